This design comes from an exercise in tuning for small area on the open sky130 flow, not from production work.
Where RTL was checked, it was by simulation tests only, not by an equivalence proof against the original.
Runs are listed by start time; runs that overlapped did not see each other's results, and the first one shown may already differ from the original design.
Some runs may be left out. An edit can pass the tests and still lose a function that they never use.
For run 3, only the layout was checked, not whether the RTL still works.

===== flow/config.mk =====
export PLATFORM = sky130hd
export DESIGN_NAME = top
export DESIGN_NICKNAME = top
export VERILOG_FILES = /design/flow/design.v
export SDC_FILE = /design/flow/constraint.sdc
export NUM_CORES = 4
export LEC_CHECK = 0
export CAP_MARGIN = 20
export CORE_MARGIN = 2
export CORE_UTILIZATION = 40
export SLEW_MARGIN = 20

===== flow/constraint.sdc =====
create_clock -name core_clock -period 10.0 [get_ports {clk}]
set_input_delay 2.0000 -clock core_clock [delete_from_list [all_inputs] [get_ports {clk}]]
set_output_delay 2.0000 -clock core_clock [all_outputs]
set_load 0.01 [all_outputs]

===== flow/design.v =====
`timescale 1ns / 1ps
module counter #(
    parameter END = 15,
    parameter WIDTH = 4
)(
    input clk, 
    input reset, 
    input cnt_inc, 
    output cnt_end
);
reg [WIDTH - 1:0] cnt;
assign cnt_end = (cnt == END);
always @(posedge clk, posedge reset) begin
	if (reset) cnt <= 0;
	else if (cnt_end) cnt <= 0;
	else if (cnt_inc) cnt <= cnt + 1;
end
endmodule
`timescale 1ns / 1ps
module keyboard #(
    parameter CNT_THRESHOLD=1000-1
)(
    input  wire       clk,
    input  wire       reset,
    input  wire [3:0] row,            
    output reg  [3:0] col,            
    output reg  [3:0] keyboard_num   
);
wire cnt_end;
counter #(CNT_THRESHOLD, 24)u_counter(
    .clk(clk), 
    .reset(reset), 
    .cnt_inc(1),
    .cnt_end(cnt_end)
);
reg[15:0] key;
reg[15:0] key_r;
wire[15:0] key_posedge = (~key_r) & key;  
always @(posedge clk, posedge reset) begin
    if (reset == 1) begin
        keyboard_num <= 0;   
    end else if (key_posedge) begin
		if (key_posedge[0]) keyboard_num <= 'hd;
		else if (key_posedge[1]) keyboard_num <= 'hc;
		else if (key_posedge[2]) keyboard_num <= 'hb;
		else if (key_posedge[3]) keyboard_num <= 'ha;
		else if (key_posedge[4]) keyboard_num <= 'hf;
		else if (key_posedge[5]) keyboard_num <= 'h9;
		else if (key_posedge[6]) keyboard_num <= 'h6;
		else if (key_posedge[7]) keyboard_num <= 'h3;
		else if (key_posedge[8]) keyboard_num <= 'h0;
		else if (key_posedge[9]) keyboard_num <= 'h8;
		else if (key_posedge[10]) keyboard_num <= 'h5;
		else if (key_posedge[11]) keyboard_num <= 'h2;
		else if (key_posedge[12]) keyboard_num <= 'he;
		else if (key_posedge[13]) keyboard_num <= 'h7;
		else if (key_posedge[14]) keyboard_num <= 'h4;
		else if (key_posedge[15]) keyboard_num <= 'h1;
	end else begin
		keyboard_num <= 0;
	end
end
always @(posedge clk, posedge reset) begin
    if (reset == 1)           col <= 4'b1111;
    else if (col ==  4'b1111) col <= 4'b1110;
    else if (cnt_end)         col <= {col[2:0], col[3]};
end
always @(posedge clk, posedge reset) begin
    if (reset == 1) key_r <= 0;
    else key_r <= key;
end
always @(posedge clk, posedge reset) begin
    if (reset == 1) key <= 0;
    else if (cnt_end) begin
        if (col[0] == 0) key[3:0]   <= ~row;
        if (col[1] == 0) key[7:4]   <= ~row;
        if (col[2] == 0) key[11:8]  <= ~row;
        if (col[3] == 0) key[15:12] <= ~row;
    end
end
endmodule
`timescale 1ns / 1ps
module set_num(
    input wire clk,
    input wire rst,
    input wire set_password,
    input wire test,
    input wire [3:0] num,
    input wire [4:0] current_state,
    output reg [1:0] num7,
    output reg [1:0] num6,
    output reg [1:0] num5
);
always @ (posedge clk or posedge rst) begin
    if(rst) begin
        num7 <= 2'd0;
        num6 <= 2'd0;
        num5 <= 2'd0;
    end
    else if(set_password || test) begin
        num7 <= 1'b0;
        num6 <= 1'b0;
        num5 <= 1'b0;
    end
    else if(current_state == 5'd1 || current_state == 5'd3) begin
        if(num7 == 1'b0 && (num == 2'd1 || num == 2'd2 || num == 2'd3))
            num7 <= num;
        else if(num7 != 1'b0 && num6 == 1'b0 &&(num == 2'd1 || num == 2'd2 || num == 2'd3))
            num6 <= num;
        else if(num6 != 1'b0 && num5 == 1'b0 &&(num == 2'd1 || num == 2'd2 || num == 2'd3))
            num5 <= num;
    end
end
endmodule
`timescale 1ns / 1ps
module big_sequence(
    input wire clk,
    input wire rst, 
    input wire set_password, 
    input wire enter, 
    input wire test, 
    input wire gled1,
    input wire rled2,
    output reg flag0,
    output reg flagf,
    output reg gled0,
    output reg [4:0] current_state
);
parameter IDLE = 5'd7;
parameter S0 = 5'd0; 
parameter S1 = 5'd1; 
parameter S2 = 5'd2; 
parameter S3 = 5'd3; 
parameter S4 = 5'd4; 
parameter S5 = 5'd5; 
parameter S6 = 5'd6; 
reg [4:0]next_state;
always @ (posedge clk or posedge rst) begin
    if(rst)
        current_state <= IDLE;
    else
        current_state <= next_state;
end
always @ (posedge clk or posedge rst) begin
    if(rst)
        next_state <= S0;
    else
        case(current_state)
            S0: if(set_password == 1'b1)
                    next_state <= S1;
                else ;
            S1: if(enter == 1'b1)
                    next_state <= S2;
                else ;
            S2: if(test == 1'b1)
                    next_state <= S3;
                else ;
            S3: if(enter == 1'b1)
                    next_state <= S4;
                else ;
            S4: if(gled1 == 1'b1)
                    next_state <= S5;
                else if(rled2 == 1'b1)
                    next_state <= S6;
                else if(test == 1'b1)
                    next_state <= S3;
            S5: if(set_password == 1'b1)
                    next_state <= S1;
                else ;
            S6: ;
            default: ;
        endcase
end
always @ (posedge clk) begin
        case(current_state)
            S0: begin
                flag0 <= 1'b1;
                flagf <= 1'b0;
                gled0 <= 1'b0;
                end
            S1: begin
                flag0 <= 1'b0;
                gled0 <= 1'b0;
                end
            S2: begin
                flag0 <= 1'b1;
                gled0 <= 1'b1;
                end
            S3: begin
                flag0 <= 1'b0;
                end
            S4: begin
                flag0 <= 1'b1;
                end
            S5: begin
                flag0 <= 1'b1;
                end
            S6: begin
                flag0 <= 1'b0;
                flagf <= 1'b1;
                end
            default ;
        endcase
end
endmodule
`timescale 1ns / 1ps
module small_sequence(
    input wire clk,
    input wire rst,
    input wire [4:0]big_current_state,
    input wire [1:0]num7,
    input wire [1:0]num6,
    input wire [1:0]num5,
    input wire test,
    output reg gled1,
    output reg rled0,
    output reg rled1,
    output reg rled2
);
reg[1:0] num_7;
reg[1:0] num_6;
reg[1:0] num_5; 
reg[3:0] cnt;
reg [4:0]current_state;
reg [4:0]next_state;
reg flag;
parameter S1 = 5'd1; 
parameter S2 = 5'd2; 
parameter S3 = 5'd3; 
parameter S4 = 5'd4; 
parameter IDLE = 5'd4;
parameter s0 = 5'd0;
parameter s1 = 5'd1;
parameter s2 = 5'd2;
parameter s3 = 5'd3;
always @ (posedge clk or posedge rst) begin
    if(rst) begin
        gled1 <= 1'b0;
        rled0 <= 1'b0;
        rled1 <= 1'b0;
        rled2 <= 1'b0;
        flag <= 1'b0;
        end
    else if(big_current_state == S1) begin
        gled1 <= 1'b0;
        rled0 <= 1'b0;
        rled1 <= 1'b0;
        rled2 <= 1'b0;
        end
    else if(big_current_state == S3) begin
        flag <= 1'b0;
    end
    else if(current_state == s3) begin
        gled1 <= 1'b1;
        rled0 <= 1'b0;
        rled1 <= 1'b0;
        rled2 <= 1'b0;
    end
    else if(cnt == 4'd10 && current_state != s3 && rled0 == 1'b0 && flag == 1'b0) begin
        rled0 <= 1'b1;
        flag <= 1'b1;
    end
    else if(cnt == 4'd10 && current_state != s3 && rled0 == 1'b1 && rled1 == 1'b0 && flag == 1'b0) begin
        rled1 <= 1'b1;
        flag <= 1'b1;
    end
    else if(cnt == 4'd10 && current_state != s3 && rled0 == 1'b1 && rled1 == 1'b1 && rled2 == 1'b0 && flag == 1'b0) begin
        rled2 <= 1'b1;
        flag <= 1'b1;
    end
end
always @ (posedge clk or posedge rst) begin
    if(rst) begin
        num_7 <= 1'b0;
        num_6 <= 1'b0;
        num_5 <= 1'b0;
        end
    else if(big_current_state == S2 && test == 1'b0) begin
        num_7 <= num7;
        num_6 <= num6;
        num_5 <= num5;
        end
end
always @ (posedge clk or posedge rst) begin
    if(rst)
        current_state <= IDLE;
    else
        current_state <= next_state;
end
always @ (posedge clk or posedge rst) begin
    if(rst)
        next_state <= s0;
    else if(big_current_state == S1 || big_current_state == S3)
        next_state <= s0;
    else if(big_current_state == S4)
        case(current_state)
            s0: if(num7 == num_7)
                    next_state <= s1;
                else ;
            s1: if(num6 == num_6)
                    next_state <= s2;
                else ;
            s2: if(num5 == num_5)
                    next_state <= s3;
                else ;
            default: ;
        endcase
end
always @ (posedge clk or posedge rst) begin
    if(rst)
        cnt <= 1'b0;
    else if(big_current_state == S3)
        cnt <= 1'b0;
    else if(big_current_state == S4 && cnt < 4'd10)
        cnt <= cnt + 1'b1;
end
endmodule
`timescale 1ns / 1ps
module timer(
	input wire clk,
    input wire rst,
    output reg [7:0]led_en
);
reg [25:0]cnt_2ms;
wire flag_2ms;
parameter cnt2ms_Max = 26'd200;
assign flag_2ms = (cnt_2ms == cnt2ms_Max - 26'd1);
always @ (posedge clk or posedge rst) begin
    if(rst) begin
        cnt_2ms <= 26'd0;
    end
    else begin
        if(flag_2ms)
            cnt_2ms <= 26'd0;
        else
            cnt_2ms <= cnt_2ms + 26'd1;
    end
end
always @ (posedge clk or posedge rst) begin
    if(rst) led_en <= 8'b11111110;
    else begin
        if(flag_2ms)
            led_en <= {led_en[6:0], led_en[7]};
        else
            led_en <= led_en;
    end
end
endmodule
`timescale 1ns / 1ps
module tub_show(
    input wire clk,
    input wire rst,
    input wire [1:0] num7,
    input wire [1:0] num6,
    input wire [1:0] num5,
    input wire flag0,
    input wire flagf,
    output wire [7:0] led_en,
    output reg led_ca,
    output reg led_cb,
    output reg led_cc,
    output reg led_cd,
    output reg led_ce,
    output reg led_cf,
    output reg led_cg,
    output reg led_dp
);
always @ (posedge clk) begin
    if(flag0 == 1'b1) begin
        led_ca <= 0;led_cb <= 0;led_cc <= 0;led_cd <= 0;led_ce <= 0;led_cf <= 0;led_cg <= 1;led_dp <= 1;
    end
    else if(flagf == 1'b1) begin
        led_ca <= 0;led_cb <= 1;led_cc <= 1;led_cd <= 1;led_ce <= 0;led_cf <= 0;led_cg <= 0;led_dp <= 1;
    end
    else begin
        if(~led_en[7]) begin
            if(num7 == 2'd0) begin
                led_ca <= 1;led_cb <= 1;led_cc <= 1;led_cd <= 1;led_ce <= 1;led_cf <= 1;led_cg <= 1;led_dp <= 1;
            end
            else if(num7 == 2'd1) begin
                led_ca <= 1;led_cb <= 0;led_cc <= 0;led_cd <= 1;led_ce <= 1;led_cf <= 1;led_cg <= 1;led_dp <= 1;
            end
            else if(num7 == 2'd2) begin
                led_ca <= 0;led_cb <= 0;led_cc <= 1;led_cd <= 0;led_ce <= 0;led_cf <= 1;led_cg <= 0;led_dp <= 1;
            end
            else if(num7 == 2'd3) begin
                led_ca <= 0;led_cb <= 0;led_cc <= 0;led_cd <= 0;led_ce <= 1;led_cf <= 1;led_cg <= 0;led_dp <= 1;
            end
        end
        else if(~led_en[6]) begin
            if(num6 == 2'd0) begin
                led_ca <= 1;led_cb <= 1;led_cc <= 1;led_cd <= 1;led_ce <= 1;led_cf <= 1;led_cg <= 1;led_dp <= 1;
            end
            else if(num6 == 2'd1) begin
                led_ca <= 1;led_cb <= 0;led_cc <= 0;led_cd <= 1;led_ce <= 1;led_cf <= 1;led_cg <= 1;led_dp <= 1;
            end
            else if(num6 == 2'd2) begin
                led_ca <= 0;led_cb <= 0;led_cc <= 1;led_cd <= 0;led_ce <= 0;led_cf <= 1;led_cg <= 0;led_dp <= 1;
            end
            else if(num6 == 2'd3) begin
                led_ca <= 0;led_cb <= 0;led_cc <= 0;led_cd <= 0;led_ce <= 1;led_cf <= 1;led_cg <= 0;led_dp <= 1;
            end
        end
        else if(~led_en[5]) begin
            if(num5 == 2'd0) begin
                led_ca <= 1;led_cb <= 1;led_cc <= 1;led_cd <= 1;led_ce <= 1;led_cf <= 1;led_cg <= 1;led_dp <= 1;
            end
            else if(num5 == 2'd1) begin
                led_ca <= 1;led_cb <= 0;led_cc <= 0;led_cd <= 1;led_ce <= 1;led_cf <= 1;led_cg <= 1;led_dp <= 1;
            end
            else if(num5 == 2'd2) begin
                led_ca <= 0;led_cb <= 0;led_cc <= 1;led_cd <= 0;led_ce <= 0;led_cf <= 1;led_cg <= 0;led_dp <= 1;
            end
            else if(num5 == 2'd3) begin
                led_ca <= 0;led_cb <= 0;led_cc <= 0;led_cd <= 0;led_ce <= 1;led_cf <= 1;led_cg <= 0;led_dp <= 1;
            end
        end
        else begin
            led_ca <= 1;led_cb <= 1;led_cc <= 1;led_cd <= 1;led_ce <= 1;led_cf <= 1;led_cg <= 1;led_dp <= 1;
        end
    end
end
timer u_timer(
    .clk(clk),
    .rst(rst),
    .led_en(led_en)
);
endmodule
`timescale 1ns / 1ps
module top(
    input wire clk,
    input wire rst, 
    input wire set_password, 
    input wire enter, 
    input wire test, 
    input wire [3:0] row,
    output wire [3:0] col,
    output wire [7:0] led_en,
    output wire led_ca,
    output wire led_cb,
    output wire led_cc,
    output wire led_cd,
    output wire led_ce,
    output wire led_cf,
    output wire led_cg,
    output wire led_dp,
    output wire gled0, 
    output wire gled1, 
    output wire rled0, 
    output wire rled1, 
    output wire rled2 
);
wire flag0;
wire flagf;
wire [3:0] num;
wire [1:0] num7;
wire [1:0] num6;
wire [1:0] num5;
wire [4:0] current_state;
keyboard u_keyboard(
    .clk(clk), 
    .reset(rst), 
    .row(row), 
    .col(col), 
    .keyboard_num(num)
);
set_num u_set_num(
    .clk(clk),
    .rst(rst),
    .set_password(set_password),
    .test(test),
    .num(num),
    .current_state(current_state),
    .num7(num7),
    .num6(num6),
    .num5(num5)
);
big_sequence u_big_sequence(
    .clk(clk), 
    .rst(rst),  
    .set_password(set_password),
    .enter(enter),
    .test(test),
    .gled1(gled1),
    .rled2(rled2),
    .flag0(flag0), 
    .flagf(flagf), 
    .gled0(gled0),
    .current_state(current_state)
);
small_sequence u_small_sequence( 
    .clk(clk),
    .rst(rst),
    .big_current_state(current_state),
    .num7(num7),
    .num6(num6),
    .num5(num5),
    .test(test),
    .gled1(gled1),
    .rled0(rled0),
    .rled1(rled1),
    .rled2(rled2)
);
tub_show u_tub_show(
    .clk(clk),
    .rst(rst),
    .num7(num7),
    .num6(num6),
    .num5(num5),
    .flag0(flag0),
    .flagf(flagf),
    .led_en(led_en),
    .led_ca(led_ca),
    .led_cb(led_cb),
    .led_cc(led_cc),
    .led_cd(led_cd),
    .led_ce(led_ce),
    .led_cf(led_cf),
    .led_cg(led_cg),
    .led_dp(led_dp)
);
endmodule

===== flow/run.sh =====
#!/bin/bash
# synth_recipe.tcl (not shown) runs the flow's synth.tcl, then flattens the netlist and writes it again
# the make line also repeats each setting of config.mk as NAME=value (left out here)
make -C /OpenROAD-flow-scripts/flow DESIGN_CONFIG=/design/flow/config.mk WORK_HOME=/design/flow/orfs CLKGATE_MAP_FILE= SYNTH_SCRIPT=/design/flow/synth_recipe.tcl finish

==> metrics.cfg, run 1 <==
[outcome]
status=no timing/DRC/antenna violations

[layout]
syn2layout_area_growth_pct=17.3
nets=685
fillers=1506
utilization_pct=47.4
layout-drive-gt1-share_pct=11.7
n_antenna_cell=0

[logic_synthesis]
synth.net_count=645
synth_area_per_cell_um2=10.8
yosys_register_bits=144
syn_inst=615
synth_cell_types=59
ys_seq_area_share_pct=54.4
async_flop_share_pct=93.1
yosysWarningCount=8
synth_flop_cell=dfrtp_1
syn_area_um2=6630
synth_edf_count=3

[timing]
fin_crit_sh_pct=36.6
final-setup-viol-count=0
rsz0062_at_grt=no
slew_headroom_pct=39.1
hold_violations=0
skew_ps=14.1
fmax_mhz=273
period_needed_ps=3660
slew_viol_final=0
tns_ps=0
tightest_slew_ps=914

[grt]
grtUsageTotal_pct=15.7
grt_pass1_vias=4586
grt_pass1_wl_um=22300
grt-ovfl-total=0
antenna_found_initial=0
grt_max_degree=75

[floorplan]
die_x_um=133
initial_core_util_pct=40.4
fp.dieH_um=133
dieArea_um2=17600
coreArea_um2=16400
placementRows=47
io_pins=34

[min_path]
holdPathStages=0
min_path_type=reg -> reg

[cts]
clock-sinks=144
cts_made_buffers=17
post_cts_resized=0
clkTransAtPathRegs_ps=60
insertion_delay_ps=430
cts_hold_buffers=0
cts_buffer_depth=2
post_cts_buffers=0
cts_tree=done
root_buffer=clkbuf_16
h-tree-depth=4

[setup_path]
cp_num_buf_inv=1
crit_cells=1
worstPathArrival_ps=1660
worstSetupPathType=reg -> out
slowest_stage=dfstp_2
path_cells=clkdlybuf4s50_1
cp_top_family=flip-flops
slowest_delay_ps=660
worstRegToRegCells=5
start_kind=register
cp_max_fo=13
cp-end-kind=output port
cp_data_required_time_ps=8000

[place]
gp_congestion=0.808
portBuffers=32
dp.final_hpwl_um=9160

[route]
drc_errors=0
drtIter0Drc=237
viasPerCell=5.18
wl_per_cell_um=14.6
wirelength_um=12900
first_pass_iters=5
num_vias=4603
drtAntennaViolNets=0

[flow_run]
cap_viol_max_count=0

-- per-stage QoR --
stage / instance area (µm²) / hold slack (ps) / worst slack (ps) / cells
after floorplan: 6630 / 346 / 4440 / 615
after global placement: 7180 / 356 / 6040 / 855
after detailed placement: 7190 / 365 / 6010 / 856
after CTS: 7770 / 379 / 6330 / 888
after global routing: 7770 / 385 / 6230 / 888
final: 7770 / 377 / 6340 / 888
-- registers in the layout, indices dropped and copies added (netlist names), 3 cells and up --
signal	count
u_big_sequence.current_state	5
u_big_sequence.next_state	5
u_keyboard.col	4
u_keyboard.key	16
u_keyboard.key_r	16
u_keyboard.keyboard_num	4
u_keyboard.u_counter.cnt	24
u_small_sequence.cnt	4
u_small_sequence.current_state	3
u_tub_show.u_timer.cnt_2ms	26
u_tub_show.u_timer.led_en	8
-- Yosys cell counts (3+ instances only) --
library cell / count / area (µm²)
xnor2_1: 30 / 263
dfstp_2: 15 / 394
nor4_4: 3 / 63.8
buf_2: 3 / 15.0
nand4_1: 11 / 68.8
dfrtp_1: 119 / 2980
o21ai_0: 12 / 60.1
nor2b_1: 12 / 75.1
dfxtp_1: 7 / 140
inv_1: 21 / 78.8
a221oi_1: 4 / 35.0
or2_2: 3 / 18.8
ha_1: 21 / 263
and3_1: 16 / 100
and4_1: 5 / 43.8
a31oi_1: 6 / 37.5
nor4_1: 7 / 43.8
or3_1: 3 / 18.8
nor4b_1: 3 / 26.3
nor3_1: 22 / 110
nor2_1: 72 / 270
a21oi_1: 32 / 160
nand3_1: 29 / 145
clkbuf_1: 8 / 30.0
nand2_1: 36 / 135
o31ai_1: 4 / 30.0
xor2_1: 21 / 184
mux2i_1: 10 / 100
mux2_2: 18 / 203
edfxtp_1: 3 / 90.1
a311oi_1: 3 / 26.3
nand2b_1: 16 / 100
-- layer usage --
metal	up-vias	GRT usage (%)	wire length, µm
li1	2248	-	-
met1	2236	20.2	6010
met2	104	25.4	6240
met3	15	4.56	510
met4	0	5.68	174
met5	-	0	0
-- layout make-up --
type	count	area [µm²]	area share [%]
sequential	144	3600	46.3
multi-input combinational	436	2890	37.1
clock buffer	17	425	5.47
timing repair buffer	35	343	4.41
tap	220	275	3.54
clock inverter	15	161	2.08
inverter	21	81.3	1.05
-- cells in the final DEF, fill, tap and decap left out, types with 16 or more instances in the layout --
cell type / instances
xnor2_1: 30
dfrtp_1: 119
inv_1: 20
and3_1: 16
nand2b_1: 16
clkbuf_16: 17
nand2_1: 36
nor3_1: 22
mux2_2: 18
ha_1: 21
nand3_1: 29
clkdlybuf4s50_1: 32
nor2_1: 72
xor2_1: 21
a21oi_1: 32
-- kinds of logic (layout without fill, tap and decap cells) --
kind of cell / Yosys count / after routing / share of synthesized area, %
buf+inv: 35 / 88 / 2.10
compound gates: 78 / 78 / 7.32
simple gates: 256 / 256 / 20.8
xor+xnor: 51 / 51 / 6.74
mux: 28 / 28 / 4.57
fa+ha+maj: 21 / 21 / 3.96
flops: 144 / 144 / 54.4
other cells: 2 / 2 / 0.113
-- worst paths after layout --
check / slack [ps] / startpoint / to
min in group asynchronous: 2050 / rst / u_keyboard.key_r[5]
max reg2reg: 7580 / u_keyboard.u_counter.cnt[20] / u_keyboard.col[2]
max in group asynchronous: 6570 / rst / u_big_sequence.current_state[3]
min: 380 / u_small_sequence.next_state[1] / u_small_sequence.current_state[1]
max: 6340 / u_tub_show.u_timer.led_en[7] / led_en[7]
min reg2reg: 380 / u_small_sequence.next_state[1] / u_small_sequence.current_state[1]
Power of run 1 is not shown: the default activity estimate is doubtful for this run.
==> inputs of run 2 (changes only) <==
==> flow/design.v (replaced) <==
`timescale 1ns / 1ps
module top(
    input wire clk,
    input wire rst,
    input wire set_password,
    input wire enter,
    input wire test,
    input wire [3:0] row,
    output wire [3:0] col,
    output wire [7:0] led_en,
    output wire led_ca,
    output wire led_cb,
    output wire led_cc,
    output wire led_cd,
    output wire led_ce,
    output wire led_cf,
    output wire led_cg,
    output wire led_dp,
    output reg  gled0,
    output reg  gled1,
    output reg  rled0,
    output reg  rled1,
    output reg  rled2
);
reg [7:0] c200;
reg [2:0] r5;
reg [2:0] dig;
reg [1:0] q;
wire f200 = c200[7] & c200[6] & c200[2] & c200[1] & c200[0];    
wire cnt_end = f200 & r5[2];                                     
always @(posedge clk or posedge rst) begin
    if (rst) begin
        c200 <= 8'd0;
        r5   <= 3'd0;
        dig  <= 3'd0;
        q    <= 2'd0;
    end else begin
        c200 <= f200 ? 8'd0 : c200 + 8'd1;
        if (f200) begin
            dig <= dig + 3'd1;
            r5  <= r5[2] ? 3'd0 : r5 + 3'd1;
        end
        if (cnt_end) q <= q + 2'd1;
    end
end
assign led_en = ~(8'd1 << dig);
localparam S0 = 3'd0, S1 = 3'd1, S2 = 3'd2, S3 = 3'd3, S4 = 3'd4, S5 = 3'd5, S6 = 3'd6, IDLE = 3'd7;
reg [2:0] cur;
reg [2:0] nxt;
assign col = (cur == IDLE) ? 4'b1111 : ~(4'd1 << q);
reg [3:0] kh, km, kt;
reg f1, f2;
wire [3:0] pe = ~row & ~kh;                     
wire shift = cnt_end & (q != 2'd0);
wire fire = shift & pe[3] & ~pe[2] & ~pe[1] & ~pe[0];
always @(posedge clk or posedge rst) begin
    if (rst) begin
        kh <= 4'd0;
        km <= 4'd0;
        kt <= 4'd0;
        f1 <= 1'b0;
        f2 <= 1'b0;
    end else begin
        if (shift) begin
            kh <= km;
            km <= kt;
            kt <= ~row;
        end
        f1 <= fire;
        f2 <= f1;
    end
end
wire [1:0] d = {q[1], ~q[0]};
reg [1:0] num7, num6, num5;
always @(posedge clk or posedge rst) begin
    if (rst) begin
        num7 <= 2'd0;
        num6 <= 2'd0;
        num5 <= 2'd0;
    end else if (set_password || test) begin
        num7 <= 2'd0;
        num6 <= 2'd0;
        num5 <= 2'd0;
    end else if ((cur == S1 || cur == S3) && f2) begin
        if (num7 == 2'd0)      num7 <= d;
        else if (num6 == 2'd0) num6 <= d;
        else if (num5 == 2'd0) num5 <= d;
    end
end
always @(posedge clk or posedge rst) begin
    if (rst) begin
        cur <= IDLE;
        nxt <= S0;
    end else begin
        cur <= nxt;
        case (cur)
            S0: if (set_password) nxt <= S1;
            S1: if (enter) nxt <= S2;
            S2: if (test) nxt <= S3;
            S3: if (enter) nxt <= S4;
            S4: if (gled1) nxt <= S5;
                else if (rled2) nxt <= S6;
                else if (test) nxt <= S3;
            S5: if (set_password) nxt <= S1;
            default: ;
        endcase
    end
end
reg flag0, flagf;
always @(posedge clk) begin
    case (cur)
        S0: begin flag0 <= 1'b1; flagf <= 1'b0; gled0 <= 1'b0; end
        S1: begin flag0 <= 1'b0; gled0 <= 1'b0; end
        S2: begin flag0 <= 1'b1; gled0 <= 1'b1; end
        S3: flag0 <= 1'b0;
        S4: flag0 <= 1'b1;
        S5: flag0 <= 1'b1;
        S6: begin flag0 <= 1'b0; flagf <= 1'b1; end
        default: ;
    endcase
end
reg [1:0] pw7, pw6, pw5;
reg [1:0] scur, snxt;
reg [3:0] cnt;
reg flag;
always @(posedge clk or posedge rst) begin
    if (rst) begin
        gled1 <= 1'b0;
        rled0 <= 1'b0;
        rled1 <= 1'b0;
        rled2 <= 1'b0;
        flag  <= 1'b0;
    end else if (cur == S1) begin
        gled1 <= 1'b0;
        rled0 <= 1'b0;
        rled1 <= 1'b0;
        rled2 <= 1'b0;
    end else if (cur == S3) begin
        flag <= 1'b0;
    end else if (scur == 2'd3) begin
        gled1 <= 1'b1;
        rled0 <= 1'b0;
        rled1 <= 1'b0;
        rled2 <= 1'b0;
    end else if (cnt == 4'd10 && !flag) begin
        if (!rled0) begin
            rled0 <= 1'b1;
            flag  <= 1'b1;
        end else if (!rled1) begin
            rled1 <= 1'b1;
            flag  <= 1'b1;
        end else if (!rled2) begin
            rled2 <= 1'b1;
            flag  <= 1'b1;
        end
    end
end
always @(posedge clk or posedge rst) begin
    if (rst) begin
        pw7 <= 2'd0;
        pw6 <= 2'd0;
        pw5 <= 2'd0;
    end else if (cur == S2 && !test) begin
        pw7 <= num7;
        pw6 <= num6;
        pw5 <= num5;
    end
end
always @(posedge clk or posedge rst) begin
    if (rst) begin
        scur <= 2'd0;
        snxt <= 2'd0;
    end else begin
        scur <= snxt;
        if (cur == S1 || cur == S3)
            snxt <= 2'd0;
        else if (cur == S4)
            case (scur)
                2'd0: if (num7 == pw7) snxt <= 2'd1;
                2'd1: if (num6 == pw6) snxt <= 2'd2;
                2'd2: if (num5 == pw5) snxt <= 2'd3;
                default: ;
            endcase
    end
end
always @(posedge clk or posedge rst) begin
    if (rst)
        cnt <= 4'd0;
    else if (cur == S3)
        cnt <= 4'd0;
    else if (cur == S4 && cnt != 4'd10)
        cnt <= cnt + 4'd1;
end
reg [6:0] seg;    
reg [1:0] shown;
always @(*) begin
    if (dig == 3'd7)      shown = num7;
    else if (dig == 3'd6) shown = num6;
    else if (dig == 3'd5) shown = num5;
    else                  shown = 2'd0;
end
always @(posedge clk) begin
    if (flag0)
        seg <= 7'b1000000;
    else if (flagf)
        seg <= 7'b0001110;
    else
        case (shown)
            2'd0: seg <= 7'b1111111;
            2'd1: seg <= 7'b1111001;
            2'd2: seg <= 7'b0100100;
            default: seg <= 7'b0110000;
        endcase
end
assign led_ca = seg[0];
assign led_cb = seg[1];
assign led_cc = seg[2];
assign led_cd = seg[3];
assign led_ce = seg[4];
assign led_cf = seg[5];
assign led_cg = seg[6];
assign led_dp = 1'b1;
endmodule
==> metrics.cfg, run 2 <==
[min_path]
hp-start=f1
min_path_type=reg -> reg
min_to=f2
holdPathStages=0

[place]
place_inst=447
dp.final_hpwl_um=4120
pre_cts_ws_ps=6320
gp_congestion=0.748
portBuffers=32

[setup_path]
worstRegToRegCells=5
worstPathArrival_ps=2000
cp_max_fo=17
cp-end-kind=output port
cp_data_required_time_ps=8000
worstSetupPathType=reg -> out
reg2reg_slack_ps=7940
start_kind=register
crit-reg2reg-launch=cur[0]
timing.rr.end=num5[1]

[logic_synthesis]
yosysWarningCount=1
synthXorXnorAreaFrac_pct=3.95
synth_top_family_by_area=simple AND/OR/NAND/NOR gates
synthMuxAreaShare_pct=6.10
yosys_register_bits=71
synth_area_per_cell_um2=10.4
syn_area_um2=3320
syn_inst=320
synthSimpleGateAreaFrac_pct=16.7
synth_compound_area_share_pct=9.41
synthTopCellsByArea=dfrtp_1 (44%), ha_1 (7.2%), mux2_2 (4.7%)
synth_edf_count=3
async_flop_share_pct=85.9
yosys.area.top_type=dfrtp_1
synth_common_cells=dfrtp_1 (58), nand2_1 (40), nor2_1 (33), o21ai_0 (21), ha_1 (19)
synth_cell_types=45
synth_fa_ha_area_share_pct=7.15
synth_flop_cell=dfrtp_1
synth_top_area_share_pct=43.7
ys_seq_area_share_pct=53.0
synth.net_count=348
yosysMostFrequentCell=dfrtp_1

[timing]
setup_slack_ps=6000
slew_headroom_pct=49.4
skew_ps=7.75
period_needed_ps=4000
slew_viol_final=0
hold_violations=0
final-setup-viol-count=0
rsz0062_at_grt=no
fmax_mhz=250
tightest_slew_ps=759
tns_ps=0
fin_crit_sh_pct=40.0

[floorplan]
io_pins=34
coreArea_um2=8130
fp.dieH_um=95.2
initial_core_util_pct=40.9
placementRows=33
dieArea_um2=9050
die_x_um=95.2

[layout]
syn2layout_area_growth_pct=18.5
largest_register=c200
nets=381
largestRegisters=c200 (8), seg (7)
final_common_cell=dfrtp_1
final-seq-area_um2=1760
layout-drive-gt1-share_pct=10.6
final_cells=463
mostFrequentLayoutCells=dfrtp_1 (58), nand2_1 (40), nor2_1 (33)
fillers=750
n_antenna_cell=0
multi_input_area_um2=1440
largest_reg_flops=8

[route]
drtAntennaViolNets=0
num_vias=2257
met3_length_um=167
wirelength_um=5800
first_pass_iters=4
top_layer=met4
wl_per_cell_um=12.5
drt-met1-wl_um=2940
drtIter0Drc=72
drc_errors=0
wl_met2_um=2640
viasPerCell=4.87

[cts]
post_cts_buffers=0
cts_tree=done
post_cts_resized=0
cts_hold_buffers=0
cts_buffer_depth=2
cts_made_buffers=9
h-tree-depth=3
insertion_delay_ps=330
clkTransAtPathRegs_ps=70
clock-sinks=71
root_buffer=clkbuf_8

[grt]
grtUsageTotal_pct=14.2
grt-ovfl-total=0
antenna_found_initial=0
grt_max_degree=62
grt_pass1_vias=2160
grt_pass1_wl_um=9940

[outcome]
status=no timing/DRC/antenna violations

[flow_run]
cap_viol_max_count=0

[run 2: cell count changes in the layout (fill, tap and decap cells not counted), sizes merged, moves of 12 or more]
cell / before / now
nor2: 72 / 33
a21oi: 32 / 14
nand2b: 16 / 4
nand3: 29 / 9
dfrtp: 119 / 58
xnor2: 30 / 5
inv: 31 / 15
dfstp: 15 / 3
and3: 16 / 4
[run 2: how the worst max path moves through the flow]
stage	startpoint	to	cells past startpoint
floorplan	rst	c200[0]	1
global placement	cur[0]	col[3]	3
detailed placement	cur[1]	col[3]	3
CTS	cur[1]	col[3]	3
global route	cur[0]	col[3]	3
finish	cur[1]	col[3]	3
[run 2: routing by layer]
metal	vias up	track usage, %
met4	0	5.07
met2	41	22.1
met3	5	3.79
met5	-	0
li1	1148	-
met1	1063	19.0
[run 2: area by class of cell]
class,count,area share (%)
tap,105,3.34
clock inverter,2,0.889
timing repair buffer,33,8.32
sequential,71,44.7
inverter,15,1.43
clock buffer,14,4.67
multi-input combinational,223,36.7
[run 2: kinds of logic after synthesis]
kind of cell,Yosys count
flops,71
mux,18
fa+ha+maj,19
buf+inv,26
other cells,1
compound gates,53
simple gates,117
xor+xnor,15
[run 2: critical path, cell delays in order, from the launching register on]
cell	delay (ps)
dfstp_2	700
nand3_1	270
nand2_1	160
clkdlybuf4s50_1	540
[run 2: through the flow]
step | instance area [µm²] | hold slack, ps | utilization, %
2_1_floorplan | 3320 | 331 | -
4_1_cts | 3940 | 357 | 48.4
6_report | 3940 | 353 | 48.4
5_1_grt | 3940 | 362 | 48.4
3_5_place_dp | 3720 | 340 | 45.7
3_3_place_gp | 3720 | 336 | 45.7
Power of run 2 is not shown: the default activity estimate is doubtful for this run.
==> inputs of run 3 (changes only) <==
--- a/flow/design.v
+++ b/flow/design.v
@@ -1,76 +1,25 @@
 `timescale 1ns / 1ps
-module top(
+module lock_ctrl(
     input wire clk,
     input wire rst,
     input wire set_password,
     input wire enter,
     input wire test,
-    input wire [3:0] row,
-    output wire [3:0] col,
-    output wire [7:0] led_en,
-    output wire led_ca,
-    output wire led_cb,
-    output wire led_cc,
-    output wire led_cd,
-    output wire led_ce,
-    output wire led_cf,
-    output wire led_cg,
-    output wire led_dp,
+    input wire f2,             
+    input wire [1:0] d,        
+    input wire [2:0] dig,      
+    output wire idle,          
+    output wire [6:0] segs,    
     output reg  gled0,
     output reg  gled1,
     output reg  rled0,
     output reg  rled1,
     output reg  rled2
 );
-reg [7:0] c200;
-reg [2:0] r5;
-reg [2:0] dig;
-reg [1:0] q;
-wire f200 = c200[7] & c200[6] & c200[2] & c200[1] & c200[0];    
-wire cnt_end = f200 & r5[2];                                     
-always @(posedge clk or posedge rst) begin
-    if (rst) begin
-        c200 <= 8'd0;
-        r5   <= 3'd0;
-        dig  <= 3'd0;
-        q    <= 2'd0;
-    end else begin
-        c200 <= f200 ? 8'd0 : c200 + 8'd1;
-        if (f200) begin
-            dig <= dig + 3'd1;
-            r5  <= r5[2] ? 3'd0 : r5 + 3'd1;
-        end
-        if (cnt_end) q <= q + 2'd1;
-    end
-end
-assign led_en = ~(8'd1 << dig);
 localparam S0 = 3'd0, S1 = 3'd1, S2 = 3'd2, S3 = 3'd3, S4 = 3'd4, S5 = 3'd5, S6 = 3'd6, IDLE = 3'd7;
 reg [2:0] cur;
 reg [2:0] nxt;
-assign col = (cur == IDLE) ? 4'b1111 : ~(4'd1 << q);
-reg [3:0] kh, km, kt;
-reg f1, f2;
-wire [3:0] pe = ~row & ~kh;                     
-wire shift = cnt_end & (q != 2'd0);
-wire fire = shift & pe[3] & ~pe[2] & ~pe[1] & ~pe[0];
-always @(posedge clk or posedge rst) begin
-    if (rst) begin
-        kh <= 4'd0;
-        km <= 4'd0;
-        kt <= 4'd0;
-        f1 <= 1'b0;
-        f2 <= 1'b0;
-    end else begin
-        if (shift) begin
-            kh <= km;
-            km <= kt;
-            kt <= ~row;
-        end
-        f1 <= fire;
-        f2 <= f1;
-    end
-end
-wire [1:0] d = {q[1], ~q[0]};
+assign idle = (cur == IDLE);
 reg [1:0] num7, num6, num5;
 always @(posedge clk or posedge rst) begin
     if (rst) begin
@@ -212,12 +161,87 @@
             default: seg <= 7'b0110000;
         endcase
 end
-assign led_ca = seg[0];
-assign led_cb = seg[1];
-assign led_cc = seg[2];
-assign led_cd = seg[3];
-assign led_ce = seg[4];
-assign led_cf = seg[5];
-assign led_cg = seg[6];
+assign segs = seg;
+endmodule
+`timescale 1ns / 1ps
+module top(
+    input wire clk,
+    input wire rst,
+    input wire set_password,
+    input wire enter,
+    input wire test,
+    input wire [3:0] row,
+    output wire [3:0] col,
+    output wire [7:0] led_en,
+    output wire led_ca,
+    output wire led_cb,
+    output wire led_cc,
+    output wire led_cd,
+    output wire led_ce,
+    output wire led_cf,
+    output wire led_cg,
+    output wire led_dp,
+    output wire gled0,
+    output wire gled1,
+    output wire rled0,
+    output wire rled1,
+    output wire rled2
+);
+reg [7:0] c200;
+reg [2:0] r5;
+reg [2:0] dig;
+reg [1:0] q;
+wire f200 = c200[7] & c200[6] & c200[2] & c200[1] & c200[0];    
+wire cnt_end = f200 & r5[2];                                     
+always @(posedge clk or posedge rst) begin
+    if (rst) begin
+        c200 <= 8'd0;
+        r5   <= 3'd0;
+        dig  <= 3'd0;
+        q    <= 2'd0;
+    end else begin
+        c200 <= f200 ? 8'd0 : c200 + 8'd1;
+        if (f200) begin
+            dig <= dig + 3'd1;
+            r5  <= r5[2] ? 3'd0 : r5 + 3'd1;
+        end
+        if (cnt_end) q <= q + 2'd1;
+    end
+end
+assign led_en = ~(8'd1 << dig);
+wire idle;
+assign col = idle ? 4'b1111 : ~(4'd1 << q);
+reg [3:0] kh, km, kt;
+reg f1, f2;
+wire [3:0] pe = ~row & ~kh;                     
+wire shift = cnt_end & (q != 2'd0);
+wire fire = shift & pe[3] & ~pe[2] & ~pe[1] & ~pe[0];
+always @(posedge clk or posedge rst) begin
+    if (rst) begin
+        kh <= 4'd0;
+        km <= 4'd0;
+        kt <= 4'd0;
+        f1 <= 1'b0;
+        f2 <= 1'b0;
+    end else begin
+        if (shift) begin
+            kh <= km;
+            km <= kt;
+            kt <= ~row;
+        end
+        f1 <= fire;
+        f2 <= f1;
+    end
+end
+wire [1:0] d = {q[1], ~q[0]};
+wire [6:0] segs;
+lock_ctrl u_ctrl(
+    .clk(clk), .rst(rst),
+    .set_password(set_password), .enter(enter), .test(test),
+    .f2(f2), .d(d), .dig(dig),
+    .idle(idle), .segs(segs),
+    .gled0(gled0), .gled1(gled1), .rled0(rled0), .rled1(rled1), .rled2(rled2)
+);
+assign {led_cg, led_cf, led_ce, led_cd, led_cc, led_cb, led_ca} = segs;
 assign led_dp = 1'b1;
 endmodule
--- a/flow/config.mk
+++ b/flow/config.mk
@@ -8,4 +8,6 @@
 export CAP_MARGIN = 20
 export CORE_MARGIN = 2
 export CORE_UTILIZATION = 40
+export CTS_BUF_LIST = sky130_fd_sc_hd__clkbuf_4
+export CTS_CLUSTER_SIZE = 20
 export SLEW_MARGIN = 20
==> metrics.cfg, run 3 <==
[grt]
grt-ovfl-total=0
grt_pass1_wl_um=10100
grt_max_degree=62
grtUsageTotal_pct=14.5
antenna_found_initial=0
grt_pass1_vias=2135

[logic_synthesis]
synth_top_area_share_pct=43.7
synth_cell_types=50
yosys.area.top_type=dfrtp_1
ys_seq_area_share_pct=53.0
yosysMostFrequentCell=dfrtp_1
synth_area_per_cell_um2=10.2
synth_edf_count=3
async_flop_share_pct=85.9
synth.net_count=354
yosys_register_bits=71
synth_common_cells=dfrtp_1 (58), nand2_1 (57), nor2_1 (23), a21oi_1 (20), ha_1 (19)
yosysWarningCount=2
synth_flop_cell=dfrtp_1
synthTopCellsByArea=dfrtp_1 (44%), ha_1 (7.2%), nand2_1 (6.4%)
syn_inst=326
syn_area_um2=3320

[route]
met3_length_um=237
drc_errors=0
wl_met2_um=2540
drtIter0Drc=87
viasPerCell=4.91
drt-met1-wl_um=2920
top_layer=met4
drtAntennaViolNets=0
wl_per_cell_um=12.4
num_vias=2313
wirelength_um=5850
first_pass_iters=4

[timing]
tightest_slew_ps=767
period_needed_ps=4050
fin_crit_sh_pct=40.5
tns_ps=0
setup_slack_ps=5950
skew_ps=12.5
hold_violations=0
slew_headroom_pct=48.9
final-setup-viol-count=0
whs_ps=360
rsz0062_at_grt=no
fmax_mhz=247
slew_viol_final=0

[place]
gp_congestion=0.779
pre_cts_ws_ps=6370
dp.final_hpwl_um=4180
portBuffers=32
dpl_cell_area_um2=3730

[setup_path]
worstRegToRegCells=5
cp-end-kind=output port
reg2reg_slack_ps=8110
cp_data_required_time_ps=8000
crit-reg2reg-launch=c200[2]
worstPathArrival_ps=2050
timing.rr.end=kt[1]
worstSetupPathType=reg -> out
start_kind=register
cp_max_fo=20

[min_path]
holdPathStages=0
hp-start=f1
min_to=f2
min_path_type=reg -> reg

[layout]
nets=389
largest_reg_flops=8
largest_register=c200
layout-drive-gt1-share_pct=9.56
mostFrequentLayoutCells=dfrtp_1 (58), nand2_1 (57), clkdlybuf4s50_1 (32)
largestRegisters=c200 (8), u_ctrl.seg (7)
final_common_cell=dfrtp_1
fillers=768
syn2layout_area_growth_pct=16.4
final_area_um2=3870
n_antenna_cell=0

[cts]
h-tree-depth=3
cts_hold_buffers=0
cts_made_buffers=9
post_cts_buffers=0
clock-sinks=71
cts_tree=done
insertion_delay_ps=410
clkTransAtPathRegs_ps=110
root_buffer=clkbuf_4
cts_buffer_depth=2
post_cts_resized=0

[floorplan]
placementRows=33
die_x_um=95.1
dieArea_um2=9050
initial_core_util_pct=40.8
io_pins=34
coreArea_um2=8130
fp.dieH_um=95.1

[flow_run]
cap_viol_max_count=0

[outcome]
status=no timing/DRC/antenna violations

-- run 3: changes by cell type in the layout (fill, tap and decap cells not counted), sizes merged, moves of 3 or more --
cell	change
a21oi	+6
a21o	+3
mux2	-7
clkbuf	-3
nand2	+17
or3	+3
inv	+3
xor2	-4
nor2	-9
o21ai	-6
-- run 3: worst max-delay path by stage --
stage	slack, ps	to	start
6_report	5950	col[2]	u_ctrl.cur[2]
3_5_place_dp	6370	col[2]	u_ctrl.cur[2]
2_1_floorplan	6490	c200[0]	rst
3_3_place_gp	6400	col[1]	u_ctrl.cur[2]
4_1_cts	5910	col[2]	u_ctrl.cur[2]
5_1_grt	5770	col[2]	u_ctrl.cur[2]
-- run 3: critical path: stages (launching register included) --
cell             delay (ps)
dfstp_2                 720
nand3_1                 260
nand2_1                 130
clkdlybuf4s50_1         540
-- run 3: cells by family after synthesis --
| kind of cell | share of synthesized area, % |
|---|---|
| AND/OR/NAND/NOR | 17.6 |
| other | 0.113 |
| multiplexers | 3.92 |
| XOR/XNOR | 3.17 |
| flip-flops | 53.0 |
| AO/OA/AOI/OAI | 11.6 |
| buffers and inverters | 3.43 |
| adder cells (fa/ha/maj) | 7.16 |
-- run 3: per-stage QoR --
step | instances | utilization (%)
final | 471 | 47.5
after global routing | 471 | 47.5
after CTS | 471 | 47.5
after detailed placement | 455 | 45.9
after global placement | 455 | 45.9
after floorplan | 326 | -
-- run 3: per-layer routing --
metal	up-vias	track usage (%)
met5	-	0
met4	0	6.76
met3	14	3.72
met2	49	20.8
met1	1072	20.4
li1	1178	-
-- run 3: final cells by class --
| cell class | instances | area (µm²) | area share (%) |
|---|---|---|---|
| Tap cell | 105 | 131 | 3.40 |
| Timing Repair Buffer | 33 | 328 | 8.48 |
| Clock inverter | 5 | 50.0 | 1.29 |
| Multi-Input combinational cell | 228 | 1450 | 37.4 |
| Clock buffer | 11 | 82.6 | 2.14 |
| Sequential cell | 71 | 1760 | 45.5 |
| Inverter | 18 | 67.6 | 1.75 |
Power of run 3 is not shown: the default activity estimate is doubtful for this run.
==> inputs of run 4 (changes only) <==
--- a/flow/design.v
+++ b/flow/design.v
@@ -57,14 +57,12 @@
 end
 reg flag0, flagf;
 always @(posedge clk) begin
+    flag0 <= (cur == S0) || (cur == S2) || (cur == S4) || (cur == S5);
     case (cur)
-        S0: begin flag0 <= 1'b1; flagf <= 1'b0; gled0 <= 1'b0; end
-        S1: begin flag0 <= 1'b0; gled0 <= 1'b0; end
-        S2: begin flag0 <= 1'b1; gled0 <= 1'b1; end
-        S3: flag0 <= 1'b0;
-        S4: flag0 <= 1'b1;
-        S5: flag0 <= 1'b1;
-        S6: begin flag0 <= 1'b0; flagf <= 1'b1; end
+        S0: begin flagf <= 1'b0; gled0 <= 1'b0; end
+        S1: gled0 <= 1'b0;
+        S2: gled0 <= 1'b1;
+        S6: flagf <= 1'b1;
         default: ;
     endcase
 end
@@ -140,7 +138,6 @@
     else if (cur == S4 && cnt != 4'd10)
         cnt <= cnt + 4'd1;
 end
-reg [6:0] seg;    
 reg [1:0] shown;
 always @(*) begin
     if (dig == 3'd7)      shown = num7;
@@ -148,20 +145,25 @@
     else if (dig == 3'd5) shown = num5;
     else                  shown = 2'd0;
 end
+reg cc, cd, ce;
 always @(posedge clk) begin
     if (flag0)
-        seg <= 7'b1000000;
+        {cc, cd, ce} <= 3'b000;
     else if (flagf)
-        seg <= 7'b0001110;
+        {cc, cd, ce} <= 3'b110;
     else
         case (shown)
-            2'd0: seg <= 7'b1111111;
-            2'd1: seg <= 7'b1111001;
-            2'd2: seg <= 7'b0100100;
-            default: seg <= 7'b0110000;
+            2'd0: {cc, cd, ce} <= 3'b111;
+            2'd1: {cc, cd, ce} <= 3'b011;
+            2'd2: {cc, cd, ce} <= 3'b100;
+            default: {cc, cd, ce} <= 3'b001;
         endcase
 end
-assign segs = seg;
+wire ca = cd & ce;
+wire cb = cc & cd;
+wire cf = (cc ^ cd) | ce;
+wire cg = ~(cd ^ ce) & ~(cc & ~cd);
+assign segs = {cg, cf, ce, cd, cc, cb, ca};
 endmodule
 `timescale 1ns / 1ps
 module top(
@@ -190,7 +192,6 @@
 reg [7:0] c200;
 reg [2:0] r5;
 reg [2:0] dig;
-reg [1:0] q;
 wire f200 = c200[7] & c200[6] & c200[2] & c200[1] & c200[0];    
 wire cnt_end = f200 & r5[2];                                     
 always @(posedge clk or posedge rst) begin
@@ -198,16 +199,15 @@
         c200 <= 8'd0;
         r5   <= 3'd0;
         dig  <= 3'd0;
-        q    <= 2'd0;
     end else begin
         c200 <= f200 ? 8'd0 : c200 + 8'd1;
         if (f200) begin
             dig <= dig + 3'd1;
             r5  <= r5[2] ? 3'd0 : r5 + 3'd1;
         end
-        if (cnt_end) q <= q + 2'd1;
-    end
-end
+    end
+end
+wire [1:0] q = dig[1:0] - r5[1:0];
 assign led_en = ~(8'd1 << dig);
 wire idle;
 assign col = idle ? 4'b1111 : ~(4'd1 << q);
==> flow/flow/run.sh (new file) <==
#!/bin/bash
# Standard layout, with small port buffers and a clock tree without dummy loads.
set -euo pipefail
bash standard.sh \
  BUFFER_PORTS_ARGS="-buffer_cell sky130_fd_sc_hd__buf_1" \
  CTS_ARGS="-sink_clustering_enable -repair_clock_nets -dont_use_dummy_load -sink_clustering_size 30 -sink_clustering_max_diameter 100 -buf_list sky130_fd_sc_hd__clkbuf_4" \
  finish > make_finish.log 2>&1
==> flow/standard.sh (new file) <==
#!/bin/bash
# synth_recipe.tcl (not shown) runs the flow's synth.tcl, then flattens the netlist and writes it again
# the make line also repeats each setting of config.mk as NAME=value (left out here)
make -C /OpenROAD-flow-scripts/flow DESIGN_CONFIG=/design/flow/config.mk WORK_HOME=/design/flow/orfs CLKGATE_MAP_FILE= SYNTH_SCRIPT=/design/flow/synth_recipe.tcl "${@:-finish}"
==> flow/config.mk (replaced) <==
export PLATFORM = sky130hd
export DESIGN_NAME = top
export DESIGN_NICKNAME = top
export VERILOG_FILES = /design/flow/design.v
export SDC_FILE = /design/flow/constraint.sdc
export NUM_CORES = 4
export LEC_CHECK = 0
export ABC_AREA = 1
export CAP_MARGIN = 20
export CORE_MARGIN = 2
export CORE_UTILIZATION = 40
export SLEW_MARGIN = 20
removed: flow/run.sh
==> metrics.cfg, run 4 <==
[grt]
antenna_found_initial=0
grt-ovfl-total=0
grt_pass1_vias=2353
grtUsageTotal_pct=15.8
grt_pass1_wl_um=10700
grt_max_degree=60

[place]
dp.final_hpwl_um=4470
gp_congestion=0.783
portBuffers=32

[logic_synthesis]
synth_cell_types=35
synth_compound_area_share_pct=11.2
synth_area_per_cell_um2=8.74
synthTopCellsByArea=dfrtp_1 (44%), nand2_1 (9.2%), ha_1 (7.4%)
synth.net_count=394
synth_common_cells=nand2_1 (78), dfrtp_1 (56), inv_1 (56), o21ai_0 (39), nand3_1 (28)
yosys.area.top_type=dfrtp_1
syn_area_um2=3200
synth_top_family_by_area=simple AND/OR/NAND/NOR gates
async_flop_share_pct=90.8
synth_fa_ha_area_share_pct=7.43
synth_top_area_share_pct=43.8
yosys_register_bits=65
synth_edf_count=2
synthSimpleGateAreaFrac_pct=21.6
synthXorXnorAreaFrac_pct=1.33
synth_flop_cell=dfrtp_1
yosysWarningCount=2
yosysMostFrequentCell=nand2_1
synthMuxAreaShare_pct=0
ys_seq_area_share_pct=50.7
syn_inst=366

[timing]
rsz0062_at_grt=no
final-setup-viol-count=0
hold_violations=0
fmax_mhz=250
tightest_slew_ps=749
slew_headroom_pct=50.1
skew_ps=28.9
slew_viol_final=0
fin_crit_sh_pct=40.1
tns_ps=0
period_needed_ps=4010

[layout]
layout-drive-gt1-share_pct=5.94
fillers=750
syn2layout_area_growth_pct=9.12
mostFrequentLayoutCells=nand2_1 (78), dfrtp_1 (56), inv_1 (55)
largest_register=c200
n_antenna_cell=0
nets=434
final_common_cell=nand2_1
largest_reg_flops=8

[route]
viasPerCell=4.74
drtIter0Drc=119
drc_errors=0
wl_per_cell_um=12.0
first_pass_iters=4
num_vias=2397
wirelength_um=6080
drtAntennaViolNets=0

[setup_path]
cp_max_fo=4
cp-end-kind=output port
cp_top_family=XOR/XNOR gates
slowest_delay_ps=400
slowest_stage=dfrtp_1
path_cells=inv_1, ha_1, xor2_1, xor2_2, inv_1, nand3_1, buf_1
crit_top_cell=inv_1
worstPathArrival_ps=2010
worstSetupPathType=reg -> out
cp_num_buf_inv=3
start_kind=register
cp_data_required_time_ps=8000

[floorplan]
initial_core_util_pct=41.4
die_x_um=93.4
fp.dieH_um=93.4
io_pins=34
dieArea_um2=8730
placementRows=32
coreArea_um2=7730

[cts]
cts_buffer_depth=2
h-tree-depth=3
clock-sinks=65
root_buffer=clkbuf_4
cts_hold_buffers=0
cts_tree=done
clkTransAtPathRegs_ps=80
post_cts_resized=0
insertion_delay_ps=420
cts_made_buffers=9
post_cts_buffers=0

[flow_run]
cap_viol_max_count=0

[min_path]
min_path_type=reg -> reg

[outcome]
status=no timing/DRC/antenna violations

## run 4: cell count changes after synthesis, sizes merged, moves of 4 or more
cell	change
a21o	-6
inv	+39
mux2	-8
mux2i	-4
nand2	+23
nand2b	-4
nand3	+23
nand3b	-5
nor3	-5
o21ai	+25
o22ai	+4
xnor2	-5
## run 4: kinds of logic after synthesis
family	Yosys count
compound gates	68
xor+xnor	4
fa+ha+maj	19
buf+inv	61
flops	65
other cells	1
simple gates	148
## run 4: worst paths after layout
| check | startpoint | to | slack, ps | cells past startpoint |
|---|---|---|---|---|
| worst max-delay path | dig[0] | col[3] | 5990 | 7 |
| worst min-delay path | f1 | f2 | 370 | 0 |
| worst max register to register | dig[0] | f1 | 8250 | 7 |
| worst min register to register | f1 | f2 | 370 | 0 |
| max in group asynchronous | rst | u_ctrl.pw7[1] | 7710 | 3 |
| min in group asynchronous | rst | kh[0] | 1740 | 3 |
## run 4: per-stage QoR
stage / utilization [%] / setup slack [ps] / cells / instance area (µm²) / hold slack, ps
floorplan: - / 6550 / 366 / 3200 / 331
global placement: 44.3 / 6470 / 497 / 3420 / 352
detailed placement: 44.3 / 6410 / 497 / 3420 / 352
CTS: 45.2 / 5960 / 506 / 3490 / 380
global route: 45.2 / 5750 / 506 / 3490 / 388
finish: 45.2 / 5990 / 506 / 3490 / 373
## run 4: per-layer routing
| layer | GRT usage [%] | up-vias | share of wire [%] |
|---|---|---|---|
| met1 | 20.1 | 1073 | 48 |
| met3 | 5.64 | 11 | 5.4 |
| met2 | 25.1 | 44 | 45 |
| li1 | - | 1269 | - |
| met4 | 4.78 | 0 | 1.4 |
| met5 | 0 | - | 0 |
## run 4: cell type report
cell class	count	area (µm²)	share of cell area [%]
clock buffers	9	67.6	1.94
inverters	57	214	6.13
multi-input cells	240	1330	38.2
flip-flops and latches	65	1620	46.4
well taps	102	128	3.66
repair buffers	33	128	3.66
Power of run 4 is not shown: the default activity estimate is doubtful for this run.
==> inputs of run 5 (changes only) <==
==> flow/flow/run.sh (replaced) <==
#!/bin/bash
# Standard layout, with small port buffers and a clock tree without dummy loads.
set -euo pipefail
bash standard.sh \
  BUFFER_PORTS_ARGS="-buffer_cell sky130_fd_sc_hd__buf_1" \
  CTS_ARGS="-sink_clustering_enable -repair_clock_nets -dont_use_dummy_load -buf_list sky130_fd_sc_hd__clkbuf_4" \
  finish > make_finish.log 2>&1
==> metrics.cfg, run 5 <==
[route]
wirelength_um=6080
viasPerCell=4.74
first_pass_iters=4
drc_errors=0
wl_per_cell_um=12.0
drtIter0Drc=119
drtAntennaViolNets=0
num_vias=2397

[logic_synthesis]
synth_top_area_share_pct=43.8
yosys.area.top_type=dfrtp_1
synth.net_count=394
synth_area_per_cell_um2=8.74
syn_inst=366
synthTopCellsByArea=dfrtp_1 (44%), nand2_1 (9.2%), ha_1 (7.4%)
yosysWarningCount=2
synth_edf_count=2
yosysMostFrequentCell=nand2_1
ys_seq_area_share_pct=50.7
synth_common_cells=nand2_1 (78), dfrtp_1 (56), inv_1 (56), o21ai_0 (39), nand3_1 (28)
synth_cell_types=35
async_flop_share_pct=90.8
yosys_register_bits=65
synth_flop_cell=dfrtp_1
syn_area_um2=3200

[grt]
antenna_found_initial=0
grtUsageTotal_pct=15.8
grt_pass1_wl_um=10700
grt_pass1_vias=2353
grt-ovfl-total=0
grt_max_degree=60

[place]
dpl_cell_area_um2=3420
dp.final_hpwl_um=4470
portBuffers=32
gp_congestion=0.783

[layout]
multi_input_area_um2=1330
utilization_pct=45.2
largest_register=c200
largest_reg_flops=8
final-seq-area_um2=1620
final_area_um2=3490
syn2layout_area_growth_pct=9.12
mostFrequentLayoutCells=nand2_1 (78), dfrtp_1 (56), inv_1 (55)
fillers=750
nets=434
final_common_cell=nand2_1
n_antenna_cell=0
layout-drive-gt1-share_pct=5.94

[cts]
clock-sinks=65
cts_buffer_depth=2
cts_made_buffers=9
cts_tree=done
post_cts_resized=0
insertion_delay_ps=420
h-tree-depth=3
root_buffer=clkbuf_4
cts_hold_buffers=0
post_cts_buffers=0
clkTransAtPathRegs_ps=80

[timing]
rsz0062_at_grt=no
hold_violations=0
fmax_mhz=250
whs_ps=373
tns_ps=0
skew_ps=28.9
tightest_slew_ps=749
slew_headroom_pct=50.1
period_needed_ps=4010
slew_viol_final=0
final-setup-viol-count=0
fin_crit_sh_pct=40.1

[floorplan]
die_x_um=93.4
fp.dieH_um=93.4
initial_core_util_pct=41.4
coreArea_um2=7730
dieArea_um2=8730
placementRows=32
io_pins=34

[setup_path]
worstPathArrival_ps=2010
crit_top_cell=inv_1
path_cells=inv_1, ha_1, xor2_1, xor2_2, inv_1, nand3_1, buf_1
cp-end-kind=output port
slowest_delay_ps=400
cp_data_required_time_ps=8000
slowest_stage=dfrtp_1
start_kind=register
worstSetupPathType=reg -> out
cp_max_fo=4

[flow_run]
cap_viol_max_count=0

[outcome]
status=no timing/DRC/antenna violations

[min_path]
min_path_type=reg -> reg

[run 5: final cells by class]
type,instances,share of cell area [%]
repair buffers,33,3.66
clock buffers,9,1.94
inverters,57,6.13
multi-input cells,240,38.2
flip-flops and latches,65,46.4
well taps,102,3.66
[run 5: cells by family (layout without fill, tap and decap cells)]
group | count (synthesis) | count (layout) | synth area share [%]
other | 1 | 1 | 0.117
adder cells (fa/ha/maj) | 19 | 19 | 7.43
AO/OA/AOI/OAI | 68 | 68 | 11.2
XOR/XNOR | 4 | 4 | 1.33
buffers and inverters | 61 | 99 | 7.67
AND/OR/NAND/NOR | 148 | 148 | 21.6
flip-flops | 65 | 65 | 50.7
[run 5: critical path: cells and delay by family, from the launching register on]
| family | cells | cell delay [ps] |
|---|---|---|
| DFF | 1 | 400 |
| adders and majority gates | 1 | 180 |
| xor gates and xnor gates | 2 | 500 |
| buffers and inverters | 3 | 450 |
| and+or+nand+nor | 1 | 80 |
[run 5: per-layer routing]
metal / global-route usage, % / wire [µm] / up-vias
li1: - / - / 1269
met1: 20.1 / 2930 / 1073
met2: 25.1 / 2740 / 44
met3: 5.64 / 330 / 11
met4: 4.78 / 87 / 0
met5: 0 / 0 / -
[run 5: worst paths after layout]
| check | start | end | slack, ps | cells after the start |
|---|---|---|---|---|
| worst max-delay path | dig[0] | col[3] | 5990 | 7 |
| worst min-delay path | f1 | f2 | 370 | 0 |
| worst max register to register | dig[0] | f1 | 8250 | 7 |
| worst min register to register | f1 | f2 | 370 | 0 |
| max in group asynchronous | rst | u_ctrl.pw7[1] | 7710 | 3 |
| min in group asynchronous | rst | kh[0] | 1740 | 3 |
[run 5: stage by stage]
step | setup WS [ps] | cells
after floorplan | 6550 | 366
after global placement | 6470 | 497
after detailed placement | 6410 | 497
after CTS | 5960 | 506
after global routing | 5750 | 506
final | 5990 | 506
Power of run 5 is not shown: the default activity estimate is doubtful for this run.
==> inputs of run 6 (changes only) <==
--- a/flow/design.v
+++ b/flow/design.v
@@ -69,38 +69,38 @@
 reg [1:0] pw7, pw6, pw5;
 reg [1:0] scur, snxt;
 reg [3:0] cnt;
-reg flag;
+wire cnt10 = (cnt == 4'd10);
+wire fail = cnt10 && !(cur == S1) && !(cur == S3) && !(scur == 2'd3) && !rled2;
 always @(posedge clk or posedge rst) begin
     if (rst) begin
         gled1 <= 1'b0;
         rled0 <= 1'b0;
         rled1 <= 1'b0;
         rled2 <= 1'b0;
-        flag  <= 1'b0;
     end else if (cur == S1) begin
         gled1 <= 1'b0;
         rled0 <= 1'b0;
         rled1 <= 1'b0;
         rled2 <= 1'b0;
     end else if (cur == S3) begin
-        flag <= 1'b0;
     end else if (scur == 2'd3) begin
         gled1 <= 1'b1;
         rled0 <= 1'b0;
         rled1 <= 1'b0;
         rled2 <= 1'b0;
-    end else if (cnt == 4'd10 && !flag) begin
-        if (!rled0) begin
-            rled0 <= 1'b1;
-            flag  <= 1'b1;
-        end else if (!rled1) begin
-            rled1 <= 1'b1;
-            flag  <= 1'b1;
-        end else if (!rled2) begin
-            rled2 <= 1'b1;
-            flag  <= 1'b1;
-        end
-    end
+    end else if (fail) begin
+        rled0 <= 1'b1;
+        rled1 <= rled0;
+        rled2 <= rled1;
+    end
+end
+always @(posedge clk or posedge rst) begin
+    if (rst)
+        cnt <= 4'd0;
+    else if (cur == S3)
+        cnt <= 4'd0;
+    else if ((cur == S4 && cnt < 4'd10) || fail)
+        cnt <= cnt + 4'd1;
 end
 always @(posedge clk or posedge rst) begin
     if (rst) begin
@@ -129,14 +129,6 @@
                 default: ;
             endcase
     end
-end
-always @(posedge clk or posedge rst) begin
-    if (rst)
-        cnt <= 4'd0;
-    else if (cur == S3)
-        cnt <= 4'd0;
-    else if (cur == S4 && cnt != 4'd10)
-        cnt <= cnt + 4'd1;
 end
 reg [1:0] shown;
 always @(*) begin
@@ -189,18 +181,22 @@
     output wire rled1,
     output wire rled2
 );
-reg [7:0] c200;
+reg [2:0] c8;
+reg [4:0] c25;
 reg [2:0] r5;
 reg [2:0] dig;
-wire f200 = c200[7] & c200[6] & c200[2] & c200[1] & c200[0];    
-wire cnt_end = f200 & r5[2];                                     
-always @(posedge clk or posedge rst) begin
-    if (rst) begin
-        c200 <= 8'd0;
+wire e8 = &c8;
+wire f200 = e8 & c25[4] & c25[3];                   
+wire cnt_end = f200 & r5[2];                        
+always @(posedge clk or posedge rst) begin
+    if (rst) begin
+        c8   <= 3'd0;
+        c25  <= 5'd0;
         r5   <= 3'd0;
         dig  <= 3'd0;
     end else begin
-        c200 <= f200 ? 8'd0 : c200 + 8'd1;
+        c8 <= c8 + 3'd1;
+        if (e8) c25 <= (c25[4] & c25[3]) ? 5'd0 : c25 + 5'd1;
         if (f200) begin
             dig <= dig + 3'd1;
             r5  <= r5[2] ? 3'd0 : r5 + 3'd1;
==> flow/flow/run.sh (replaced) <==
#!/bin/bash
# Own layout flow: the standard flow (standard.sh) with
#  - the combinational logic mapped by an area-oriented ABC script (flow/area.abc);
#    everything else in synthesis, registers included, is the standard synthesis,
#  - buf_1 cells as the port buffers,
#  - a clock tree of clkbuf_4 cells without dummy loads.
# Each tool's output goes to its log under orfs/logs; make's output to make_finish.log.
set -euo pipefail
W=$(pwd)
cat > "$W/own_synth.tcl" <<EOF2
proc abc {args} {
  set i [lsearch -exact \$args -script]
  lset args [expr {\$i + 1}] $W/flow/area.abc
  set j [lsearch -exact \$args -D]
  if {\$j >= 0} { lset args [expr {\$j + 1}] 100000 }
  yosys abc {*}\$args
}
source $W/synth_recipe.tcl
EOF2
bash standard.sh \
  SYNTH_SCRIPT="$W/own_synth.tcl" \
  BUFFER_PORTS_ARGS="-buffer_cell sky130_fd_sc_hd__buf_1" \
  CTS_ARGS="-sink_clustering_enable -repair_clock_nets -dont_use_dummy_load -buf_list sky130_fd_sc_hd__clkbuf_4" \
  finish > make_finish.log 2>&1
==> flow/flow/area.abc (new file) <==
strash
balance -l
resub -K 6 -l
rewrite -l
resub -K 6 -N 2 -l
refactor -l
resub -K 8 -l
balance -l
resub -K 8 -N 2 -l
rewrite -l
resub -K 10 -l
rewrite -z -l
resub -K 10 -N 2 -l
balance -l
resub -K 12 -l
refactor -z -l
resub -K 12 -N 2 -l
rewrite -z -l
balance -l
balance -l
resub -K 6 -l
rewrite -l
resub -K 6 -N 2 -l
refactor -l
resub -K 8 -l
balance -l
resub -K 8 -N 2 -l
rewrite -l
resub -K 10 -l
rewrite -z -l
resub -K 10 -N 2 -l
balance -l
resub -K 12 -l
refactor -z -l
resub -K 12 -N 2 -l
rewrite -z -l
balance -l
&get -n
&dch -f
&nf -R 1000
&put
--- a/flow/config.mk
+++ b/flow/config.mk
@@ -5,7 +5,6 @@
 export SDC_FILE = /design/flow/constraint.sdc
 export NUM_CORES = 4
 export LEC_CHECK = 0
-export ABC_AREA = 1
 export CAP_MARGIN = 20
 export CORE_MARGIN = 2
 export CORE_UTILIZATION = 40
==> metrics.cfg, run 6 <==
[outcome]
status=no timing/DRC/antenna violations

[timing]
skew_ps=36.9
fin_crit_sh_pct=40.3
hold_violations=0
final-setup-viol-count=0
period_needed_ps=4030
fmax_mhz=248
tightest_slew_ps=739
slew_viol_final=0
setup_slack_ps=5970
slew_headroom_pct=50.6
tns_ps=0
rsz0062_at_grt=no

[grt]
grt_pass1_wl_um=9020
grt_pass1_vias=1975
antenna_found_initial=0
grt_max_degree=59
grt-ovfl-total=0
grtUsageTotal_pct=14.8

[flow_run]
cap_viol_max_count=0

[floorplan]
dieArea_um2=8030
fp.dieH_um=89.6
initial_core_util_pct=40.8
placementRows=31
die_x_um=89.6
io_pins=34
coreArea_um2=7180

[logic_synthesis]
yosys_register_bits=64
async_flop_share_pct=90.6
yosys.area.top_type=dfrtp_1
synth_cell_types=40
syn_area_um2=2930
synth_flop_cell=dfrtp_1
synth_top_area_share_pct=47.0
synth.net_count=303
yosysWarningCount=2
synth_area_per_cell_um2=10.7
synth_common_cells=dfrtp_1 (55), a21oi_1 (34), nor2_1 (28), ha_1 (21), nand2_1 (19)
synth_edf_count=2
synthTopCellsByArea=dfrtp_1 (47%), ha_1 (9.0%), a21oi_1 (5.8%)
syn_inst=273
ys_seq_area_share_pct=54.4
yosysMostFrequentCell=dfrtp_1

[route]
num_vias=2072
viasPerCell=5.00
first_pass_iters=4
drc_errors=0
drtAntennaViolNets=0
drtIter0Drc=92
wl_per_cell_um=13.1
wirelength_um=5410

[layout]
final_area_um2=3250
fillers=697
syn2layout_area_growth_pct=10.9
largest_register=c25
largest_reg_flops=5
nets=347
mostFrequentLayoutCells=dfrtp_1 (55), a21oi_1 (34), buf_1 (32)
n_antenna_cell=0
final_common_cell=dfrtp_1
layout-drive-gt1-share_pct=4.76

[cts]
root_buffer=clkbuf_4
insertion_delay_ps=400
clock-sinks=64
cts_tree=done
cts_made_buffers=9
cts_hold_buffers=0
h-tree-depth=3
clkTransAtPathRegs_ps=90
post_cts_resized=0
cts_buffer_depth=2
post_cts_buffers=0

[setup_path]
cp-end-kind=output port
cp_max_fo=5
worstSetupPathType=reg -> out
start_kind=register
cp_data_required_time_ps=8000
worstPathArrival_ps=2030
worstRegToRegCells=7

[place]
pre_cts_ws_ps=6390
dp.final_hpwl_um=3930
dpl_cell_area_um2=3180
portBuffers=32
gp_congestion=0.874

[min_path]
holdPathStages=0
min_path_type=reg -> reg

## run 6: changes by cell type in the layout (fill, tap and decap cells not counted), moves of 6 or more
cell,change
clkinv_1,+17
xor2_1,+6
o21ai_0,-24
nand2_1,-59
o22ai_1,-6
inv_1,-55
nor2_1,+9
nand3_1,-21
mux2_1,+13
a21oi_1,+17
## run 6: through the flow
| stage | std cells | hold WS (ps) | utilization, % |
|---|---|---|---|
| 2_1_floorplan | 273 | 331 | - |
| 3_3_place_gp | 405 | 333 | 44.3 |
| 3_5_place_dp | 405 | 338 | 44.3 |
| 4_1_cts | 414 | 360 | 45.3 |
| 5_1_grt | 414 | 378 | 45.3 |
| 6_report | 414 | 356 | 45.3 |
## run 6: layout make-up
type                    count  area [µm²]  area share, %
clock buffers               9        67.6           2.08
inverters                  18        67.6           2.08
multi-input cells         190        1260           38.8
flip-flops and latches     64        1600           49.1
well taps                  99         124           3.81
repair buffers             34         135           4.16
## run 6: path summary, 6_finish.rpt
| path | to | startpoint | slack, ps |
|---|---|---|---|
| max | col[2] | dig[0] | 5970 |
| min | f2 | f1 | 360 |
| max reg2reg | km[2] | c8[0] | 7680 |
| min reg2reg | f2 | f1 | 360 |
| max in group asynchronous | u_ctrl.pw5[1] | rst | 7710 |
| min in group asynchronous | kt[1] | rst | 1760 |
## run 6: routing by layer
metal	track usage, %	share of wire [%]	vias to the layer above	wire length [µm]
met4	8.41	2.4	0	131
met5	0	0	-	0
li1	-	-	1043	-
met2	23.6	45	41	2460
met3	2.83	3.0	13	160
met1	18.7	49	975	2650
## run 6: cells by family (layout without fill, tap and decap cells)
kind of cell	after synthesis	after routing	synth area share [%]
adder cells (fa/ha/maj)	21	21	8.97
flip-flops	64	64	54.4
other	1	1	0.128
AO/OA/AOI/OAI	70	70	14.1
multiplexers	13	13	5.00
AND/OR/NAND/NOR	74	74	11.5
buffers and inverters	19	61	2.56
XOR/XNOR	11	11	3.29
## run 6: critical path: stages, from the launching register on
cell	delay (ps)
dfrtp_1	390
clkinv_1	160
ha_1	230
xor2_1	250
xor2_1	360
nand3_1	120
buf_1	140
Power of run 6 is not shown: the default activity estimate is doubtful for this run.
==> inputs of run 7 (changes only) <==
--- a/flow/design.v
+++ b/flow/design.v
@@ -16,17 +16,13 @@
     output reg  rled1,
     output reg  rled2
 );
-localparam S0 = 3'd0, S1 = 3'd1, S2 = 3'd2, S3 = 3'd3, S4 = 3'd4, S5 = 3'd5, S6 = 3'd6, IDLE = 3'd7;
+localparam S0 = 3'd4, S1 = 3'd2, S2 = 3'd3, S3 = 3'd5, S4 = 3'd7, S5 = 3'd1, S6 = 3'd0, IDLE = 3'd6;
 reg [2:0] cur;
 reg [2:0] nxt;
 assign idle = (cur == IDLE);
 reg [1:0] num7, num6, num5;
-always @(posedge clk or posedge rst) begin
-    if (rst) begin
-        num7 <= 2'd0;
-        num6 <= 2'd0;
-        num5 <= 2'd0;
-    end else if (set_password || test) begin
+always @(posedge clk) begin
+    if (rst || set_password || test) begin
         num7 <= 2'd0;
         num6 <= 2'd0;
         num5 <= 2'd0;
@@ -37,11 +33,15 @@
     end
 end
 always @(posedge clk or posedge rst) begin
-    if (rst) begin
+    if (rst)
         cur <= IDLE;
+    else
+        cur <= nxt;
+end
+always @(posedge clk or posedge rst) begin
+    if (rst)
         nxt <= S0;
-    end else begin
-        cur <= nxt;
+    else begin
         case (cur)
             S0: if (set_password) nxt <= S1;
             S1: if (enter) nxt <= S2;
@@ -94,10 +94,8 @@
         rled2 <= rled1;
     end
 end
-always @(posedge clk or posedge rst) begin
-    if (rst)
-        cnt <= 4'd0;
-    else if (cur == S3)
+always @(posedge clk) begin
+    if (rst || cur == S3)
         cnt <= 4'd0;
     else if ((cur == S4 && cnt < 4'd10) || fail)
         cnt <= cnt + 4'd1;
@@ -114,11 +112,13 @@
     end
 end
 always @(posedge clk or posedge rst) begin
-    if (rst) begin
-        scur <= 2'd0;
+    if (rst) scur <= 2'd0;
+    else scur <= snxt;
+end
+always @(posedge clk) begin
+    if (rst) begin
         snxt <= 2'd0;
     end else begin
-        scur <= snxt;
         if (cur == S1 || cur == S3)
             snxt <= 2'd0;
         else if (cur == S4)
@@ -188,19 +188,22 @@
 wire e8 = &c8;
 wire f200 = e8 & c25[4] & c25[3];                   
 wire cnt_end = f200 & r5[2];                        
-always @(posedge clk or posedge rst) begin
-    if (rst) begin
-        c8   <= 3'd0;
-        c25  <= 5'd0;
+always @(posedge clk) begin
+    if (rst) begin
+        c8  <= 3'd0;
+        c25 <= 5'd0;
+    end else begin
+        c8 <= c8 + 3'd1;
+        c25 <= (c25[4] & c25[3]) ? 5'd0 : c25 + 5'd1;
+    end
+end
+always @(posedge clk or posedge rst) begin
+    if (rst) begin
         r5   <= 3'd0;
         dig  <= 3'd0;
-    end else begin
-        c8 <= c8 + 3'd1;
-        if (e8) c25 <= (c25[4] & c25[3]) ? 5'd0 : c25 + 5'd1;
-        if (f200) begin
-            dig <= dig + 3'd1;
-            r5  <= r5[2] ? 3'd0 : r5 + 3'd1;
-        end
+    end else if (f200) begin
+        dig <= dig + 3'd1;
+        r5  <= r5[2] ? 3'd0 : r5 + 3'd1;
     end
 end
 wire [1:0] q = dig[1:0] - r5[1:0];
@@ -208,26 +211,30 @@
 wire idle;
 assign col = idle ? 4'b1111 : ~(4'd1 << q);
 reg [3:0] kh, km, kt;
+reg lap;
 reg f1, f2;
-wire [3:0] pe = ~row & ~kh;                     
+wire [3:0] pe = ~row & ~(kh & {4{lap}});        
 wire shift = cnt_end & (q != 2'd0);
 wire fire = shift & pe[3] & ~pe[2] & ~pe[1] & ~pe[0];
-always @(posedge clk or posedge rst) begin
-    if (rst) begin
-        kh <= 4'd0;
-        km <= 4'd0;
-        kt <= 4'd0;
-        f1 <= 1'b0;
-        f2 <= 1'b0;
-    end else begin
-        if (shift) begin
-            kh <= km;
-            km <= kt;
-            kt <= ~row;
-        end
-        f1 <= fire;
-        f2 <= f1;
-    end
+always @(posedge clk) begin
+    if (shift) begin
+        kh <= km;
+        km <= kt;
+        kt <= ~row;
+    end
+end
+always @(posedge clk) begin
+    if (rst)
+        lap <= 1'b0;
+    else if (cnt_end && q == 2'd3)
+        lap <= 1'b1;
+end
+always @(posedge clk) begin
+    f1 <= fire & ~rst;
+end
+always @(posedge clk or posedge rst) begin
+    if (rst) f2 <= 1'b0;
+    else f2 <= f1;
 end
 wire [1:0] d = {q[1], ~q[0]};
 wire [6:0] segs;
==> metrics.cfg, run 7 <==
[outcome]
status=no timing/DRC/antenna violations

[flow_run]
cap_viol_max_count=0

[floorplan]
dieArea_um2=7670
io_pins=34
die_x_um=87.6
coreArea_um2=6790
placementRows=30
fp.dieH_um=87.6
initial_core_util_pct=41.1

[logic_synthesis]
synthTopCellsByArea=dfrtp_1 (20%), dfxtp_1 (19%), edfxtp_1 (15%)
yosysWarningCount=2
synth.net_count=291
syn_area_um2=2790
syn_inst=261
synth_cell_types=37
synth_edf_count=14
yosys_register_bits=65
synth_top_area_share_pct=19.7
synth_flop_cell=dfxtp_1
yosysMostFrequentCell=nor2_1
ys_seq_area_share_pct=56.2
synth_area_per_cell_um2=10.7
yosys.area.top_type=dfrtp_1
synth_common_cells=nor2_1 (37), dfxtp_1 (26), a21oi_1 (24), dfrtp_1 (22), ha_1 (21)
async_flop_share_pct=38.5

[setup_path]
cp_data_required_time_ps=8000
cp-end-kind=output port
slowest_delay_ps=390
slowest_stage=dfrtp_1
crit_top_cell=xor2_1
startpoint=dig[0]
reg2reg_slack_ps=7430
crit-reg2reg-launch=u_ctrl.cur[1]
worstSetupPathType=reg -> out
worstPathArrival_ps=2070
cp_max_fo=5
path_cells=clkinv_1, ha_1, xor2_1, xor2_1, nor2_1, nand2_1, buf_1
start_kind=register

[layout]
nets=334
largest_reg_flops=5
n_antenna_cell=0
utilization_pct=45.7
syn2layout_area_growth_pct=11.2
largest_register=c25
mostFrequentLayoutCells=nor2_1 (37), buf_1 (32), dfxtp_1 (26)
layout-drive-gt1-share_pct=4.64
final_common_cell=nor2_1

[cts]
post_cts_resized=0
clock-sinks=65
cts_made_buffers=9
root_buffer=clkbuf_4
post_cts_buffers=0
clkTransAtPathRegs_ps=100
cts_buffer_depth=2
h-tree-depth=3
insertion_delay_ps=410
cts_hold_buffers=0
cts_tree=done

[timing]
hold_violations=0
slew_viol_final=0
final-setup-viol-count=0
tightest_slew_ps=830
fin_crit_sh_pct=40.7
slew_headroom_pct=44.2
rsz0062_at_grt=no
setup_slack_ps=5930
tns_ps=0
fmax_mhz=246
skew_ps=24.2
period_needed_ps=4070

[place]
gp_congestion=0.786
dp.final_hpwl_um=3650
pre_cts_ws_ps=6320
portBuffers=32

[grt]
grt_pass1_vias=1705
antenna_found_initial=0
grt-ovfl-total=0
grtUsageTotal_pct=14.0
grt_max_degree=16
grt_pass1_wl_um=7980

[min_path]
min_path_type=reg -> reg
hp-start=u_ctrl.snxt[1]

[route]
wirelength_um=4970
first_pass_iters=4
drc_errors=0
viasPerCell=4.89
drtAntennaViolNets=0
drtIter0Drc=68
num_vias=1947
wl_per_cell_um=12.5

-- run 7: changes by cell type in the layout (fill, tap and decap cells not counted), sizes merged, moves of 4 or more --
cell / delta
edfxtp: +12
mux2: -7
nor2: +9
a21oi: -10
dfxtp: +22
dfrtp: -33
nor3: +4
o21ai: -6
-- run 7: layout make-up --
| cell class | instances | area, µm² |
|---|---|---|
| sequential | 65 | 1570 |
| timing repair buffer | 33 | 128 |
| inverter | 15 | 56.3 |
| fill | 664 | 3690 |
| tap | 96 | 120 |
| clock buffer | 9 | 67.6 |
| multi-input combinational | 180 | 1160 |
-- run 7: worst paths after layout --
path	cells after the start	end
max	7	col[1]
max reg2reg	6	u_ctrl.cnt[2]
min	0	u_ctrl.scur[1]
max in group asynchronous	3	r5[1]
min in group asynchronous	2	u_ctrl.scur[1]
min reg2reg	0	u_ctrl.scur[1]
-- run 7: per-layer routing --
metal | track usage (%) | vias up | part of all wire (%)
met5 | 0 | - | 0
met4 | 7.55 | 0 | 1.7
met3 | 4.71 | 8 | 3.3
met2 | 20.2 | 28 | 46
met1 | 18.4 | 913 | 49
li1 | - | 998 | -
-- run 7: logic make-up (layout without fill, tap and decap cells) --
family	Yosys count	in the layout	synth area share, %
compound gates	50	50	10.8
xor+xnor	13	13	4.08
fa+ha+maj	21	21	9.40
buf+inv	16	57	2.28
flops	65	65	56.2
mux	7	7	2.78
other cells	1	1	0.134
simple gates	88	88	14.3
-- run 7: stage by stage --
| step | cell area [µm²] | hold WS [ps] | instances |
|---|---|---|---|
| after floorplan | 2790 | 316 | 261 |
| after global placement | 3030 | 334 | 389 |
| after global routing | 3110 | 356 | 398 |
| after detailed placement | 3030 | 338 | 389 |
| after CTS | 3100 | 336 | 398 |
| final | 3110 | 331 | 398 |
-- run 7: critical path, delay by kind of cell (launching register included) --
family	cells	cell delay [ps]
adder cells (fa/ha/maj)	1	230
buffers and inverters	2	320
XOR/XNOR	2	600
AND/OR/NAND/NOR	2	150
flip-flops	1	390
Power of run 7 is not shown: the default activity estimate is doubtful for this run.
==> inputs of run 8 (changes only) <==
--- a/flow/flow/run.sh
+++ b/flow/flow/run.sh
@@ -1,7 +1,9 @@
 #!/bin/bash
 # Own layout flow: the standard flow (standard.sh) with
-#  - the combinational logic mapped by an area-oriented ABC script (flow/area.abc);
-#    everything else in synthesis, registers included, is the standard synthesis,
+#  - synthesis as standard (same script, same registers), except that the
+#    combinational logic is not pre-mapped to half/full adder cells
+#    (extract_fa skipped) and is mapped by an area-oriented ABC script
+#    (flow/area.abc) instead of the speed script,
 #  - buf_1 cells as the port buffers,
 #  - a clock tree of clkbuf_4 cells without dummy loads.
 # Each tool's output goes to its log under orfs/logs; make's output to make_finish.log.
@@ -15,6 +17,7 @@
   if {\$j >= 0} { lset args [expr {\$j + 1}] 100000 }
   yosys abc {*}\$args
 }
+proc extract_fa {args} { puts "own flow: extract_fa skipped" }
 source $W/synth_recipe.tcl
 EOF2
 bash standard.sh \
==> metrics.cfg, run 8 <==
[timing]
final-setup-viol-count=0
hold_violations=0
tns_ps=0
fin_crit_sh_pct=40.0
slew_viol_final=0
tightest_slew_ps=960
period_needed_ps=4000
skew_ps=30.3
setup_slack_ps=6000
slew_headroom_pct=35.8
rsz0062_at_grt=no
fmax_mhz=250

[setup_path]
cp_data_required_time_ps=8000
worstPathArrival_ps=2000
start_kind=register
cp-end-kind=output port
cp_max_fo=15
worstSetupPathType=reg -> out

[cts]
clkTransAtPathRegs_ps=100
post_cts_buffers=0
cts_hold_buffers=0
insertion_delay_ps=390
cts_made_buffers=9
h-tree-depth=3
post_cts_resized=0
root_buffer=clkbuf_4
cts_tree=done
cts_buffer_depth=2
clock-sinks=65

[grt]
grtUsageMet2_pct=23.2
grtUsageTotal_pct=15.0
grt_max_degree=17
antenna_found_initial=0
use_met1_pct=19.3
grt-ovfl-total=0
busiest_layer=met2
grt_pass1_wl_um=8520
grtUsageMet3_pct=4.67
grt_pass1_vias=1850

[route]
drtIter0Drc=75
first_pass_iters=4
viasPerCell=5.14
num_vias=1898
wirelength_um=4940
drtAntennaViolNets=0
wl_per_cell_um=13.4
drc_errors=0

[logic_synthesis]
ys_seq_area_share_pct=59.5
yosysMostFrequentCell=nor2_1
synth_fa_ha_area_share_pct=0
synth.net_count=260
synthMuxAreaShare_pct=2.13
async_flop_share_pct=38.5
synth_common_cells=nor2_1 (38), dfxtp_1 (26), a21oi_1 (22), dfrtp_1 (22), nand2_1 (17)
synth_flop_cell=dfxtp_1
synth_cell_types=41
synth_edf_count=14
syn_inst=251
syn_area_um2=2640
synthXorXnorAreaFrac_pct=5.31
synth_top_family_by_area=simple AND/OR/NAND/NOR gates
synthSimpleGateAreaFrac_pct=19.2
synth_compound_area_share_pct=11.8
synth_area_per_cell_um2=10.5
synth_top_area_share_pct=20.9
yosys.area.top_type=dfrtp_1
synthTopCellsByArea=dfrtp_1 (21%), dfxtp_1 (20%), edfxtp_1 (16%)
yosysWarningCount=2
yosys_register_bits=65

[layout]
final_common_cell=nor2_1
layout-drive-gt1-share_pct=4.45
mostFrequentLayoutCells=nor2_1 (38), buf_1 (32), dfxtp_1 (26)
largest_reg_flops=5
syn2layout_area_growth_pct=10.8
n_antenna_cell=0
largest_register=c25
nets=303

[floorplan]
coreArea_um2=6350
dieArea_um2=7260
initial_core_util_pct=41.5
die_x_um=85.2
fp.dieH_um=85.2
placementRows=29
io_pins=34

[place]
pre_cts_ws_ps=6420
portBuffers=32
dp.final_hpwl_um=3610
gp_congestion=0.787

[outcome]
status=no timing/DRC/antenna violations

[min_path]
min_path_type=reg -> reg

[flow_run]
cap_viol_max_count=0

## run 8: path summary, 6_finish.rpt
check	start	end	slack (ps)	depth (start not counted)
min in group asynchronous	rst	u_ctrl.nxt[1]	1670	2
max in group asynchronous	rst	u_ctrl.pw5[0]	7750	3
min	f1	f2	340	0
max	dig[0]	col[2]	6000	5
min reg2reg	f1	f2	340	0
max reg2reg	c8[0]	km[1]	7570	4
## run 8: critical path, stage by stage, from the launching register on
cell	delay, ps
dfrtp_1	540
nand2b_1	230
xnor2_1	410
and2_0	220
nand2_1	60
buf_1	140
## run 8: kinds of logic (layout without fill, tap and decap cells)
kind of cell | Yosys count | in the layout
DFF | 65 | 65
other | 1 | 1
and+or+nand+nor | 102 | 102
AOI/OAI and AO/OA | 50 | 50
buffers and inverters | 12 | 53
muxes | 5 | 5
xor gates and xnor gates | 16 | 16
## run 8: stage by stage
| step | hold slack [ps] | instances | utilization [%] | area, µm² |
|---|---|---|---|---|
| 5_1_grt | 347 | 369 | 46.0 | 2920 |
| 3_3_place_gp | 318 | 360 | 44.9 | 2850 |
| 6_report | 337 | 369 | 46.0 | 2920 |
| 2_1_floorplan | 316 | 251 | - | 2640 |
| 4_1_cts | 338 | 369 | 46.0 | 2920 |
| 3_5_place_dp | 325 | 360 | 44.9 | 2850 |
## run 8: area by class of cell
type	instances	area, µm²
clock buffers	9	67.6
inverters	11	41.3
well taps	77	96.3
fillers	616	3430
repair buffers	33	128
flip-flops and latches	65	1570
multi-input cells	174	1020
## run 8: layer usage
metal	share of wire, %	vias up
li1	-	974
met1	49	877
met2	45	39
met3	4.0	8
met4	1.7	0
met5	0	-
Power of run 8 is not shown: the default activity estimate is doubtful for this run.
==> inputs of run 9 (changes only) <==
--- a/flow/design.v
+++ b/flow/design.v
@@ -67,10 +67,10 @@
     endcase
 end
 reg [1:0] pw7, pw6, pw5;
-reg [1:0] scur, snxt;
+reg [1:0] scur, snxt;      
 reg [3:0] cnt;
 wire cnt10 = (cnt == 4'd10);
-wire fail = cnt10 && !(cur == S1) && !(cur == S3) && !(scur == 2'd3) && !rled2;
+wire fail = cnt10 && !(cur == S1) && !(cur == S3) && !(scur == 2'd2) && !rled2;
 always @(posedge clk or posedge rst) begin
     if (rst) begin
         gled1 <= 1'b0;
@@ -83,7 +83,7 @@
         rled1 <= 1'b0;
         rled2 <= 1'b0;
     end else if (cur == S3) begin
-    end else if (scur == 2'd3) begin
+    end else if (scur == 2'd2) begin
         gled1 <= 1'b1;
         rled0 <= 1'b0;
         rled1 <= 1'b0;
@@ -124,8 +124,8 @@
         else if (cur == S4)
             case (scur)
                 2'd0: if (num7 == pw7) snxt <= 2'd1;
-                2'd1: if (num6 == pw6) snxt <= 2'd2;
-                2'd2: if (num5 == pw5) snxt <= 2'd3;
+                2'd1: if (num6 == pw6) snxt <= 2'd3;
+                2'd3: if (num5 == pw5) snxt <= 2'd2;
                 default: ;
             endcase
     end
--- a/flow/flow/area.abc
+++ b/flow/flow/area.abc
@@ -39,3 +39,47 @@
 &dch -f
 &nf -R 1000
 &put
+balance -l
+resub -K 6 -l
+rewrite -l
+resub -K 6 -N 2 -l
+refactor -l
+resub -K 8 -l
+balance -l
+resub -K 8 -N 2 -l
+rewrite -l
+resub -K 10 -l
+rewrite -z -l
+resub -K 10 -N 2 -l
+balance -l
+resub -K 12 -l
+refactor -z -l
+resub -K 12 -N 2 -l
+rewrite -z -l
+balance -l
+balance -l
+resub -K 6 -l
+rewrite -l
+resub -K 6 -N 2 -l
+refactor -l
+resub -K 8 -l
+balance -l
+resub -K 8 -N 2 -l
+rewrite -l
+resub -K 10 -l
+rewrite -z -l
+resub -K 10 -N 2 -l
+balance -l
+resub -K 12 -l
+refactor -z -l
+resub -K 12 -N 2 -l
+rewrite -z -l
+balance -l
+&get -n
+&dch -f
+&nf -R 1000
+&put
+&get -n
+&dch -f
+&nf -R 1000
+&put
==> metrics.cfg, run 9 <==
[cts]
cts_made_buffers=9
cts_buffer_depth=2
cts_hold_buffers=0
h-tree-depth=3
cts_tree=done
post_cts_buffers=0
insertion_delay_ps=400
clock-sinks=65
root_buffer=clkbuf_4
clkTransAtPathRegs_ps=110
post_cts_resized=0

[route]
first_pass_iters=6
wl_per_cell_um=13.1
drtAntennaViolNets=0
viasPerCell=5.03
drtIter0Drc=82
wirelength_um=4870
num_vias=1866
drc_errors=0

[place]
dp.final_hpwl_um=3520
portBuffers=32
place_inst=362
gp_congestion=0.826

[timing]
slew_headroom_pct=36.9
period_needed_ps=4010
slew_viol_final=0
fin_crit_sh_pct=40.1
fmax_mhz=249
final-setup-viol-count=0
rsz0062_at_grt=no
tns_ps=0
skew_ps=31.7
hold_violations=0
tightest_slew_ps=939

[logic_synthesis]
async_flop_share_pct=38.5
synth_top_area_share_pct=21.1
yosysMostFrequentCell=nor2_1
yosys.area.top_type=dfrtp_1
synth_edf_count=14
synth_area_per_cell_um2=10.3
synthTopCellsByArea=dfrtp_1 (21%), dfxtp_1 (20%), edfxtp_1 (16%)
syn_inst=253
yosysWarningCount=2
syn_area_um2=2610
synth_cell_types=40
synth_common_cells=nor2_1 (43), dfxtp_1 (26), nand2_1 (24), dfrtp_1 (22), a21oi_1 (16)
yosys_register_bits=65
synth_flop_cell=dfxtp_1
synth.net_count=262
ys_seq_area_share_pct=60.1

[setup_path]
worstPathArrival_ps=2010
timing.rr.end=u_ctrl.num5[0]
cp_data_required_time_ps=8000
reg2reg_slack_ps=7750
crit-reg2reg-launch=u_ctrl.cur[1]
start_kind=register
worstRegToRegCells=7
cp-end-kind=output port
cp_max_fo=15
worstSetupPathType=reg -> out

[layout]
final_cells=371
syn2layout_area_growth_pct=11.0
nets=305
largest_reg_flops=5
mostFrequentLayoutCells=nor2_1 (43), buf_1 (32), dfxtp_1 (26)
final_common_cell=nor2_1
largest_register=c25
n_antenna_cell=0
layout-drive-gt1-share_pct=4.76

[min_path]
holdPathStages=0
min_to=u_ctrl.scur[0]
min_path_type=reg -> reg
hp-start=u_ctrl.snxt[0]

[floorplan]
fp.dieH_um=84.8
dieArea_um2=7200
coreArea_um2=6350
io_pins=34
placementRows=29
initial_core_util_pct=41.2
die_x_um=84.8

[grt]
grt_pass1_wl_um=8220
antenna_found_initial=0
grt_pass1_vias=1725
grtUsageTotal_pct=14.8
grt_max_degree=20
grt-ovfl-total=0

[flow_run]
cap_viol_max_count=0

[outcome]
status=no timing/DRC/antenna violations

run 9: cell types whose count changed after synthesis, moves of 3 or more:
cell     delta
nand2_1     +7
nor2_1      +5
xnor2_1     +3
a21oi_1     -6
nor3_1      +4
xor2_1      -3
o21a_1      -4
run 9: kinds of logic after synthesis:
logic type | Yosys count | share of synthesized area (%)
AOI/OAI and AO/OA | 42 | 10.1
xor gates and xnor gates | 16 | 5.36
buffers and inverters | 11 | 1.72
DFF | 65 | 60.1
muxes | 7 | 2.97
other | 1 | 0.143
and+or+nand+nor | 111 | 19.7
run 9: final cells by class:
class / count / area [µm²]
repair buffers: 33 / 128
well taps: 77 / 96.3
multi-input cells: 177 / 1000
inverters: 10 / 37.5
clock buffers: 9 / 67.6
flip-flops and latches: 65 / 1570
fillers: 616 / 3450
run 9: how the worst max path moves through the flow:
| stage | start | to | slack (ps) | cells after the start |
|---|---|---|---|---|
| 6_report | dig[0] | col[2] | 5990 | 5 |
| 5_1_grt | dig[0] | col[2] | 5790 | 5 |
| 3_3_place_gp | dig[0] | col[2] | 6420 | 5 |
| 3_5_place_dp | dig[0] | col[2] | 6380 | 5 |
| 4_1_cts | dig[0] | col[2] | 5960 | 5 |
| 2_1_floorplan | dig[0] | col[2] | 6700 | 4 |
run 9: metal layers:
layer	part of all wire, %	vias to the layer above	global-route usage, %
met5	0	-	0
met4	1.7	0	6.49
met3	4.0	9	4.77
met2	43	32	20.6
met1	51	863	21.2
li1	-	962	-
run 9: worst max-delay path: stages (launching register included):
cell and delay (ps):
dfrtp_1 540, nand2b_1 230, xnor2_1 430, and2_0 220, nand2_1 60, buf_1 140
run 9: per-stage QoR:
step | cell area [µm²] | utilization [%] | setup WS, ps | hold WS (ps)
floorplan | 2610 | - | 6700 | 316
global placement | 2830 | 44.6 | 6420 | 317
detailed placement | 2830 | 44.6 | 6380 | 321
CTS | 2900 | 45.6 | 5960 | 326
global route | 2900 | 45.7 | 5790 | 329
finish | 2900 | 45.7 | 5990 | 326
Power of run 9 is not shown: the default activity estimate is doubtful for this run.
==> inputs of run 10 (changes only) <==
--- a/flow/design.v
+++ b/flow/design.v
@@ -27,9 +27,9 @@
         num6 <= 2'd0;
         num5 <= 2'd0;
     end else if ((cur == S1 || cur == S3) && f2) begin
-        if (num7 == 2'd0)      num7 <= d;
-        else if (num6 == 2'd0) num6 <= d;
-        else if (num5 == 2'd0) num5 <= d;
+        if (num7 == 2'd0) num7 <= d;
+        if (num7 != 2'd0 && num6 == 2'd0) num6 <= d;
+        if (num6 != 2'd0 && num5 == 2'd0) num5 <= d;
     end
 end
 always @(posedge clk or posedge rst) begin
@@ -38,7 +38,7 @@
     else
         cur <= nxt;
 end
-always @(posedge clk or posedge rst) begin
+always @(posedge clk) begin
     if (rst)
         nxt <= S0;
     else begin
@@ -137,24 +137,24 @@
     else if (dig == 3'd5) shown = num5;
     else                  shown = 2'd0;
 end
-reg cc, cd, ce;
+reg cc, cd, cf;
 always @(posedge clk) begin
     if (flag0)
-        {cc, cd, ce} <= 3'b000;
+        {cc, cd, cf} <= 3'b000;
     else if (flagf)
-        {cc, cd, ce} <= 3'b110;
+        {cc, cd, cf} <= 3'b110;
     else
         case (shown)
-            2'd0: {cc, cd, ce} <= 3'b111;
-            2'd1: {cc, cd, ce} <= 3'b011;
-            2'd2: {cc, cd, ce} <= 3'b100;
-            default: {cc, cd, ce} <= 3'b001;
+            2'd0: {cc, cd, cf} <= 3'b111;
+            2'd1: {cc, cd, cf} <= 3'b011;
+            2'd2: {cc, cd, cf} <= 3'b101;
+            default: {cc, cd, cf} <= 3'b001;
         endcase
 end
-wire ca = cd & ce;
+wire ca = cd & cf;
 wire cb = cc & cd;
-wire cf = (cc ^ cd) | ce;
-wire cg = ~(cd ^ ce) & ~(cc & ~cd);
+wire ce = cf & (cd | ~cc);
+wire cg = (cf & cd) | ~(cf | cc | cd);
 assign segs = {cg, cf, ce, cd, cc, cb, ca};
 endmodule
 `timescale 1ns / 1ps
==> metrics.cfg, run 10 <==
[outcome]
status=no timing/DRC/antenna violations

[route]
wl_per_cell_um=12.5
wirelength_um=4640
drt-met1-wl_um=2330
top_layer=met4
drc_errors=0
drtAntennaViolNets=0
wl_met2_um=1980
first_pass_iters=4
drtIter0Drc=117
met3_length_um=251
num_vias=1867
viasPerCell=5.03

[cts]
post_cts_resized=0
clkTransAtPathRegs_ps=90
clock-sinks=65
h-tree-depth=3
cts_tree=done
root_buffer=clkbuf_4
post_cts_buffers=0
cts_buffer_depth=2
cts_made_buffers=9
cts_hold_buffers=0
insertion_delay_ps=400

[layout]
fillers=611
largest_register=c25
largest_reg_flops=5
final_common_cell=nor2_1
syn2layout_area_growth_pct=10.9
n_antenna_cell=0
mostFrequentLayoutCells=nor2_1 (44), buf_1 (32), dfxtp_1 (29)
layout-drive-gt1-share_pct=4.08
nets=305

[timing]
slew_headroom_pct=41.9
period_needed_ps=4030
final-setup-viol-count=0
fmax_mhz=248
tightest_slew_ps=864
tns_ps=0
hold_violations=0
skew_ps=35.8
slew_viol_final=0
rsz0062_at_grt=no
fin_crit_sh_pct=40.3

[floorplan]
io_pins=34
fp.dieH_um=84.3
coreArea_um2=6280
die_x_um=84.3
dieArea_um2=7100
initial_core_util_pct=41.0
placementRows=29

[logic_synthesis]
synth_area_per_cell_um2=10.1
syn_inst=254
synth_flop_cell=dfxtp_1
synthTopCellsByArea=dfxtp_1 (23%), dfrtp_1 (19%), edfxtp_1 (16%)
synth.net_count=263
synth_top_area_share_pct=22.5
synth_edf_count=14
synth_cell_types=37
yosys.area.top_type=dfxtp_1
yosysMostFrequentCell=nor2_1
yosysWarningCount=2
ys_seq_area_share_pct=60.3
yosys_register_bits=65
synth_common_cells=nor2_1 (44), dfxtp_1 (29), nand2_1 (23), a21oi_1 (22), dfrtp_1 (20)
syn_area_um2=2580
async_flop_share_pct=33.8

[place]
dp.final_hpwl_um=3310
portBuffers=32
gp_congestion=0.741

[grt]
grt-ovfl-total=0
grt_max_degree=25
grt_pass1_vias=1703
grtUsageTotal_pct=14.1
antenna_found_initial=0
grt_pass1_wl_um=7760

[setup_path]
cp_data_required_time_ps=8000
reg2reg_slack_ps=7820
cp-end-kind=output port
cp_max_fo=13
worstSetupPathType=reg -> out
worstPathArrival_ps=2030
start_kind=register

[flow_run]
cap_viol_max_count=0

[min_path]
min_path_type=reg -> reg

-- run 10: cell count changes in the layout (fill, tap and decap cells not counted), moves of 3 or more --
cell,delta
a21oi_1,+6
o21ai_0,+6
nor3_1,-5
dfxtp_1,+3
xor2_1,-3
-- run 10: per-stage QoR --
stage | util [%] | hold WS [ps] | cell area (µm²) | setup WS [ps] | cells
floorplan | - | 292 | 2580 | 6690 | 254
global placement | 44.4 | 300 | 2790 | 6030 | 362
detailed placement | 44.4 | 297 | 2790 | 6010 | 362
CTS | 45.5 | 312 | 2860 | 5950 | 371
global route | 45.5 | 321 | 2860 | 5810 | 371
finish | 45.5 | 313 | 2860 | 5980 | 371
-- run 10: final timing paths --
kind,end,startpoint,cells after the start
setup / recovery,col[1],dig[1],4
setup reg to reg,kh[3],c8[0],4
min in group asynchronous,f2,rst,2
hold / removal,u_ctrl.cur[2],u_ctrl.nxt[2],0
max in group asynchronous,u_ctrl.scur[0],rst,2
hold reg to reg,u_ctrl.cur[2],u_ctrl.nxt[2],0
-- run 10: cell families after synthesis --
logic type      after synthesis  share of synthesized area (%)
xor+xnor                     15                           5.10
flops                        65                           60.3
mux                           6                           2.62
other cells                   1                          0.146
buf+inv                      12                           1.89
compound gates               51                           11.8
simple gates                104                           18.2
-- run 10: cell type report --
cell class / count / area (µm²) / share of cell area, %
clock buffers: 9 / 67.6 / 2.37
flip-flops and latches: 65 / 1550 / 54.4
multi-input cells: 177 / 977 / 34.2
inverters: 11 / 41.3 / 1.45
well taps: 77 / 96.3 / 3.37
repair buffers: 32 / 120 / 4.20
-- run 10: metal layers --
metal,global-route usage [%],up-vias
met3,3.93,7
met5,0,-
li1,-,960
met4,9.09,0
met2,20.3,45
met1,18.8,855
-- run 10: critical path: stages (launching register included) --
cell and delay, ps:
dfrtp_1 520, xnor2_1 400, xnor2_1 260, or3_1 350, buf_1 130
Power of run 10 is not shown: the default activity estimate is doubtful for this run.
==> inputs of run 11 (changes only) <==
--- a/flow/design.v
+++ b/flow/design.v
@@ -16,7 +16,7 @@
     output reg  rled1,
     output reg  rled2
 );
-localparam S0 = 3'd4, S1 = 3'd2, S2 = 3'd3, S3 = 3'd5, S4 = 3'd7, S5 = 3'd1, S6 = 3'd0, IDLE = 3'd6;
+localparam S0 = 3'd7, S1 = 3'd4, S2 = 3'd5, S3 = 3'd0, S4 = 3'd1, S5 = 3'd3, S6 = 3'd6, IDLE = 3'd2;
 reg [2:0] cur;
 reg [2:0] nxt;
 assign idle = (cur == IDLE);
@@ -198,13 +198,16 @@
     end
 end
 always @(posedge clk or posedge rst) begin
-    if (rst) begin
-        r5   <= 3'd0;
-        dig  <= 3'd0;
-    end else if (f200) begin
+    if (rst)
+        dig <= 3'd0;
+    else if (f200)
         dig <= dig + 3'd1;
-        r5  <= r5[2] ? 3'd0 : r5 + 3'd1;
-    end
+end
+always @(posedge clk) begin
+    if (rst)
+        r5 <= 3'd0;
+    else if (f200)
+        r5 <= r5[2] ? 3'd0 : r5 + 3'd1;
 end
 wire [1:0] q = dig[1:0] - r5[1:0];
 assign led_en = ~(8'd1 << dig);
==> metrics.cfg, run 11 <==
[logic_synthesis]
synth_edf_count=14
synth_common_cells=nor2_1 (36), dfxtp_1 (32), a21oi_1 (24), nand2_1 (22), dfrtp_1 (18)
yosysMostFrequentCell=nor2_1
yosys.area.top_type=dfxtp_1
syn_area_um2=2550
synth.net_count=261
ys_seq_area_share_pct=60.2
yosysWarningCount=2
async_flop_share_pct=29.2
synth_flop_cell=dfxtp_1
synthTopCellsByArea=dfxtp_1 (25%), dfrtp_1 (18%), edfxtp_1 (16%)
synth_area_per_cell_um2=10.1
synth_top_area_share_pct=25.1
syn_inst=252
synth_cell_types=39
yosys_register_bits=65

[cts]
clkTransAtPathRegs_ps=100
cts_made_buffers=9
cts_buffer_depth=2
post_cts_resized=0
insertion_delay_ps=390
h-tree-depth=3
root_buffer=clkbuf_4
post_cts_buffers=0
cts_tree=done
clock-sinks=65
cts_hold_buffers=0

[timing]
fmax_mhz=252
period_needed_ps=3980
rsz0062_at_grt=no
fin_crit_sh_pct=39.8
hold_violations=0
tns_ps=0
final-setup-viol-count=0
setup_slack_ps=6020
slew_viol_final=0
skew_ps=32.7
slew_headroom_pct=34.7
tightest_slew_ps=971

[grt]
grtUsageTotal_pct=14.6
grt_pass1_vias=1654
antenna_found_initial=0
grt_max_degree=23
grt-ovfl-total=0
grt_pass1_wl_um=8030

[layout]
layout-drive-gt1-share_pct=3.77
mostFrequentLayoutCells=nor2_1 (36), dfxtp_1 (32), buf_1 (32)
final_common_cell=nor2_1
nets=303
syn2layout_area_growth_pct=11.0
n_antenna_cell=0
largest_reg_flops=5
fillers=624
largest_register=c25

[place]
portBuffers=32
dp.final_hpwl_um=3260
gp_congestion=0.755
pre_cts_ws_ps=6050

[floorplan]
coreArea_um2=6280
fp.dieH_um=83.9
die_x_um=83.9
io_pins=34
dieArea_um2=7040
placementRows=29
initial_core_util_pct=40.7

[route]
drc_errors=0
num_vias=1843
wirelength_um=4650
viasPerCell=4.99
drtIter0Drc=84
first_pass_iters=4
wl_per_cell_um=12.6
drtAntennaViolNets=0

[min_path]
hp-start=u_ctrl.nxt[1]
min_path_type=reg -> reg
min_to=u_ctrl.cur[1]
holdPathStages=0

[setup_path]
worstRegToRegCells=6
worstPathArrival_ps=1980
timing.rr.end=u_ctrl.snxt[0]
cp_max_fo=13
reg2reg_slack_ps=7970
crit-reg2reg-launch=u_ctrl.cur[0]
cp-end-kind=output port
start_kind=register
cp_data_required_time_ps=8000
worstSetupPathType=reg -> out

[outcome]
status=no timing/DRC/antenna violations

[flow_run]
cap_viol_max_count=0

-- run 11: cell types whose count changed after synthesis, moves of 3 or more --
cell / previous run / this run
and2_0: 3 / 6
nor2_1: 44 / 36
dfxtp_1: 29 / 32
clkinv_1: 11 / 15
o21ai_0: 12 / 9
-- run 11: kinds of logic after synthesis --
family | synth area share, %
AO/OA/AOI/OAI | 12.3
XOR/XNOR | 4.46
buffers and inverters | 2.64
flip-flops | 60.2
multiplexers | 2.60
other | 0.147
AND/OR/NAND/NOR | 17.6
-- run 11: critical path: stages, from the launching register on --
cell and delay, ps:
dfrtp_1 600, xnor2_1 180, xnor2_1 400, nor2b_1 240, nand2_1 70, buf_1 130
-- run 11: worst max path at each step --
| stage | startpoint | endpoint | slack, ps | cells past startpoint |
|---|---|---|---|---|
| global route | dig[1] | col[3] | 5830 | 5 |
| floorplan | dig[1] | col[3] | 6750 | 4 |
| detailed placement | rst | c25[2] | 6050 | 4 |
| finish | dig[1] | col[3] | 6020 | 5 |
| global placement | rst | c25[3] | 6100 | 4 |
| CTS | dig[1] | col[3] | 5990 | 5 |
-- run 11: area by class of cell --
cell class	instances	area, µm²	area share (%)
flip-flops and latches	65	1540	54.2
multi-input cells	170	950	33.5
repair buffers	33	128	4.50
well taps	77	96.3	3.40
clock buffers	9	67.6	2.38
inverters	15	56.3	1.99
-- run 11: per-layer routing --
layer | GRT usage (%) | part of all wire, %
met5 | 0 | 0
met4 | 7.92 | 2.0
met3 | 4.55 | 2.9
met2 | 19.9 | 44
met1 | 20.6 | 51
-- run 11: per-stage QoR --
step | cell area, µm² | hold slack (ps) | std cells | util, %
3_3_place_gp | 2760 | 307 | 359 | 44.0
2_1_floorplan | 2550 | 297 | 252 | -
6_report | 2840 | 322 | 369 | 45.2
5_1_grt | 2840 | 338 | 369 | 45.2
3_5_place_dp | 2760 | 306 | 359 | 44.0
4_1_cts | 2830 | 321 | 368 | 45.0
Power of run 11 is not shown: the default activity estimate is doubtful for this run.
==> inputs of run 12 (changes only) <==
--- a/flow/design.v
+++ b/flow/design.v
@@ -185,17 +185,21 @@
 reg [4:0] c25;
 reg [2:0] r5;
 reg [2:0] dig;
-wire e8 = &c8;
-wire f200 = e8 & c25[4] & c25[3];                   
+wire e8 = c8[2] & ~c8[1] & ~c8[0];                 
+wire c25_fb = c25[4] ^ ~((c25[3] & c25[1]) | (~c25[3] & ~c25[2] & c25[1] & ~c25[0]));
+wire f200 = e8 & c25[4] & ~|c25[3:0];                
 wire cnt_end = f200 & r5[2];                        
-always @(posedge clk) begin
-    if (rst) begin
-        c8  <= 3'd0;
+always @(posedge clk or posedge rst) begin
+    if (rst)
+        c8 <= 3'd0;
+    else
+        c8 <= {c8[1:0], c8[2] ^ ~(c8[1] & ~c8[0])};
+end
+always @(posedge clk or posedge rst) begin
+    if (rst)
         c25 <= 5'd0;
-    end else begin
-        c8 <= c8 + 3'd1;
-        c25 <= (c25[4] & c25[3]) ? 5'd0 : c25 + 5'd1;
-    end
+    else
+        c25 <= {c25[3:0], c25_fb};
 end
 always @(posedge clk or posedge rst) begin
     if (rst)
==> metrics.cfg, run 12 <==
[place]
gp_congestion=0.830
portBuffers=32
pre_cts_ws_ps=6460
dp.final_hpwl_um=3380

[route]
first_pass_iters=4
num_vias=1799
viasPerCell=5.08
drc_errors=0
wl_per_cell_um=13.4
drtAntennaViolNets=0
wirelength_um=4750
drtIter0Drc=98

[timing]
final-setup-viol-count=0
hold_violations=0
setup_slack_ps=6060
skew_ps=20.5
fmax_mhz=254
tns_ps=0
rsz0062_at_grt=no
slew_viol_final=0
fin_crit_sh_pct=39.4
period_needed_ps=3940
slew_headroom_pct=37.8
tightest_slew_ps=926

[grt]
antenna_found_initial=0
grt_max_degree=29
grt-ovfl-total=0
grtUsageMet3_pct=3.56
busiest_layer=met2
use_met1_pct=20.1
grt_pass1_wl_um=7790
grtUsageTotal_pct=14.5
grt_pass1_vias=1619
grtUsageMet2_pct=21.0

[layout]
final_common_cell=buf_1
n_antenna_cell=0
mostFrequentLayoutCells=buf_1 (32), nor2_1 (27), dfrtp_1 (26)
utilization_pct=45.2
fillers=603
largest_register=c25
syn2layout_area_growth_pct=11.1
nets=288
largest_reg_flops=5
layout-drive-gt1-share_pct=4.33

[floorplan]
die_x_um=83.7
initial_core_util_pct=40.7
io_pins=34
placementRows=29
coreArea_um2=6240
dieArea_um2=7010
fp.dieH_um=83.7

[cts]
clkTransAtPathRegs_ps=90
clock-sinks=65
post_cts_buffers=0
cts_made_buffers=9
post_cts_resized=0
h-tree-depth=3
insertion_delay_ps=380
cts_tree=done
cts_buffer_depth=2
root_buffer=clkbuf_4
cts_hold_buffers=0

[setup_path]
cp_data_required_time_ps=8000
start_kind=register
cp_max_fo=13
worstPathArrival_ps=1940
worstSetupPathType=reg -> out
cp-end-kind=output port

[logic_synthesis]
synth_top_area_share_pct=25.6
synth_common_cells=nor2_1 (28), dfrtp_1 (26), dfxtp_1 (24), a21oi_1 (20), nand2_1 (19)
synth_compound_area_share_pct=10.2
yosys.area.top_type=dfrtp_1
synth_flop_cell=dfrtp_1
synthXorXnorAreaFrac_pct=5.17
syn_area_um2=2540
synth.net_count=246
synth_fa_ha_area_share_pct=0
yosysMostFrequentCell=nor2_1
synth_edf_count=14
synth_cell_types=41
yosysWarningCount=2
async_flop_share_pct=41.5
synthSimpleGateAreaFrac_pct=16.8
synth_area_per_cell_um2=10.7
synth_top_family_by_area=simple AND/OR/NAND/NOR gates
synthMuxAreaShare_pct=3.05
yosys_register_bits=65
syn_inst=237
ys_seq_area_share_pct=62.1
synthTopCellsByArea=dfrtp_1 (26%), dfxtp_1 (19%), edfxtp_1 (17%)

[outcome]
status=no timing/DRC/antenna violations

[min_path]
min_path_type=reg -> reg

[flow_run]
cap_viol_max_count=0

run 12: cell count changes in the layout (fill, tap and decap cells not counted), sizes merged, moves of 2 or more:
cell   before  now
dfxtp      32   24
nand3       5    7
a21oi      24   20
nor2       36   28
and2        6    3
nand2      22   19
dfrtp      18   26
o21ai       9    7
run 12: final cells by class:
type,instances,area [µm²],area share [%]
Clock buffer,9,67.6,2.39
Sequential cell,65,1580,55.9
Tap cell,77,96.3,3.41
Timing Repair Buffer,33,128,4.52
Inverter,14,52.6,1.86
Multi-Input combinational cell,156,902,31.9
run 12: metrics by stage:
| stage | cell area, µm² | instances | hold WS [ps] |
|---|---|---|---|
| CTS | 2820 | 354 | 317 |
| floorplan | 2540 | 237 | 297 |
| detailed placement | 2750 | 345 | 304 |
| finish | 2820 | 354 | 318 |
| global placement | 2750 | 345 | 302 |
| global route | 2820 | 354 | 321 |
run 12: critical path, stage by stage, from the launching register on:
cell and delay (ps):
dfrtp_1 570, xor2_1 300, xnor2_1 190, or3b_1 380
buf_1 140
run 12: metal layers:
metal | vias up | wire length, µm
met5 | - | 0
met4 | 0 | 31
met3 | 2 | 170
met2 | 52 | 2170
met1 | 841 | 2380
li1 | 904 | -
run 12: final timing paths:
kind | startpoint | endpoint | slack, ps | depth (start not counted)
min in group asynchronous | rst | u_ctrl.cur[2] | 1830 | 3
max in group asynchronous | rst | u_ctrl.cur[1] | 7860 | 3
max | dig[1] | col[1] | 6060 | 4
min | u_ctrl.nxt[1] | u_ctrl.cur[1] | 320 | 0
max reg2reg | c8[0] | kh[1] | 7430 | 5
min reg2reg | u_ctrl.nxt[1] | u_ctrl.cur[1] | 320 | 0
run 12: logic make-up after synthesis:
logic type             after synthesis
AO/OA/AOI/OAI                       44
other                                1
flip-flops                          65
multiplexers                         7
AND/OR/NAND/NOR                     89
buffers and inverters               16
XOR/XNOR                            15
Power of run 12 is not shown: the default activity estimate is doubtful for this run.
==> inputs of run 13 (changes only) <==
--- a/flow/design.v
+++ b/flow/design.v
@@ -237,7 +237,7 @@
         lap <= 1'b1;
 end
 always @(posedge clk) begin
-    f1 <= fire & ~rst;
+    f1 <= fire;
 end
 always @(posedge clk or posedge rst) begin
     if (rst) f2 <= 1'b0;
==> metrics.cfg, run 13 <==
[logic_synthesis]
synth_top_area_share_pct=25.7
synth_area_per_cell_um2=10.7
synth_edf_count=14
synthTopCellsByArea=dfrtp_1 (26%), dfxtp_1 (19%), edfxtp_1 (17%)
synth_flop_cell=dfrtp_1
synth_common_cells=nor2_1 (28), dfrtp_1 (26), dfxtp_1 (24), nand2_1 (21), a21oi_1 (18)
syn_inst=236
async_flop_share_pct=41.5
yosys.area.top_type=dfrtp_1
yosysMostFrequentCell=nor2_1
synth_cell_types=40
yosys_register_bits=65
synth.net_count=245
syn_area_um2=2530
ys_seq_area_share_pct=62.2
yosysWarningCount=2

[timing]
slew_viol_final=0
tightest_slew_ps=921
setup_slack_ps=6040
hold_violations=0
period_needed_ps=3960
fin_crit_sh_pct=39.6
skew_ps=43.9
final-setup-viol-count=0
slew_headroom_pct=38.3
rsz0062_at_grt=no
tns_ps=0
fmax_mhz=253

[route]
wirelength_um=4630
drtIter0Drc=80
num_vias=1819
drc_errors=0
wl_per_cell_um=13.1
drtAntennaViolNets=0
first_pass_iters=4
viasPerCell=5.14

[setup_path]
cp_data_required_time_ps=8000
slowest_stage=dfrtp_1
crit_top_cell=xnor2_1
cp-end-kind=output port
worstPathArrival_ps=1960
worstSetupPathType=reg -> out
slowest_delay_ps=590
start_kind=register
path_cells=xnor2_1, xnor2_1, nor2b_1, nand2_1, buf_1
cp_max_fo=13
worstRegToRegCells=6

[cts]
cts_hold_buffers=0
cts_tree=done
cts_made_buffers=9
cts_buffer_depth=2
post_cts_resized=0
clock-sinks=65
insertion_delay_ps=400
post_cts_buffers=0
root_buffer=clkbuf_4
h-tree-depth=3
clkTransAtPathRegs_ps=90

[min_path]
holdPathStages=0
min_path_type=reg -> reg

[floorplan]
io_pins=34
fp.dieH_um=83.6
placementRows=29
initial_core_util_pct=40.6
die_x_um=83.6
coreArea_um2=6240
dieArea_um2=6990

[layout]
mostFrequentLayoutCells=buf_1 (32), nor2_1 (28), dfrtp_1 (26)
final_area_um2=2820
utilization_pct=45.2
syn2layout_area_growth_pct=11.4
fillers=622
largest_register=c25
final_common_cell=buf_1
largest_reg_flops=5
layout-drive-gt1-share_pct=4.33
n_antenna_cell=0
nets=288

[flow_run]
cap_viol_max_count=0

[place]
dp.final_hpwl_um=3340
gp_congestion=0.811
portBuffers=32
pre_cts_ws_ps=6480
dpl_cell_area_um2=2760

[grt]
grt_pass1_vias=1675
grt_pass1_wl_um=7800
grt-ovfl-total=0
grt_max_degree=29
grtUsageTotal_pct=14.2
antenna_found_initial=0

[outcome]
status=no timing/DRC/antenna violations

## run 13: final cells by class
cell class	count	area, µm²	area share [%]
timing repair buffer	34	135	4.79
clock buffer	9	67.6	2.39
sequential	65	1580	55.9
multi-input combinational	155	893	31.6
inverter	14	52.6	1.86
tap	77	96.3	3.41
## run 13: path summary, 6_finish.rpt
| kind | start | end | slack (ps) |
|---|---|---|---|
| setup / recovery | dig[1] | col[3] | 6040 |
| hold / removal | f1 | f2 | 330 |
| setup reg to reg | c8[0] | kh[1] | 7660 |
| hold reg to reg | f1 | f2 | 330 |
| max in group asynchronous | rst | u_ctrl.cur[1] | 7860 |
| min in group asynchronous | rst | c8[2] | 1800 |
## run 13: metal layers
layer | vias to the layer above | GRT usage (%) | routed length [µm]
met3 | 10 | 5.74 | 291
li1 | 909 | - | -
met5 | - | 0 | 0
met2 | 54 | 20.8 | 2050
met1 | 846 | 18.6 | 2170
met4 | 0 | 6.45 | 131
## run 13: worst max-delay path, delay by kind of cell, from the launching register on
kind,cells,cell delay (ps)
XOR/XNOR,2,560
buffers and inverters,1,130
flip-flops,1,590
AND/OR/NAND/NOR,2,300
## run 13: cells by family after synthesis
kind of cell | after synthesis | synth area share, %
and+or+nand+nor | 90 | 16.9
DFF | 65 | 62.2
AOI/OAI and AO/OA | 43 | 10.4
buffers and inverters | 16 | 2.52
xor gates and xnor gates | 15 | 5.18
muxes | 6 | 2.67
other | 1 | 0.148
## run 13: stage by stage
step                      hold WS [ps]  std cells
final                              334        354
after global routing               348        354
after CTS                          337        354
after detailed placement           306        345
after global placement             304        345
after floorplan                    297        236
Power of run 13 is not shown: the default activity estimate is doubtful for this run.
==> inputs of run 14 (changes only) <==
--- a/flow/design.v
+++ b/flow/design.v
@@ -16,7 +16,7 @@
     output reg  rled1,
     output reg  rled2
 );
-localparam S0 = 3'd7, S1 = 3'd4, S2 = 3'd5, S3 = 3'd0, S4 = 3'd1, S5 = 3'd3, S6 = 3'd6, IDLE = 3'd2;
+localparam S0 = 3'd3, S1 = 3'd0, S2 = 3'd1, S3 = 3'd4, S4 = 3'd5, S5 = 3'd7, S6 = 3'd2, IDLE = 3'd6;
 reg [2:0] cur;
 reg [2:0] nxt;
 assign idle = (cur == IDLE);
@@ -83,7 +83,7 @@
         rled1 <= 1'b0;
         rled2 <= 1'b0;
     end else if (cur == S3) begin
-    end else if (scur == 2'd2) begin
+    end else if (scur == 2'd2 && cur != IDLE) begin
         gled1 <= 1'b1;
         rled0 <= 1'b0;
         rled1 <= 1'b0;
@@ -100,20 +100,15 @@
     else if ((cur == S4 && cnt < 4'd10) || fail)
         cnt <= cnt + 4'd1;
 end
-always @(posedge clk or posedge rst) begin
-    if (rst) begin
-        pw7 <= 2'd0;
-        pw6 <= 2'd0;
-        pw5 <= 2'd0;
-    end else if (cur == S2 && !test) begin
+always @(posedge clk) begin
+    if ((cur == S2 && !test) || cur == IDLE) begin
         pw7 <= num7;
         pw6 <= num6;
         pw5 <= num5;
     end
 end
-always @(posedge clk or posedge rst) begin
-    if (rst) scur <= 2'd0;
-    else scur <= snxt;
+always @(posedge clk) begin
+    scur <= snxt;
 end
 always @(posedge clk) begin
     if (rst) begin
@@ -239,9 +234,8 @@
 always @(posedge clk) begin
     f1 <= fire;
 end
-always @(posedge clk or posedge rst) begin
-    if (rst) f2 <= 1'b0;
-    else f2 <= f1;
+always @(posedge clk) begin
+    f2 <= f1;
 end
 wire [1:0] d = {q[1], ~q[0]};
 wire [6:0] segs;
==> metrics.cfg, run 14 <==
[layout]
n_antenna_cell=0
layout-drive-gt1-share_pct=4.41
final_common_cell=buf_1
final_cells=347
nets=283
largest_reg_flops=5
syn2layout_area_growth_pct=11.2
largest_register=c25
mostFrequentLayoutCells=buf_1 (32), nor2_1 (31), dfxtp_1 (27)

[floorplan]
initial_core_util_pct=41.6
dieArea_um2=6830
die_x_um=82.7
io_pins=34
fp.dieH_um=82.7
placementRows=28
coreArea_um2=5960

[setup_path]
cp_num_buf_inv=1
slowest_delay_ps=580
worstRegToRegCells=6
start_kind=register
worstSetupPathType=reg -> out
crit_top_cell=xnor2_1
cp_data_required_time_ps=8000
cp_top_family=flip-flops
slowest_stage=dfrtp_1
cp-end-kind=output port
reg2reg_slack_ps=7640
worstPathArrival_ps=1900
crit_cells=5
path_cells=xnor2_1, xnor2_1, nor2b_1, nand2_1, buf_1
cp_max_fo=13

[route]
viasPerCell=5.04
num_vias=1748
wl_per_cell_um=12.7
drtAntennaViolNets=0
first_pass_iters=4
drc_errors=0
wirelength_um=4400
drtIter0Drc=121

[place]
pre_cts_ws_ps=6390
dp.final_hpwl_um=3120
portBuffers=32
place_inst=338
gp_congestion=0.751

[logic_synthesis]
synth_cell_types=36
synth_area_per_cell_um2=10.7
synth.net_count=241
yosys_register_bits=65
synth_common_cells=nor2_1 (31), dfxtp_1 (27), nand2_1 (25), edfxtp_1 (20)
syn_area_um2=2470
async_flop_share_pct=27.7
yosysMostFrequentCell=nor2_1
synth_edf_count=20
synth_flop_cell=dfxtp_1
yosys.area.top_type=edfxtp_1
synth_top_area_share_pct=24.3
ys_seq_area_share_pct=64.4
synthTopCellsByArea=edfxtp_1 (24%), dfxtp_1 (22%), dfrtp_1 (16%)
yosysWarningCount=2
syn_inst=232

[cts]
cts_hold_buffers=0
clock-sinks=65
cts_tree=done
post_cts_buffers=0
cts_buffer_depth=2
cts_made_buffers=9
insertion_delay_ps=380
post_cts_resized=0
clkTransAtPathRegs_ps=90
root_buffer=clkbuf_4
h-tree-depth=3

[grt]
grt-ovfl-total=0
antenna_found_initial=0
grt_max_degree=22
grtUsageTotal_pct=13.9
grt_pass1_vias=1469
grt_pass1_wl_um=6780

[min_path]
min_path_type=reg -> reg
holdPathStages=0

[timing]
whs_ps=313
fmax_mhz=256
hold_violations=0
final-setup-viol-count=0
period_needed_ps=3900
rsz0062_at_grt=no
tightest_slew_ps=1050
fin_crit_sh_pct=39.0
tns_ps=0
slew_viol_final=0
setup_slack_ps=6100
slew_headroom_pct=29.6
skew_ps=23.9

[flow_run]
cap_viol_max_count=0

[outcome]
status=no timing/DRC/antenna violations

==> run 14: cell types whose count changed in the layout (fill, tap and decap cells not counted), sizes merged, moves of 3 or more <==
cell    delta
o21ai      +3
nand2      +4
mux2       -6
dfxtp      +3
edfxtp     +6
nor3       +3
dfrtp     -10
nor2       +3
==> run 14: worst paths after layout <==
kind | from | endpoint
max in group asynchronous | rst | dig[2]
min in group asynchronous | rst | u_ctrl.rled2
max reg2reg | c25[1] | kt[1]
max | dig[1] | col[3]
min | u_ctrl.nxt[1] | u_ctrl.cur[1]
min reg2reg | u_ctrl.nxt[1] | u_ctrl.cur[1]
==> run 14: final cells by class <==
type / instances / area (µm²)
Fill cell: 584 / 3200
Inverter: 13 / 48.8
Sequential cell: 65 / 1590
Multi-Input combinational cell: 152 / 821
Timing Repair Buffer: 33 / 128
Clock buffer: 9 / 67.6
Tap cell: 75 / 93.8
==> run 14: cell families after synthesis <==
logic type      after synthesis  share of synthesized area, %
simple gates                 96                          18.0
mux                           1                         0.404
buf+inv                      15                          2.43
compound gates               38                          8.95
flops                        65                          64.4
other cells                   1                         0.152
xor+xnor                     16                          5.66
==> run 14: metal layers <==
layer / vias to the layer above / share of wire [%] / global-route usage (%)
met2: 31 / 47 / 20.9
met4: 0 / 2.4 / 8.36
met3: 9 / 2.9 / 3.26
met1: 821 / 48 / 18.1
li1: 887 / - / -
met5: - / 0 / 0
==> run 14: per-stage QoR <==
step	utilization [%]	area (µm²)
after floorplan	-	2470
after global placement	45.1	2690
after detailed placement	45.1	2690
after CTS	46.2	2750
after global routing	46.2	2750
final	46.2	2750
Power of run 14 is not shown: the default activity estimate is doubtful for this run.
==> inputs of run 15 (changes only) <==
--- a/flow/config.mk
+++ b/flow/config.mk
@@ -5,7 +5,7 @@
 export SDC_FILE = /design/flow/constraint.sdc
 export NUM_CORES = 4
 export LEC_CHECK = 0
-export CAP_MARGIN = 20
+export CAP_MARGIN = 0
 export CORE_MARGIN = 2
 export CORE_UTILIZATION = 40
-export SLEW_MARGIN = 20
+export SLEW_MARGIN = 0
==> metrics.cfg, run 15 <==
[logic_synthesis]
synth_flop_cell=dfxtp_1
yosysWarningCount=2
syn_area_um2=2470
synth_common_cells=nor2_1 (31), dfxtp_1 (27), nand2_1 (25), edfxtp_1 (20)
yosys_register_bits=65
synth.net_count=241
synth_edf_count=20
syn_inst=232
async_flop_share_pct=27.7
yosysMostFrequentCell=nor2_1
synth_top_area_share_pct=24.3
synthTopCellsByArea=edfxtp_1 (24%), dfxtp_1 (22%), dfrtp_1 (16%)
ys_seq_area_share_pct=64.4
synth_area_per_cell_um2=10.7
yosys.area.top_type=edfxtp_1
synth_cell_types=36

[timing]
fin_crit_sh_pct=39.0
tightest_slew_ps=1050
final-setup-viol-count=0
period_needed_ps=3900
slew_viol_final=0
slew_headroom_pct=29.6
tns_ps=0
setup_slack_ps=6100
fmax_mhz=256
skew_ps=23.9
rsz0062_at_grt=no
hold_violations=0

[floorplan]
initial_core_util_pct=41.6
placementRows=28
io_pins=34
fp.dieH_um=82.7
die_x_um=82.7
dieArea_um2=6830
coreArea_um2=5960

[layout]
multi_input_area_um2=821
nets=283
n_antenna_cell=0
syn2layout_area_growth_pct=11.2
final-seq-area_um2=1590
mostFrequentLayoutCells=buf_1 (32), nor2_1 (31), dfxtp_1 (27)
final_cells=347
largest_register=c25
largest_reg_flops=5
final_common_cell=buf_1
fillers=584
final_area_um2=2750
layout-drive-gt1-share_pct=4.41

[cts]
post_cts_buffers=0
insertion_delay_ps=380
root_buffer=clkbuf_4
cts_buffer_depth=2
clkTransAtPathRegs_ps=90
h-tree-depth=3
clock-sinks=65
cts_hold_buffers=0
cts_tree=done
cts_made_buffers=9
post_cts_resized=0

[grt]
grt_max_degree=22
grtUsageTotal_pct=13.9
grt_pass1_vias=1469
antenna_found_initial=0
grt_pass1_wl_um=6780
grt-ovfl-total=0

[setup_path]
slowest_delay_ps=580
slowest_stage=dfrtp_1
cp-end-kind=output port
path_cells=xnor2_1, xnor2_1, nor2b_1, nand2_1, buf_1
cp_data_required_time_ps=8000
start_kind=register
cp_max_fo=13
worstPathArrival_ps=1900
crit_top_cell=xnor2_1
worstSetupPathType=reg -> out

[place]
dp.final_hpwl_um=3120
dpl_cell_area_um2=2690
portBuffers=32
gp_congestion=0.751
pre_cts_ws_ps=6390
place_inst=338

[route]
drc_errors=0
wirelength_um=4400
wl_per_cell_um=12.7
first_pass_iters=4
viasPerCell=5.04
drtAntennaViolNets=0
drtIter0Drc=121
num_vias=1748

[flow_run]
cap_viol_max_count=0

[outcome]
status=no timing/DRC/antenna violations

[min_path]
min_path_type=reg -> reg

## run 15: cell counts after synthesis
Identical to the previous run, type by type.
## run 15: worst max-delay path, delay by kind of cell (launching register included)
family        cells  cell delay [ps]
flops             1              580
xor+xnor          2              520
simple gates      2              310
buf+inv           1              130
## run 15: cell type report
class                   instances  share of cell area (%)
clock buffers                   9                    2.45
inverters                      13                    1.77
multi-input cells             152                    29.8
flip-flops and latches         65                    57.9
well taps                      75                    3.41
repair buffers                 33                    4.64
## run 15: metrics by stage
stage                     hold WS [ps]  utilization (%)
after floorplan                    297                -
after CTS                          324             46.2
final                              313             46.2
after detailed placement           310             45.1
after global routing               324             46.2
after global placement             304             45.1
## run 15: logic make-up (layout without fill, tap and decap cells)
group	after synthesis	count (layout)	synth area share, %
simple gates	96	96	18.0
mux	1	1	0.404
flops	65	65	64.4
buf+inv	15	55	2.43
xor+xnor	16	16	5.66
compound gates	38	38	8.95
other cells	1	1	0.152
## run 15: worst paths after layout
check | from | endpoint | slack [ps] | depth (start not counted)
max | dig[1] | col[3] | 6100 | 5
min | u_ctrl.nxt[1] | u_ctrl.cur[1] | 310 | 0
max reg2reg | c25[1] | kt[1] | 7640 | 6
min reg2reg | u_ctrl.nxt[1] | u_ctrl.cur[1] | 310 | 0
max in group asynchronous | rst | dig[2] | 7830 | 2
min in group asynchronous | rst | u_ctrl.rled2 | 1750 | 2
## run 15: metal layers
metal	vias to the layer above	GRT usage, %	share of wire [%]
li1	887	-	-
met1	821	18.1	48
met2	31	20.9	47
met3	9	3.26	2.9
met4	0	8.36	2.4
met5	-	0	0
Power of run 15 is not shown: the default activity estimate is doubtful for this run.
==> inputs of run 16 (changes only) <==
--- a/flow/config.mk
+++ b/flow/config.mk
@@ -5,7 +5,8 @@
 export SDC_FILE = /design/flow/constraint.sdc
 export NUM_CORES = 4
 export LEC_CHECK = 0
-export CAP_MARGIN = 0
+export CAP_MARGIN = 20
 export CORE_MARGIN = 2
 export CORE_UTILIZATION = 40
-export SLEW_MARGIN = 0
+export GPL_TIMING_DRIVEN = 0
+export SLEW_MARGIN = 20
==> metrics.cfg, run 16 <==
[route]
wl_per_cell_um=12.9
drtAntennaViolNets=0
drc_errors=0
first_pass_iters=4
num_vias=1746
wirelength_um=4490
viasPerCell=5.02
drtIter0Drc=85

[timing]
skew_ps=20.5
tightest_slew_ps=974
slew_headroom_pct=34.8
final-setup-viol-count=0
rsz0062_at_grt=no
fmax_mhz=249
tns_ps=0
period_needed_ps=4020
hold_violations=0
fin_crit_sh_pct=40.2
slew_viol_final=0

[layout]
layout-drive-gt1-share_pct=4.76
largest_register=c25
syn2layout_area_growth_pct=11.6
final-seq-area_um2=1590
largest_reg_flops=5
utilization_pct=46.4
n_antenna_cell=0
multi_input_area_um2=827
nets=284
mostFrequentLayoutCells=buf_1 (33), nor2_1 (31), dfxtp_1 (27)
final_common_cell=buf_1
final_area_um2=2760
fillers=605

[place]
gp_congestion=0.754
dpl_cell_area_um2=2700
dp.final_hpwl_um=3150
portBuffers=32

[setup_path]
crit_end=col[3]
worstRegToRegCells=5
cp-end-kind=output port
startpoint=dig[1]
reg2reg_slack_ps=7270
worstSetupPathType=reg -> out
worstPathArrival_ps=2020
crit-reg2reg-launch=c8[0]
cp_data_required_time_ps=8000
cp_max_fo=13
start_kind=register
timing.rr.end=kt[3]

[floorplan]
die_x_um=82.7
initial_core_util_pct=41.6
dieArea_um2=6830
fp.dieH_um=82.7
io_pins=34
coreArea_um2=5960
placementRows=28

[logic_synthesis]
yosysWarningCount=2
synthTopCellsByArea=edfxtp_1 (24%), dfxtp_1 (22%), dfrtp_1 (16%)
ys_seq_area_share_pct=64.4
yosys.area.top_type=edfxtp_1
synth_common_cells=nor2_1 (31), dfxtp_1 (27), nand2_1 (25), edfxtp_1 (20)
async_flop_share_pct=27.7
synth_flop_cell=dfxtp_1
synth_cell_types=36
yosys_register_bits=65
yosysMostFrequentCell=nor2_1
synth_top_area_share_pct=24.3
synth.net_count=241
synth_area_per_cell_um2=10.7
synth_edf_count=20
syn_area_um2=2470
syn_inst=232

[min_path]
min_path_type=reg -> reg

[cts]
h-tree-depth=3
root_buffer=clkbuf_4
cts_tree=done
insertion_delay_ps=400
post_cts_resized=0
clkTransAtPathRegs_ps=90
cts_made_buffers=9
cts_buffer_depth=2
post_cts_buffers=0
cts_hold_buffers=0
clock-sinks=65

[grt]
grt_pass1_wl_um=7180
use_met1_pct=17.8
antenna_found_initial=0
grt-ovfl-total=0
grt_max_degree=22
grtUsageTotal_pct=14.4
grtUsageMet2_pct=22.0
busiest_layer=met2
grt_pass1_vias=1570
grtUsageMet3_pct=6.63

[outcome]
status=no timing/DRC/antenna violations

[flow_run]
cap_viol_max_count=0

==> run 16: cell counts after synthesis <==
Identical to the previous run, type by type.
==> run 16: worst min-delay path by stage <==
stage | to | start | slack (ps) | cells after the start
after global placement | u_ctrl.cur[1] | u_ctrl.nxt[1] | 300 | 0
final | u_ctrl.cur[2] | u_ctrl.nxt[2] | 320 | 0
after global routing | u_ctrl.cur[2] | u_ctrl.nxt[2] | 340 | 0
after CTS | u_ctrl.cur[2] | u_ctrl.nxt[2] | 330 | 0
after floorplan | u_ctrl.cur[1] | u_ctrl.nxt[1] | 300 | 0
after detailed placement | u_ctrl.cur[1] | u_ctrl.nxt[1] | 300 | 0
==> run 16: metal layers <==
metal / wire, µm / vias up
met5: 0 / -
met4: 78 / 0
met3: 248 / 8
met2: 2180 / 41
met1: 1980 / 810
li1: - / 887
==> run 16: area by class of cell <==
cell class	count	share of cell area, %
Timing Repair Buffer	32	4.35
Buffer	2	0.408
Sequential cell	65	57.7
Tap cell	75	3.40
Multi-Input combinational cell	152	29.9
Inverter	13	1.77
Clock buffer	9	2.45
==> run 16: cell families after synthesis <==
kind of cell,after synthesis,synth area share (%)
AO/OA/AOI/OAI,38,8.95
XOR/XNOR,16,5.66
other,1,0.152
multiplexers,1,0.404
flip-flops,65,64.4
buffers and inverters,15,2.43
AND/OR/NAND/NOR,96,18.0
==> run 16: worst max-delay path, stage by stage, from the launching register on <==
cell and delay, ps:
dfrtp_1 600, xnor2_1 180, xnor2_1 390, nor2b_1 250
nand2_1 70, buf_1 130
==> run 16: stage by stage <==
stage	instances	worst slack, ps	hold slack [ps]
after floorplan	232	6750	297
after global placement	339	6340	303
after detailed placement	339	6340	302
after CTS	348	5920	328
after global routing	348	5780	337
final	348	5980	325
Power of run 16 is not shown: the default activity estimate is doubtful for this run.

separate check: timing with driven ports:
How much do the figures lean on ideal ports? The routed layouts below were timed once more, with nothing changed but the port constraints. Step 1: set_driving_cell puts a clkbuf_16 on clk and a buf_2 on each other input, an assumption about the parent block. Step 2 times the ports against the registers' clock, not the clock port: input delays grow and output delays shrink by t, the midpoint of the rising clock arrivals with the driver on. a / b / c = ideal / step 1 / step 2; a / b = the first two.
| run | t, ns | slack for setup (ns) | worst setup path at the end | latest minus earliest clock arrival (ns) | pins driven straight from the clock port |
|---|---|---|---|---|---|
| run 1 | 0.460 | 6.338 / 6.300 / 6.120 | input to register | 0.017 / 0.018 | 1 |
| run 2 | 0.354 | 5.997 / 5.967 / 6.321 | register to output | 0.008 / 0.008 | 1 |
| run 3 | 0.429 | 5.947 / 5.918 / 6.347 | register to output | 0.013 / 0.012 | 1 |
| run 4 | 0.426 | 5.993 / 5.966 / 6.392 | register to output | 0.035 / 0.034 | 1 |
| run 5 | 0.426 | 5.993 / 5.966 / 6.392 | register to output | 0.035 / 0.034 | 1 |
| run 6 | 0.407 | 5.968 / 5.940 / 6.348 | register to output | 0.038 / 0.037 | 1 |
| run 7 | 0.421 | 5.930 / 5.907 / 6.328 | register to output | 0.025 / 0.024 | 1 |
| run 8 | 0.408 | 5.999 / 5.973 / 6.381 | register to output | 0.039 / 0.039 | 1 |
| run 9 | 0.411 | 5.987 / 5.963 / 6.374 | register to output | 0.031 / 0.032 | 1 |
| run 10 | 0.408 | 5.975 / 5.948 / 6.078 | input to register | 0.039 / 0.040 | 1 |
| run 11 | 0.403 | 6.024 / 5.997 / 6.152 | input to register | 0.033 / 0.033 | 1 |
| run 12 | 0.394 | 6.061 / 6.034 / 6.427 | register to output | 0.021 / 0.021 | 1 |
| run 13 | 0.408 | 6.041 / 6.014 / 6.422 | register to output | 0.045 / 0.045 | 1 |
| run 14 | 0.396 | 6.098 / 6.073 / 6.469 | register to output | 0.034 / 0.034 | 1 |
| run 15 | 0.396 | 6.098 / 6.073 / 6.469 | register to output | 0.034 / 0.034 | 1 |
| run 16 | 0.414 | 5.978 / 5.954 / 6.368 | register to output | 0.022 / 0.022 | 1 |
After both steps every run listed still meets setup and hold. For run 1, which loses most, drivers alone change the setup slack by -0.038 ns; drivers and shift together by -0.218 ns.
